Context: an optimization exercise on an open-source flow, tuned for small area, a short achievable clock period and few clock cycles per item. The choices shown serve that exercise and are no tape-out recipe. Only simulation tests tie the RTL to the original design; equivalence was not proved. The runs stand in the order in which they began. Some may have run side by side, so a run need not build on the results above it, and the first need not be the original design. The series may have gaps, and a smaller design here may also do less where the tests do not look. No driver is modelled on the clock port, so clocking that relies on it looks cheaper here than on a real chip. Power and IR drop assume default switching activity.

==> flow/design.v <==
`timescale 1ns / 1ps
module deinterleaver(
    input  wire clk,
    input  wire reset ,
    input  wire [3:0] in_bits,
    input  wire data_ready,
    input  wire hold,           
    output wire in_ready,
    output reg  out_ready ,
    output reg  data_out
);
    reg [7:0] matrix [0:15];
    reg read;
    reg [6:0] cycle_count;   
    reg [3:0] row;
    reg [2:0] bit_pos_r;
    wire [1:0] col_w     = cycle_count[4:3];
    wire [2:0] bit_pos_w = cycle_count[2:0];
    assign in_ready = !read && !hold;
always @(posedge clk) begin
   if (reset) begin
      out_ready <= 0 ;
      read <= 0;
      cycle_count <= 7'd31;
      row <= 0;
      bit_pos_r <= 0;
      end else begin
        out_ready <= 0;
        if (in_ready && data_ready) begin
            matrix[12-4*col_w][bit_pos_w] <= in_bits[0];
            matrix[13- 4*col_w][bit_pos_w] <= in_bits[1];
            matrix[14-4*col_w][bit_pos_w] <= in_bits[2];
            matrix[15- 4*col_w][bit_pos_w] <= in_bits[3];
            if (cycle_count == 7'd0) begin
                read <= 1;
                cycle_count <= 7'd31;
            end else begin
                cycle_count <= cycle_count -1;
            end
        end
        else if (read) begin
    data_out <= matrix[row][bit_pos_r];
   out_ready <=1 ;
    if (bit_pos_r == 7) begin
        bit_pos_r <= 0;
        if (row == 15) begin
            row <= 0;
            read <= 0;
            cycle_count <= 7'd31;
        end else begin
            row <= row + 1;
        end
      end else begin
        bit_pos_r <= bit_pos_r + 1;
      end
     end
    end
end
endmodule
module serial_to_pair (
    input clk,
    input reset,
    input deint_out,
    input deint_out_valid,
    output reg [1:0] vitebri_data_in,
    output reg vitebri_valid_in
);
    reg [0:0] bit0;
    reg collected;
    always @(posedge clk) begin
        if (reset) begin
            vitebri_valid_in <= 0;
            vitebri_data_in <= 2'b00;
            bit0 <= 0;
            collected <= 0;
        end else begin
            vitebri_valid_in <= 0;
            if (deint_out_valid) begin
                if (!collected) begin
                    bit0 <= deint_out;
                    collected <= 1;
                end else begin
                    vitebri_data_in <= {bit0, deint_out};
                    vitebri_valid_in <= 1;
                    collected <= 0;
                end
            end
        end
    end
endmodule
module vitebri (
    input reset,
    input [1:0] data_in,
    output reg [61:0] data_out,
    output reg valid_output,
    input valid_input,
    input clk,
    output wire busy
);
     reg PathM0 [0:63];
     reg PathM1 [0:63];
     reg PathM2 [0:63];
     reg PathM3 [0:63];
     reg [1:0] hummingd [0:7];
     reg [15:0] PM0 [0:64];
     reg [15:0] PM1 [0:64];
     reg [15:0] PM2 [0:64];
     reg [15:0] PM3 [0:64];
     reg [15:0] PM_min0, PM_min1;
     reg PathSel;
      reg [2:0] state;
      reg [8:0] counter;
    reg [1:0] final_min;
    reg [1:0] min0 , min1 ;
    assign busy = (state != 0) || (counter != 0);
    always @(*) begin
        min0 = (PM0[64] < PM1[64]) ? 2'd0 : 2'd1 ;
        min1 = (PM2[64] < PM3[64]) ? 2'd2 : 2'd3 ;
        PM_min0 = min0[0] ? PM1[64] : PM0[64];
        PM_min1 = min1[0] ? PM3[64] : PM2[64];
        case (final_min)
            2'd0: PathSel = PathM0[counter[5:0]];
            2'd1: PathSel = PathM1[counter[5:0]];
            2'd2: PathSel = PathM2[counter[5:0]];
            default: PathSel = PathM3[counter[5:0]];
        endcase
    end
    always @(posedge clk) begin
        if (reset) begin
            counter <= 0;
            state <= 0;
            valid_output <= 0;
            PM0[0] <= 16'd0 ;
            PM1[0] <= 16'h7FFF;
            PM2[0] <= 16'h7FFF;
            PM3[0] <= 16'h7FFF;
        end else begin
            valid_output <= 0;
            if (state==0 ) begin
                    if ( valid_input ) begin
                      hummingd[0] <=(data_in[0]  ^ 1'b0) +  (data_in[1]  ^ 1'b0 );
                      hummingd[1] <=(data_in[0]  ^ 1'b1 )+  (data_in[1]  ^ 1'b1) ;
                      hummingd[2] <=(data_in[0]  ^ 1'b1 )+  (data_in[1]  ^ 1'b1) ;
                      hummingd[3] <=(data_in[0]  ^ 1'b0 )+  (data_in[1]  ^ 1'b0 );
                      hummingd[4] <=(data_in[0]  ^ 1'b0) + ( data_in[1]  ^ 1'b1) ;
                      hummingd[5] <=(data_in[0]  ^ 1'b1 )+  (data_in[1]  ^ 1'b0 );
                      hummingd[6] <=(data_in[0]  ^ 1'b1)+ ( data_in[1]  ^ 1'b0 );
                      hummingd[7] <=(data_in[0]  ^ 1'b0)+  (data_in[1]  ^ 1'b1 );
                     state <= 1 ;
                  end
            end
            if  (state == 1 ) begin
               if (PM0[counter] +hummingd[0]< PM2[counter] + hummingd[1]) begin
                        PM0[counter+1] <= PM0[counter] + hummingd[0];
                        PathM0[counter] <=  1'b0 ;
                    end else begin
                     PM0[counter+1] <= PM2[counter] + hummingd[1];
                        PathM0[counter] <=  1'b1 ;
                        end
                      if (  PM0[counter] +  hummingd[2]<  PM2[counter] +  hummingd[3]) begin
                        PM1[counter+1] <= PM0[counter] + hummingd[2];
                        PathM1[counter] <=  1'b0 ;
                    end else begin
                     PM1[counter+1] <= PM2[counter] + hummingd[3];
                        PathM1[counter] <=  1'b1 ;
                        end
                       if (PM1[counter]+hummingd[4]< PM3[counter]+hummingd[5]) begin
                        PM2[counter+1] <= PM1[counter] + hummingd[4];
                        PathM2[counter] <=  1'b0 ;
                    end else begin
                     PM2[counter+1] <= PM3[counter] + hummingd[5];
                        PathM2[counter] <=  1'b1 ;
                        end
                       if ( PM1[counter] + hummingd[6]<  PM3[counter] +hummingd[7]) begin
                        PM3[counter+1] <= PM1[counter] + hummingd[6];
                        PathM3[counter] <=  1'b0 ;
                    end else begin
                     PM3[counter+1] <= PM3[counter] + hummingd[7];
                        PathM3[counter] <=  1'b1 ;
                        end
                       if (counter != 63) begin
                        counter <= counter +1 ;
                       state <= 0 ;
                   end   else begin
                        state <= 2 ;
                    end
            end
            if  (state == 2 ) begin
                final_min <= (PM_min0 < PM_min1) ? min0 : min1 ;
                state <= 3 ;
            end
            if (state == 3) begin
                if (counter<62) begin
                    data_out[counter] <= final_min[0];
                end
                final_min <= {PathSel, final_min[1]};
                if (counter==0) begin
                    state <= 0;
                    valid_output <= 1;
                end else begin
                    counter <= counter - 1;
                end
            end
        end
    end
endmodule
module TopMod2 (
    input clk,
    input reset,
    input [3:0] file_in_bits,
    input data_ready,
    output wire in_ready,
    output wire [61:0] decoded_data,
    output wire decoded_valid
);
    wire deint_data_out;
    wire deint_out_ready;
    wire vitebri_busy;
    deinterleaver deinterleaver_inst (
        .clk(clk),
        .reset(reset),
        .in_bits(file_in_bits),
        .data_ready(data_ready),
        .hold(vitebri_busy),
        .in_ready(in_ready),
        .data_out(deint_data_out),
        .out_ready(deint_out_ready)
    );
    wire [1:0] vitebri_data_in;
    wire vitebri_valid_in;
    serial_to_pair u_serial_to_pair (
        .clk(clk),
        .reset(reset),
        .deint_out(deint_data_out),
        .deint_out_valid(deint_out_ready),
        .vitebri_data_in(vitebri_data_in),
        .vitebri_valid_in(vitebri_valid_in)
    );
    vitebri vitebri_inst (
        .clk(clk),
        .reset(reset),
        .data_in(vitebri_data_in),
        .valid_input(vitebri_valid_in),
        .data_out(decoded_data),
        .valid_output(decoded_valid),
        .busy(vitebri_busy)
    );
endmodule
==> flow/run.sh <==
#!/bin/bash
# synth_recipe.tcl (not shown) runs the flow's synth.tcl, then flattens the netlist and writes it again
# the make line also repeats each setting of config.mk as NAME=value (left out here)
make -C /OpenROAD-flow-scripts/flow DESIGN_CONFIG=/design/flow/config.mk WORK_HOME=/design/flow/orfs CLKGATE_MAP_FILE= SYNTH_SCRIPT=/design/flow/synth_recipe.tcl finish
==> flow/config.mk <==
export PLATFORM = sky130hd
export DESIGN_NAME = TopMod2
export DESIGN_NICKNAME = TopMod2
export VERILOG_FILES = /design/flow/design.v
export SDC_FILE = /design/flow/constraint.sdc
export NUM_CORES = 4
export LEC_CHECK = 0
export CAP_MARGIN = 20
export CORE_MARGIN = 2
export CORE_UTILIZATION = 40
export SLEW_MARGIN = 20
export SYNTH_MEMORY_MAX_BITS = 65536
==> flow/constraint.sdc <==
create_clock -name core_clock -period 10.0 [get_ports {clk}]
set_input_delay 2.0000 -clock core_clock [delete_from_list [all_inputs] [get_ports {clk}]]
set_output_delay 2.0000 -clock core_clock [all_outputs]
set_load 0.01 [all_outputs]
==> out/metrics.cfg, run 1 <==
[global_routing]
grt_pass1_vias=109158
track_usage_pct=29.6
grt_remaining_overflow=0
grt_pass1_wl_um=958000
grt_antenna_before_repair=44
grt_max_degree=114

[critical_path]
critical-path-max-stage-delay_ns=0.93
crit_path_frequent_cell=buf_4
r2r_slack_ns=0.96
setup.worst_path.start_class=register
reg2reg_to=vitebri_inst.PM1[17][6]
criticalPathCategory=reg -> reg
crit_chain=and2b_4 -> buf_4 -> a22oi_1 -> o22ai_1 -> a21oi_1 -> and3_1 -> a32oi_2 -> nand3_4 -> or4_1 -> xnor2_1 -> inv_1 -> ha_1 -> and4_1 -> o2111ai_1 -> o21a_1 -> o21ai_0 -> buf_4 -> nor2_1 -> buf_4 -> a22oi_2 -> buf_4
crit_required_ns=10.71
worstPathArrival_ns=9.75
cp-end-kind=register
critPathLaunch=vitebri_inst.counter[1]
r2r_start=vitebri_inst.counter[1]
ff2ff_path_depth=21
cpMaxStageDelayCell=and2b_4
cp_max_fo=65

[timing]
hold_viol=0
fin_crit_ns=9.04
fmax_ghz=0.111
finClkSkew_ns=0.0869
period_share_pct=90.4
final.setup.tns_ns=0
slew_headroom_pct=12.1
final-setup-viol-count=0
rsz0062_at_grt=false
slew_violations=0
tightest_slew_ns=1.32

[clocking]
clkSlewWorstSetupHoldPaths_ns=0.07
clock_latency_ns=1.08
post-cts-setup-buffers=0
cts_root_buf=clkbuf_16
cts_sinks=4653
clockBufferDepth=4
cts_resized=0
tritoncts=done
htree_levels=5
cts_buffers=450
hold_buffers=0

[route]
wl_um=722000
routedWlPerCell_um=41.4
vias_per_cell=6.70
firstDrtPassIters=14
antenna_left=0
vias=116846
drc_errors=0
drt_iter0_markers=21647

[synth]
ys_ff_latch=4653
synthCells=10529
yosys_warnings=4
synth_edf_count=4615
synth_ff_type=edfxtp_1
synthTopCellsByArea=edfxtp_1, mux4_2, mux2i_1
synth_nets=10677
synth.avg_cell_area_um2=17.7
synth_cell_types=127
yosysSeqAreaShare_pct=74.6
synth_common_cells=edfxtp_1, nor2_1, a22oi_1
synth_most_common_cell=edfxtp_1
yosys.area.top_type=edfxtp_1
async_flop_share_pct=0
post-synth-top-area-fraction_pct=74.2
syn_area_um2=187000

[worst_hold_path]
min_to=deinterleaver_inst.cycle_count[6]
hold_depth=2
worstHoldStart=deinterleaver_inst.cycle_count[6]
worstHoldPathType=reg -> reg

[power]
intPower_mw=32.1
netSwitchingFraction_pct=24.6
seqPwrFrac_pct=49.6
combPwrFrac_pct=10.0
clockPowerShare_pct=40.4
switchingPower_mw=10.5
p_leak_nw=71.7
vdd_drop_max_mv=0.171
finalPower_mw=42.6
power.density_nw_per_um2=201

[placed_design]
placedCellCount=16567
dpl.hpwl_um=411000
gp_congestion=0.968
port_buffers=70

[layout]
final_cells=17444
fill_cells=39399
post_route_cells_drive_above_1_share_pct=19.3
multi_input_area_um2=44000
final_nets=10994
area_growth_pct=13.3
regArea_um2=139000

[job]
maxCapViolCount=0

[floorplanning]
die_x_um=687
die_area_um2=472000
fp-row-count=250
initial_utilization_pct=40.2
io_pins=71
core_region_area_um2=464000
fp.dieH_um=687

[outcome]
status=timing/DRC/antenna clean

==> cell families after synthesis <==
kind of cell / synth area share (%)
AOI/OAI and AO/OA: 9.32
DFF: 74.6
buffers and inverters: 2.75
and+or+nand+nor: 3.59
xor gates and xnor gates: 0.600
muxes: 8.12
adders and majority gates: 0.977
==> cell usage in the layout (no fill, tap or decap), types with 310 or more instances in the layout <==
master / count
mux4_2: 310
mux2i_1: 426
a21oi_1: 320
a221oi_1: 390
clkbuf_16: 454
buf_4: 439
mux2_2: 330
edfxtp_1: 4615
a22oi_1: 512
nor2_1: 428
==> worst max-delay path, delay by kind of cell (launching register included) <==
| family | cells | cell delay, ns |
|---|---|---|
| xor+xnor | 1 | 0.68 |
| flops | 1 | 0.86 |
| simple gates | 6 | 2.47 |
| buf+inv | 5 | 1.84 |
| compound gates | 8 | 2.22 |
| fa+ha+maj | 1 | 0.33 |
==> per-stage QoR <==
| stage | worst slack [ns] | hold WS, ns | util [%] | instance area, um^2 |
|---|---|---|---|---|
| 6_report | 0.958 | 0.444 | 45.6 | 212000 |
| 5_1_grt | 0.901 | 0.495 | 45.6 | 211000 |
| 4_1_cts | 1.44 | 0.449 | 45.5 | 211000 |
| 3_5_place_dp | 1.53 | 0.441 | 42.4 | 197000 |
| 3_3_place_gp | 1.44 | 0.433 | 42.3 | 196000 |
| 2_1_floorplan | 0.434 | 0.421 | - | 187000 |
==> power by group through the flow <==
stage	clock network [mW]	logic, mW	registers (mW)
after floorplan	0	2.66	21.6
after global placement	0	4.07	21.6
after detailed placement	0	4.05	21.6
after CTS	17.2	4.07	21.2
after global routing	18.0	4.40	21.2
final	17.2	4.25	21.2
==> final cells by class <==
type,count,area share (%)
clock inverter,308,1.45
tap,6174,3.65
multi-input combinational,5063,20.8
antenna,35,0.0414
inverter,110,0.206
timing repair buffer,568,2.44
clock buffer,533,5.51
sequential,4653,65.9
==> flip-flops by register name, indices dropped and copies added (netlist names), 2 cells and up, named ones only <==
| signal | cells |
|---|---|
| deinterleaver_inst.cycle_count | 7 |
| vitebri_inst.data_out | 62 |
| deinterleaver_inst.matrix | 128 |
| vitebri_inst.PathM0 | 64 |
| vitebri_inst.PM3 | 1040 |
| deinterleaver_inst.bit_pos_r | 3 |
| vitebri_inst.PathM1 | 64 |
| vitebri_inst.PM0 | 1040 |
| vitebri_inst.PathM2 | 64 |
| vitebri_inst.hummingd | 6 |
| vitebri_inst.PathM3 | 64 |
| u_serial_to_pair.vitebri_data_in | 2 |
| deinterleaver_inst.row | 4 |
| vitebri_inst.PM2 | 1040 |
| vitebri_inst.final_min | 2 |
| vitebri_inst.counter | 9 |
| vitebri_inst.PM1 | 1040 |
| vitebri_inst.state | 3 |
==> routing by layer <==
layer | track usage [%] | up-vias | share of wire, %
met5 | 0 | - | 0.027
met4 | 17.7 | 30 | 7.1
met2 | 42.7 | 10292 | 43
li1 | - | 43903 | -
met3 | 9.17 | 2101 | 14
met1 | 39.4 | 60520 | 36
==> how the worst max path moves through the flow <==
| stage | cells after the start | slack (ns) | to |
|---|---|---|---|
| final | 21 | 0.96 | vitebri_inst.PM1[17][6] |
| after global placement | 20 | 1.44 | vitebri_inst.PM0[40][13] |
| after detailed placement | 26 | 1.53 | vitebri_inst.PM1[24][6] |
| after CTS | 26 | 1.44 | vitebri_inst.PM1[26][6] |
| after floorplan | 2 | 0.43 | vitebri_inst.data_out[0] |
| after global routing | 27 | 0.90 | vitebri_inst.PM1[16][6] |
Testbench counts, summed over its fixed seeds: cycles 36,488, frames 160.
==> run 2, diff against run 1 <==
==> flow/design.v (replaced) <==
module deinterleaver (
    input            clk,
    input            reset,
    input      [3:0] in_bits,
    input            data_ready,
    output reg       in_ready,
    output reg       rd_act,      
    output reg [2:0] rd_cyc,      
    output reg [1:0] rd_grp,      
    output     [3:0] rd_sym       
);
    reg [3:0] din_q;
    reg       xfer_q;
    reg [4:0] acc;                
    reg [4:0] wptr;               
    reg [1:0] full;
    reg [3:0] buf0 [0:7];
    reg [3:0] buf1 [0:7];
    wire rb = rd_grp[0];
    wire wlast = xfer_q && (wptr[2:0] == 3'd7);
    wire [1:0] full_nx = full | {wlast && wptr[3], wlast && !wptr[3]};
    wire rd_done = rd_act && (rd_cyc == 3'd7);
    function ok_idx;
        input [4:0] x;
        begin
            ok_idx = (x[2:0] != 3'd0) || !full[x[3]] ||
                     (rd_act && (rb == x[3]) && (rd_cyc >= 3'd5));
        end
    endfunction
    wire [3:0] n7 = rb ? buf1[7] : buf0[7];
    wire [3:0] n6 = rb ? buf1[6] : buf0[6];
    wire [3:0] n5 = rb ? buf1[5] : buf0[5];
    wire [3:0] n4 = rb ? buf1[4] : buf0[4];
    wire [3:0] n3 = rb ? buf1[3] : buf0[3];
    wire [3:0] n2 = rb ? buf1[2] : buf0[2];
    wire [3:0] n1 = rb ? buf1[1] : buf0[1];
    wire [3:0] n0 = rb ? buf1[0] : buf0[0];
    wire [1:0] k = rd_cyc[2:1];
    assign rd_sym = rd_cyc[0] ? {n3[k], n2[k], n1[k], n0[k]}
                              : {n7[k], n6[k], n5[k], n4[k]};
    always @(posedge clk) begin
        din_q <= in_bits;
        if (xfer_q) begin
            if (wptr[3]) buf1[wptr[2:0]] <= din_q;
            else         buf0[wptr[2:0]] <= din_q;
        end
        if (reset) begin
            xfer_q   <= 1'b0;
            in_ready <= 1'b1;
            acc      <= 5'd0;
            wptr     <= 5'd0;
            full     <= 2'b00;
            rd_act   <= 1'b0;
            rd_cyc   <= 3'd0;
            rd_grp   <= 2'd0;
        end else begin
            xfer_q   <= data_ready && in_ready;
            acc      <= acc + (data_ready && in_ready);
            in_ready <= ok_idx(acc) && (!in_ready || ok_idx(acc + 5'd1));
            if (xfer_q) wptr <= wptr + 5'd1;
            full <= full_nx & ~{rd_done && rb, rd_done && !rb};
            if (rd_act) begin
                rd_cyc <= rd_cyc + 3'd1;
                if (rd_done) begin
                    rd_grp <= rd_grp + 2'd1;
                    rd_act <= full_nx[!rb];
                end
            end else begin
                rd_act <= full_nx[rb];
            end
        end
    end
endmodule
module serial_to_pair (
    input  [7:0] m_in,       
    input        first,      
    input  [3:0] r,          
    output [7:0] m_out,      
    output [7:0] pp,         
    output [1:0] pp_end      
);
    function [1:0] bm;
        input [1:0] s; input u; input r1; input r2;
        begin
            bm = (r1 ^ (u ^ s[0] ^ s[1])) + (r2 ^ (u ^ s[1]));
        end
    endfunction
    reg [3:0] M [0:3];
    reg [3:0] N1 [0:3];
    reg [3:0] N2 [0:3];
    reg [3:0] A, B, mn;
    reg D1 [0:3];
    reg D2 [0:3];
    reg [1:0] P [0:3];
    reg [1:0] mi, e0, e1, en;
    integer ns;
    always @(*) begin
        M[0] = first ? 4'd0 : {2'b00, m_in[1:0]};
        M[1] = first ? 4'd7 : {2'b00, m_in[3:2]};
        M[2] = first ? 4'd7 : {2'b00, m_in[5:4]};
        M[3] = first ? 4'd7 : {2'b00, m_in[7:6]};
        for (ns = 0; ns < 4; ns = ns + 1) begin
            A = M[ns >> 1]     + bm(ns >> 1, ns & 1, r[3], r[2]);
            B = M[2 + (ns >> 1)] + bm(2 + (ns >> 1), ns & 1, r[3], r[2]);
            if (A < B) begin N1[ns] = A; D1[ns] = 1'b0; end
            else       begin N1[ns] = B; D1[ns] = 1'b1; end
        end
        for (ns = 0; ns < 4; ns = ns + 1) begin
            A = N1[ns >> 1]     + bm(ns >> 1, ns & 1, r[1], r[0]);
            B = N1[2 + (ns >> 1)] + bm(2 + (ns >> 1), ns & 1, r[1], r[0]);
            if (A < B) begin N2[ns] = A; D2[ns] = 1'b0; end
            else       begin N2[ns] = B; D2[ns] = 1'b1; end
        end
        for (ns = 0; ns < 4; ns = ns + 1) begin
            mi = {D2[ns], ns[1]};
            P[ns] = {D1[mi], D2[ns]};
        end
        mn = N2[0];
        if (N2[1] < mn) mn = N2[1];
        if (N2[2] < mn) mn = N2[2];
        if (N2[3] < mn) mn = N2[3];
        e0 = (N2[0] < N2[1]) ? 2'd0 : 2'd1;
        e1 = (N2[2] < N2[3]) ? 2'd2 : 2'd3;
        en = (N2[e0] < N2[e1]) ? e0 : e1;
    end
    wire [3:0] n0 = N2[0] - mn, n1 = N2[1] - mn, n2 = N2[2] - mn, n3 = N2[3] - mn;
    assign m_out = {n3[1:0], n2[1:0], n1[1:0], n0[1:0]};
    assign pp = {P[3], P[2], P[1], P[0]};
    assign pp_end = P[en];
endmodule
module vitebri (
    input             clk,
    input             reset,
    input             rd_act,
    input      [2:0]  rd_cyc,
    input      [1:0]  rd_grp,
    input      [3:0]  rd_sym,
    output     [61:0] data_out,
    output reg        valid_output
);
    reg [3:0] sym;
    reg       act_a, first_a, last_a;
    reg [7:0] M;
    reg [1:0] sel0, sel1, sel2, sel3;
    reg       act_p, last_p;
    reg [61:0] P0, P1, P2, P3;
    wire [7:0] m_nx, pp;
    wire [1:0] pp_end;
    serial_to_pair acs (
        .m_in(M), .first(first_a), .r(sym),
        .m_out(m_nx), .pp(pp), .pp_end(pp_end)
    );
    function [61:0] pick;
        input [1:0] s;
        input [61:0] a0, a1, a2, a3;
        begin
            case (s)
                2'd0: pick = {a0[59:0], s};
                2'd1: pick = {a1[59:0], s};
                2'd2: pick = {a2[59:0], s};
                default: pick = {a3[59:0], s};
            endcase
        end
    endfunction
    always @(posedge clk) begin
        sym <= rd_sym;
        first_a <= (rd_cyc == 3'd0) && (rd_grp == 2'd0);
        last_a  <= (rd_cyc == 3'd7) && (rd_grp == 2'd3);
        if (act_a) begin
            M <= m_nx;
            sel0 <= last_a ? pp_end : pp[1:0];
            sel1 <= pp[3:2];
            sel2 <= pp[5:4];
            sel3 <= pp[7:6];
        end
        last_p <= last_a;
        if (act_p) begin
            P0 <= pick(sel0, P0, P1, P2, P3);
            P1 <= pick(sel1, P0, P1, P2, P3);
            P2 <= pick(sel2, P0, P1, P2, P3);
            P3 <= pick(sel3, P0, P1, P2, P3);
        end
        if (reset) begin
            act_a <= 1'b0;
            act_p <= 1'b0;
            valid_output <= 1'b0;
        end else begin
            act_a <= rd_act;
            act_p <= act_a;
            valid_output <= act_p && last_p;
        end
    end
    genvar t;
    generate
        for (t = 0; t < 62; t = t + 1) begin : g_out
            assign data_out[t] = P0[61 - t];
        end
    endgenerate
endmodule
module TopMod2 (
    input clk,
    input reset,
    input [3:0] file_in_bits,
    input data_ready,
    output wire in_ready,
    output wire [61:0] decoded_data,
    output wire decoded_valid
);
    wire       rd_act;
    wire [2:0] rd_cyc;
    wire [1:0] rd_grp;
    wire [3:0] rd_sym;
    deinterleaver deinterleaver_inst (
        .clk(clk),
        .reset(reset),
        .in_bits(file_in_bits),
        .data_ready(data_ready),
        .in_ready(in_ready),
        .rd_act(rd_act),
        .rd_cyc(rd_cyc),
        .rd_grp(rd_grp),
        .rd_sym(rd_sym)
    );
    vitebri vitebri_inst (
        .clk(clk),
        .reset(reset),
        .rd_act(rd_act),
        .rd_cyc(rd_cyc),
        .rd_grp(rd_grp),
        .rd_sym(rd_sym),
        .data_out(decoded_data),
        .valid_output(decoded_valid)
    );
endmodule
==> out/metrics.cfg, run 2 <==
[outcome]
status=timing/DRC/antenna clean

[critical_path]
crit_required_ns=10.31
crit_path_frequent_cell=ha_1
criticalPathCategory=reg -> reg
cp-end-kind=register
worstPathArrival_ns=9.59
critical-path-max-stage-delay_ns=0.71
cpMaxStageDelayCell=dfxtp_1
setup.worst_path.start_class=register
cp_max_fo=18

[timing]
fmax_ghz=0.108
slew_headroom_pct=29.3
slew_violations=0
period_share_pct=92.8
hold_viol=0
fin_crit_ns=9.28
tightest_slew_ns=1.06
finClkSkew_ns=0.0195
final.setup.tns_ns=0
final-setup-viol-count=0

[synth]
syn_area_um2=20100
async_flop_share_pct=0
yosysSeqAreaShare_pct=51.3
yosys_warnings=9
synth_edf_count=322
synth_ff_type=edfxtp_1
ys_ff_latch=354
synth_cell_types=65
synth.avg_cell_area_um2=17.2
post-synth-top-area-fraction_pct=48.1
synth_most_common_cell=edfxtp_1
yosys.area.top_type=edfxtp_1
synthTopCellsByArea=edfxtp_1, mux4_2, ha_1
synthCells=1170
synth_common_cells=edfxtp_1, mux4_2, ha_1
synth_nets=1281

[clocking]
hold_buffers=0
cts_root_buf=clkbuf_16
clockBufferDepth=3
clock_latency_ns=0.57
htree_levels=2
clkSlewWorstSetupHoldPaths_ns=0.05
cts_buffers=43
cts_sinks=354
tritoncts=done

[route]
drt_iter0_markers=771
drc_errors=0
firstDrtPassIters=5
routedWlPerCell_um=21.6
vias_per_cell=5.73
wl_um=41800
antenna_left=0
vias=11090

[global_routing]
track_usage_pct=16.4
grt_antenna_before_repair=0
grt_remaining_overflow=0
grt_pass1_wl_um=67400
grt_max_degree=80
grt_pass1_vias=11655

[floorplanning]
core_region_area_um2=49900
initial_utilization_pct=40.3
die_x_um=228
die_area_um2=52000
io_pins=71
fp-row-count=82
fp.dieH_um=228

[layout]
insertedDiodeCount=0
layout_commonest_cell=edfxtp_1
postLayoutCoreUtil_pct=45.8
fill_cells=4311
final_nets=1345
area_growth_pct=13.8
multi_input_area_um2=9270
largest_register_ffs=62
top_register=vitebri_inst.P0
regArea_um2=10300
post_route_cells_drive_above_1_share_pct=29.3
final_cell_mix=edfxtp_1, mux4_2, ha_1, inv_1, clkdlybuf4s50_1

[job]
maxCapViolCount=0

[placed_design]
port_buffers=70
gp_congestion=0.821
dpl.hpwl_um=26000

[worst_hold_path]
worstHoldPathType=reg -> reg

[run 2: cell types whose count changed in the layout (fill, tap and decap cells not counted), sizes merged, moves of 154 or more]
cell / previous run / this run
a21oi: 323 / 39
a221oi: 395 / 0
a22oi: 531 / 1
buf: 499 / 15
clkbuf: 533 / 54
clkinv: 227 / 17
edfxtp: 4615 / 322
mux2: 348 / 15
mux2i: 426 / 23
nand2: 317 / 21
nor2: 572 / 59
o21ai: 229 / 27
o22ai: 160 / 6
[run 2: worst paths after layout]
path | from | to | slack (ns) | depth (start not counted)
hold reg to reg | vitebri_inst.last_a | vitebri_inst.last_p | 0.41 | 0
hold / removal | vitebri_inst.last_a | vitebri_inst.last_p | 0.41 | 0
setup reg to reg | vitebri_inst.first_a | vitebri_inst.M[3] | 0.72 | 41
setup / recovery | vitebri_inst.first_a | vitebri_inst.M[3] | 0.72 | 41
[run 2: kinds of logic after synthesis]
kind of cell,share of synthesized area (%)
xor gates and xnor gates,1.40
buffers and inverters,2.60
DFF,51.3
muxes,30.5
AOI/OAI and AO/OA,3.86
adders and majority gates,6.85
and+or+nand+nor,3.44
[run 2: cell type report]
cell class	count	area share, %
timing repair buffer	85	3.57
inverter	72	1.18
clock buffer	54	4.89
multi-input combinational	678	40.6
clock inverter	22	0.969
tap	672	3.68
sequential	354	45.1
[run 2: timing repair]
action                     in CTS  in global routing
gates resized for setup         0                  4
setup endpoints to repair       0                  8
setup buffers                   0                  1
[run 2: metrics by stage]
step | setup slack (ns) | hold slack (ns) | cell area (um^2) | instances
final | 0.717 | 0.407 | 22900 | 1937
after CTS | 0.497 | 0.419 | 22800 | 1936
after global routing | -0.00107 | 0.432 | 22900 | 1937
after detailed placement | 0.527 | 0.406 | 21500 | 1860
after global placement | 0.941 | 0.420 | 21500 | 1860
after floorplan | 1.49 | 0.362 | 20100 | 1170
[run 2: worst max-delay path, delay by kind of cell (launching register included)]
kind / cells / cell delay [ns]
and+or+nand+nor: 11 / 1.58
DFF: 1 / 0.71
buffers and inverters: 6 / 0.88
AOI/OAI and AO/OA: 10 / 1.99
muxes: 3 / 1.01
adders and majority gates: 9 / 2.60
xor gates and xnor gates: 2 / 0.24
[run 2: per-layer routing]
| metal | part of all wire (%) | GRT usage [%] |
|---|---|---|
| met1 | 44 | 22.3 |
| met2 | 50 | 27.3 |
| met3 | 4.3 | 2.96 |
| met4 | 1.8 | 4.15 |
| met5 | 0 | 0 |
Testbench counts for the RTL of run 2, summed over its fixed seeds: cycles 5,216, frames 160.
Power of run 2 is not shown: the default activity estimate is doubtful for this run.
==> run 3, diff against run 2 <==
==> flow/design.v (replaced) <==
module deinterleaver (
    input            clk,
    input            reset,
    input      [3:0] in_bits,
    input            data_ready,
    output           in_ready,
    output reg       rd_act,      
    output reg [2:0] rd_cyc,      
    output reg [1:0] rd_grp,      
    output     [3:0] rd_sym       
);
    reg [3:0] skid;               
    reg [4:0] wptr;               
    reg       wo, ro;             
    reg [1:0] cm [0:15];          
    assign in_ready = 1'b1;
    wire xfer  = data_ready && !reset;
    wire wpair = xfer && wptr[0];     
    wire wlast = wpair && (wptr[2:1] == 2'd3);
    wire rd_done = rd_act && (rd_cyc == 3'd7);
    reg [3:0] rd_sym_r;
    assign rd_sym = rd_sym_r;
    always @(*) begin
        case ({ro, rd_cyc})
            4'b0000: rd_sym_r = {cm[12], cm[8]};
            4'b0001: rd_sym_r = {cm[4], cm[0]};
            4'b0010: rd_sym_r = {cm[13], cm[9]};
            4'b0011: rd_sym_r = {cm[5], cm[1]};
            4'b0100: rd_sym_r = {cm[14], cm[10]};
            4'b0101: rd_sym_r = {cm[6], cm[2]};
            4'b0110: rd_sym_r = {cm[15], cm[11]};
            4'b0111: rd_sym_r = {cm[7], cm[3]};
            4'b1000: rd_sym_r = {cm[3], cm[2]};
            4'b1001: rd_sym_r = {cm[1], cm[0]};
            4'b1010: rd_sym_r = {cm[7], cm[6]};
            4'b1011: rd_sym_r = {cm[5], cm[4]};
            4'b1100: rd_sym_r = {cm[11], cm[10]};
            4'b1101: rd_sym_r = {cm[9], cm[8]};
            4'b1110: rd_sym_r = {cm[15], cm[14]};
            4'b1111: rd_sym_r = {cm[13], cm[12]};
        endcase
    end
    integer r, q;
    always @(posedge clk) begin
        if (xfer && !wptr[0]) skid <= in_bits;
        for (r = 0; r < 4; r = r + 1)
            for (q = 0; q < 4; q = q + 1)
                if (wpair && (wptr[2:1] == (wo ? q : r)))
                    cm[4*r + q] <= wo ? {in_bits[r], skid[r]} : {in_bits[q], skid[q]};
        if (reset) begin
            wptr   <= 5'd0;
            wo     <= 1'b0;
            ro     <= 1'b0;
            rd_act <= 1'b0;
            rd_cyc <= 3'd0;
            rd_grp <= 2'd0;
        end else begin
            if (xfer) wptr <= wptr + 5'd1;
            if (wlast) wo <= !wo;
            if (rd_done) ro <= !ro;
            if (rd_act) rd_cyc <= rd_cyc + 3'd1;
            if (rd_done) rd_grp <= rd_grp + 2'd1;
            if (wlast) rd_act <= 1'b1;
            else if (rd_done) rd_act <= 1'b0;
        end
    end
endmodule
module serial_to_pair (
    input  [11:0] t_in,
    input  [3:0]  sa,        
    input  [3:0]  sb,        
    input  [3:0]  w0,        
    output [11:0] t_out,
    output [15:0] oh,        
    output [3:0]  en         
);
    function [3:0] addbm;
        input [3:0] c; input [1:0] s; input u; input [3:0] y;
        reg [1:0] e;
        begin
            e = {u ^ s[0] ^ s[1], u ^ s[1]};
            addbm = ({4{y[e]}} & c) |                                   
                    ({4{y[~e]}} & {c[1:0], 2'b00}) |                    
                    ({4{y[e ^ 2'b01] | y[e ^ 2'b10]}} & {c[2:0], 1'b0});  
        end
    endfunction
    function lt;
        input [3:0] a, b;
        begin
            lt = |(a & ~b);
        end
    endfunction
    reg [3:0] T0 [0:3];
    reg [3:0] T1 [0:3];
    reg [3:0] T2 [0:3];
    reg [3:0] ca, cb;
    reg D1 [0:3];
    reg D2 [0:3];
    reg z0, l01, l23, l02, l03, l12, l13;
    reg [11:0] to;
    reg [15:0] o;
    reg [3:0] e;
    integer ns, k;
    always @(*) begin
        for (ns = 0; ns < 4; ns = ns + 1)
            T0[ns] = {1'b1, t_in[3*ns +: 3]};
        for (ns = 0; ns < 4; ns = ns + 1) begin
            ca = addbm(T0[ns >> 1], ns >> 1, ns & 1, sa);
            cb = addbm(T0[2 + (ns >> 1)], 2 + (ns >> 1), ns & 1, sa);
            T1[ns] = {1'b1, ca[2:0] | cb[2:0]};
            D1[ns] = !lt(ca, cb);
        end
        for (ns = 0; ns < 4; ns = ns + 1) begin
            ca = addbm(T1[ns >> 1], ns >> 1, ns & 1, sb);
            cb = addbm(T1[2 + (ns >> 1)], 2 + (ns >> 1), ns & 1, sb);
            T2[ns] = ca | cb;
            D2[ns] = !lt(ca, cb);
        end
        for (ns = 0; ns < 4; ns = ns + 1) begin
            o[4*ns + 0] = !D2[ns] & !D1[{1'b0, ns[1]}];
            o[4*ns + 1] =  D2[ns] & !D1[{1'b1, ns[1]}];
            o[4*ns + 2] = !D2[ns] &  D1[{1'b0, ns[1]}];
            o[4*ns + 3] =  D2[ns] &  D1[{1'b1, ns[1]}];
        end
        z0 = 1'b0;
        for (ns = 0; ns < 4; ns = ns + 1)
            z0 = z0 | (t_in[3*ns] & w0[ns]);
        for (ns = 0; ns < 4; ns = ns + 1)
            for (k = 0; k < 3; k = k + 1)
                to[3*ns + k] = z0 ? T2[ns][k] : T2[ns][k+1];
        l01 = lt(T2[0], T2[1]); l23 = lt(T2[2], T2[3]);
        l02 = lt(T2[0], T2[2]); l03 = lt(T2[0], T2[3]);
        l12 = lt(T2[1], T2[2]); l13 = lt(T2[1], T2[3]);
        e[0] = l01 & (l23 ? l02 : l03);
        e[1] = !l01 & (l23 ? l12 : l13);
        e[2] = l23 & !(l01 ? l02 : l12);
        e[3] = !l23 & !(l01 ? l03 : l13);
    end
    assign t_out = to;
    assign oh = o;
    assign en = e;
endmodule
module vitebri (
    input             clk,
    input             reset,
    input             rd_act,
    input      [2:0]  rd_cyc,
    input      [1:0]  rd_grp,
    input      [3:0]  rd_sym,
    output     [61:0] data_out,
    output reg        valid_output
);
    reg [3:0] sa, sb, w0;
    reg       first_a;
    reg       act_a, last_a;
    reg [11:0] M;
    reg [15:0] oh;           
    reg [3:0]  en;
    reg        act_p, last_p;
    reg [61:0] P0, P1, P2, P3;
    wire [11:0] m_nx;
    wire [15:0] oh_nx;
    wire [3:0]  en_nx;
    serial_to_pair acs (
        .t_in(M), .sa(sa), .sb(sb), .w0(w0),
        .t_out(m_nx), .oh(oh_nx), .en(en_nx)
    );
    function [1:0] eo;
        input [1:0] s; input u;
        begin
            eo = {u ^ s[0] ^ s[1], u ^ s[1]};
        end
    endfunction
    reg [3:0] w0_nx;
    integer s, u1, u2;
    always @(*) begin
        for (s = 0; s < 4; s = s + 1) begin
            w0_nx[s] = 1'b0;
            for (u1 = 0; u1 < 2; u1 = u1 + 1)
                for (u2 = 0; u2 < 2; u2 = u2 + 1)
                    w0_nx[s] = w0_nx[s] | ((rd_sym[3:2] == eo(s, u1)) &&
                                           (rd_sym[1:0] == eo({s[0], u1[0]}, u2)));
        end
    end
    function [11:0] start;
        input [3:0] r;
        begin
            case (r)
            4'd0: start = 12'b000000100111;   
            4'd1: start = 12'b110000111111;   
            4'd2: start = 12'b000110111111;   
            4'd3: start = 12'b000000111100;   
            4'd4: start = 12'b110110100111;   
            4'd5: start = 12'b111100110110;   
            4'd6: start = 12'b100111110110;   
            4'd7: start = 12'b110110111100;   
            4'd8: start = 12'b110110100111;   
            4'd9: start = 12'b111100110110;   
            4'd10: start = 12'b100111110110;   
            4'd11: start = 12'b110110111100;   
            4'd12: start = 12'b111111000110;   
            4'd13: start = 12'b111100000000;   
            4'd14: start = 12'b100111000000;   
            4'd15: start = 12'b111111110000;   
            endcase
        end
    endfunction
    wire first = (rd_cyc == 3'd0) && (rd_grp == 2'd0);
    function [61:0] nxt;
        input [3:0] o;
        input [61:0] q, a0, a1, a2, a3;
        input h;
        begin
            nxt = ({62{h}} & q) |
                  ({62{o[0]}} & {a0[59:0], 2'd0}) | ({62{o[1]}} & {a1[59:0], 2'd1}) |
                  ({62{o[2]}} & {a2[59:0], 2'd2}) | ({62{o[3]}} & {a3[59:0], 2'd3});
        end
    endfunction
    wire hold = !act_p;
    wire [3:0] oh0 = last_p ? (({4{en[0]}} & oh[3:0]) | ({4{en[1]}} & oh[7:4]) |
                               ({4{en[2]}} & oh[11:8]) | ({4{en[3]}} & oh[15:12]))
                            : oh[3:0];
    always @(posedge clk) begin
        sa <= 4'b0001 << rd_sym[3:2];
        sb <= 4'b0001 << rd_sym[1:0];
        w0 <= w0_nx;
        first_a <= first;
        last_a <= (rd_cyc == 3'd7) && (rd_grp == 2'd3);
        if (act_a) M <= first_a ? start({sa[3] | sa[2], sa[3] | sa[1], sb[3] | sb[2], sb[3] | sb[1]})
                                : m_nx;
        oh <= act_a ? oh_nx : 16'd0;
        en <= en_nx;
        last_p <= last_a;
        P0 <= nxt(oh0,       P0, P0, P1, P2, P3, hold);
        P1 <= nxt(oh[7:4],   P1, P0, P1, P2, P3, hold);
        P2 <= nxt(oh[11:8],  P2, P0, P1, P2, P3, hold);
        P3 <= nxt(oh[15:12], P3, P0, P1, P2, P3, hold);
        if (reset) begin
            act_a <= 1'b0;
            act_p <= 1'b0;
            valid_output <= 1'b0;
        end else begin
            act_a <= rd_act;
            act_p <= act_a;
            valid_output <= act_p && last_p;
        end
    end
    genvar t;
    generate
        for (t = 0; t < 62; t = t + 1) begin : g_out
            assign data_out[t] = P0[61 - t];
        end
    endgenerate
endmodule
module TopMod2 (
    input clk,
    input reset,
    input [3:0] file_in_bits,
    input data_ready,
    output wire in_ready,
    output wire [61:0] decoded_data,
    output wire decoded_valid
);
    wire       rd_act;
    wire [2:0] rd_cyc;
    wire [1:0] rd_grp;
    wire [3:0] rd_sym;
    deinterleaver deinterleaver_inst (
        .clk(clk),
        .reset(reset),
        .in_bits(file_in_bits),
        .data_ready(data_ready),
        .in_ready(in_ready),
        .rd_act(rd_act),
        .rd_cyc(rd_cyc),
        .rd_grp(rd_grp),
        .rd_sym(rd_sym)
    );
    vitebri vitebri_inst (
        .clk(clk),
        .reset(reset),
        .rd_act(rd_act),
        .rd_cyc(rd_cyc),
        .rd_grp(rd_grp),
        .rd_sym(rd_sym),
        .data_out(decoded_data),
        .valid_output(decoded_valid)
    );
endmodule
==> flow/flow/run.sh (new file) <==
#!/bin/bash
# Layout: the standard flow (standard.sh), with the port buffers made of
# plain buffer cells instead of the delay cells the resizer picks by itself.
set -euo pipefail
bash standard.sh BUFFER_PORTS_ARGS="-buffer_cell sky130_fd_sc_hd__buf_1" finish > standard_flow.log 2>&1
==> flow/standard.sh (new file) <==
#!/bin/bash
# synth_recipe.tcl (not shown) runs the flow's synth.tcl, then flattens the netlist and writes it again
# the make line also repeats each setting of config.mk as NAME=value (left out here)
make -C /OpenROAD-flow-scripts/flow DESIGN_CONFIG=/design/flow/config.mk WORK_HOME=/design/flow/orfs CLKGATE_MAP_FILE= SYNTH_SCRIPT=/design/flow/synth_recipe.tcl "${@:-finish}"
--- a/flow/config.mk
+++ b/flow/config.mk
@@ -6,7 +6,12 @@
 export NUM_CORES = 4
 export LEC_CHECK = 0
 export CAP_MARGIN = 20
+export CELL_PAD_IN_SITES_DETAIL_PLACEMENT = 1
+export CELL_PAD_IN_SITES_GLOBAL_PLACEMENT = 1
 export CORE_MARGIN = 2
 export CORE_UTILIZATION = 40
+export CTS_BUF_LIST = sky130_fd_sc_hd__clkbuf_16
+export CTS_CLUSTER_DIAMETER = 100
+export CTS_CLUSTER_SIZE = 20
 export SLEW_MARGIN = 20
 export SYNTH_MEMORY_MAX_BITS = 65536
removed: flow/run.sh
==> out/metrics.cfg, run 3 <==
[synth]
synth_common_cells=nand2_1, dfxtp_1, a22oi_1
yosys_warnings=9
synth_ff_type=dfxtp_1
yosys.area.top_type=dfxtp_1
synthCells=1755
yosysSeqAreaShare_pct=44.6
ys_ff_latch=339
synth_most_common_cell=nand2_1
synthTopCellsByArea=dfxtp_1, a222oi_1, a22oi_1
synth_cell_types=76
post-synth-top-area-fraction_pct=35.8
async_flop_share_pct=0
synth_edf_count=48
syn_area_um2=16300
synth.avg_cell_area_um2=9.27
synth_nets=1770

[clocking]
tritoncts=done
hold_buffers=0
clkSlewWorstSetupHoldPaths_ns=0.09
htree_levels=1
clock_latency_ns=0.56
cts_root_buf=clkbuf_16
cts_resized=0
post-cts-setup-buffers=0
cts_sinks=339
clockBufferDepth=3
cts_buffers=21

[layout]
layout_commonest_cell=nand2_1
largest_register_ffs=62
multi_input_area_um2=8230
fill_cells=4496
top_register=vitebri_inst.P0
postLayoutCoreUtil_pct=43.3
regArea_um2=7280
area_growth_pct=6.07
final_cell_mix=nand2_1, dfxtp_1, a22oi_1, a222oi_1, buf_1
post_route_cells_drive_above_1_share_pct=5.21
final_nets=1702
insertedDiodeCount=0

[outcome]
status=timing/DRC/antenna clean

[route]
wl_met1_um=25000
routedWlPerCell_um=26.4
vias=15481
vias_per_cell=6.99
wl_um=58500
drt_iter0_markers=2414
drc_errors=0
wl_met2_um=28400
firstDrtPassIters=13
topRoutingLayerUsed=met4
antenna_left=0
met3_length_um=3720

[critical_path]
worstPathArrival_ns=1.27
critPathLaunch=vitebri_inst.P0[8]
critPathTopFamily=flip-flops
setup.worst_path.start_class=register
cpMaxStageDelayCell=dfxtp_1
r2r_slack_ns=6.83
cp-end-kind=output port
path_buf_inv=1
cp_max_fo=6
r2r_start=vitebri_inst.sa[2]
crit_required_ns=8.00
critical-path-max-stage-delay_ns=0.46
criticalPathCategory=reg -> out
crit_chain=buf_1

[global_routing]
grt_pass1_wl_um=91900
grt_pass1_vias=15715
grt_antenna_before_repair=0
grt_remaining_overflow=0
grt_max_degree=139
track_usage_pct=27.1

[floorplanning]
die_x_um=206
core_region_area_um2=39900
io_pins=71
fp.dieH_um=206
initial_utilization_pct=40.8
fp-row-count=73
die_area_um2=42300

[timing]
slew_violations=0
fmax_ghz=0.306
fin_ws_ns=6.73
finClkSkew_ns=0.0171
final.setup.tns_ns=0
rsz0062_at_grt=false
fin_crit_ns=3.27
slew_headroom_pct=23.7
period_share_pct=32.7
holdWs_ns=0.350
hold_viol=0
tightest_slew_ns=1.14
final-setup-viol-count=0

[placed_design]
dpl.hpwl_um=32000
gp_congestion=0.901
port_buffers=69
pre_cts_ws_ns=6.51

[worst_hold_path]
worstHoldStart=vitebri_inst.last_a
worstHoldPathType=reg -> reg

[job]
maxCapViolCount=0

==> run 3: cell types whose count changed in the layout (fill, tap and decap cells not counted), sizes merged, moves of 22 or more <==
cell	change
nand2	+314
edfxtp	-274
dfxtp	+259
mux4	-254
a22oi	+253
a222oi	+246
ha	-86
buf	+78
clkdlybuf4s50	-70
inv	-50
clkbuf	-33
o21ai	+22
==> run 3: stage by stage <==
stage                     area, um^2  cells
after CTS                      17200   2214
after detailed placement       16700   2188
after floorplan                16300   1755
after global placement         16700   2188
final                          17300   2215
after global routing           17300   2215
==> run 3: worst paths after layout <==
path | end | cells after the start
max | decoded_data[53] | 1
min | vitebri_inst.last_p | 0
max reg2reg | vitebri_inst.en[2] | 6
min reg2reg | vitebri_inst.last_p | 0
==> run 3: kinds of logic after synthesis <==
family,count (synthesis),synth area share [%]
AO/OA/AOI/OAI,689,35.2
AND/OR/NAND/NOR,479,12.3
flip-flops,339,44.6
buffers and inverters,205,5.09
multiplexers,24,1.55
XOR/XNOR,10,0.538
adder cells (fa/ha/maj),8,0.615
other,1,0.0230
==> run 3: layout make-up <==
cell class,count,area share [%]
repair buffers,93,2.62
well taps,525,3.80
multi-input cells,1211,47.6
clock inverters,5,0.225
flip-flops and latches,339,42.2
clock buffers,21,3.04
inverters,21,0.486
==> run 3: metal layers <==
metal | global-route usage, % | vias to the layer above
li1 | - | 6946
met1 | 35.2 | 7879
met2 | 47.2 | 558
met3 | 2.91 | 98
met4 | 8.71 | 0
met5 | 0 | -
Testbench counts for the RTL of run 3, summed over its fixed seeds: cycles 5,208, frames 160.
Power of run 3 is not shown: the default activity estimate is doubtful for this run.
==> run 4, diff against run 3 <==
==> flow/run.sh (new file) <==
#!/bin/bash
# synth_recipe.tcl (not shown) runs the flow's synth.tcl, then flattens the netlist and writes it again
# the make line also repeats each setting of config.mk as NAME=value (left out here)
make -C /OpenROAD-flow-scripts/flow DESIGN_CONFIG=/design/flow/config.mk WORK_HOME=/design/flow/orfs CLKGATE_MAP_FILE= SYNTH_SCRIPT=/design/flow/synth_recipe.tcl finish
removed: flow/flow/run.sh
removed: flow/standard.sh
==> out/metrics.cfg, run 4 <==
[outcome]
status=timing/DRC/antenna clean

[layout]
largest_register_ffs=62
fill_cells=4479
post_route_cells_drive_above_1_share_pct=5.09
final_nets=1701
final_cell_mix=nand2_1, dfxtp_1, a22oi_1, a222oi_1, clkdlybuf4s50_1
layout_commonest_cell=nand2_1
top_register=vitebri_inst.P0
area_growth_pct=8.53
insertedDiodeCount=0
postLayoutCoreUtil_pct=44.3

[route]
wl_um=58400
routedWlPerCell_um=26.4
drc_errors=0
vias=15534
antenna_left=0
vias_per_cell=7.02
firstDrtPassIters=11
drt_iter0_markers=2499

[clocking]
cts_resized=0
clock_latency_ns=0.55
hold_buffers=0
htree_levels=1
cts_root_buf=clkbuf_16
clkSlewWorstSetupHoldPaths_ns=0.09
cts_buffers=20
post-cts-setup-buffers=0
clockBufferDepth=3
tritoncts=done
cts_sinks=339

[critical_path]
critical-path-max-stage-delay_ns=0.66
cp-end-kind=output port
crit_chain=clkdlybuf4s50_1
setup.worst_path.start_class=register
path_buf_inv=1
criticalPathCategory=reg -> out
crit_required_ns=8.00
worstPathArrival_ns=1.66
cp_max_fo=6
critPathTopFamily=buffers and inverters
cpMaxStageDelayCell=clkdlybuf4s50_1

[global_routing]
grt_antenna_before_repair=0
grt_max_degree=138
grt_remaining_overflow=0
grt_pass1_vias=15444
grt_pass1_wl_um=90300
track_usage_pct=26.7

[timing]
finClkSkew_ns=0.0192
rsz0062_at_grt=false
final-setup-viol-count=0
slew_violations=0
fmax_ghz=0.273
final.setup.tns_ns=0
tightest_slew_ns=1.10
hold_viol=0
slew_headroom_pct=26.5
period_share_pct=36.6
fin_crit_ns=3.66

[placed_design]
port_buffers=69
gp_congestion=0.820
dpl.hpwl_um=32000

[floorplanning]
initial_utilization_pct=40.8
fp.dieH_um=206
fp-row-count=73
die_x_um=206
die_area_um2=42300
io_pins=71
core_region_area_um2=39900

[synth]
yosys.area.top_type=dfxtp_1
synth_top_family_by_area=compound AO/OA/AOI/OAI gates
synth-compound-area-share_pct=35.2
synth_cell_types=76
syn_area_um2=16300
synth_edf_count=48
post-synth-top-area-fraction_pct=35.8
synth_most_common_cell=nand2_1
yosys_warnings=9
synth.avg_cell_area_um2=9.27
yosysSeqAreaShare_pct=44.6
synthCells=1755
synth_ff_type=dfxtp_1
synthAdderAreaFrac_pct=0.615
synth_mux_area_share_pct=1.55
ys_ff_latch=339
synthSimpleGateAreaFrac_pct=12.3
synth_nets=1770
synthTopCellsByArea=dfxtp_1, a222oi_1, a22oi_1
synth_common_cells=nand2_1, dfxtp_1, a22oi_1
synthXorXnorAreaFrac_pct=0.538
async_flop_share_pct=0

[job]
maxCapViolCount=0

[worst_hold_path]
worstHoldPathType=reg -> reg

==> run 4: cell counts after synthesis <==
No cell type changed its count.
==> run 4: metrics by stage <==
stage / instances / instance area, um^2 / hold slack (ns) / worst slack (ns)
after CTS: 2214 / 17700 / 0.354 / 6.30
after floorplan: 1755 / 16300 / 0.310 / 7.17
after global placement: 2189 / 17100 / 0.334 / 6.18
final: 2214 / 17700 / 0.357 / 6.34
after detailed placement: 2189 / 17100 / 0.335 / 6.13
after global routing: 2214 / 17700 / 0.366 / 6.26
==> run 4: area by class of cell <==
class	count	area (um^2)	share of cell area (%)
Multi-Input combinational cell	1211	8230	46.6
Inverter	21	83.8	0.475
Clock buffer	21	526	2.98
Sequential cell	339	7280	41.2
Tap cell	525	657	3.72
Clock inverter	4	15.0	0.0850
Timing Repair Buffer	93	875	4.95
==> run 4: path summary, 6_finish.rpt <==
kind / from / to / slack [ns] / depth (start not counted)
min: vitebri_inst.last_a / vitebri_inst.last_p / 0.36 / 0
max: vitebri_inst.P0[12] / decoded_data[49] / 6.34 / 1
max reg2reg: vitebri_inst.M[3] / vitebri_inst.en[2] / 6.83 / 6
min reg2reg: vitebri_inst.last_a / vitebri_inst.last_p / 0.36 / 0
==> run 4: logic make-up after synthesis <==
logic type      count (synthesis)
xor+xnor                       10
simple gates                  479
fa+ha+maj                       8
mux                            24
buf+inv                       205
other cells                     1
flops                         339
compound gates                689
==> run 4: metal layers <==
layer | vias up | global-route usage [%] | part of all wire [%]
met5 | - | 0 | 0
met4 | 0 | 8.20 | 2.2
met3 | 102 | 2.90 | 6.3
met2 | 600 | 45.9 | 49
met1 | 7890 | 35.1 | 43
li1 | 6942 | - | -
Power of run 4 is not shown: the default activity estimate is doubtful for this run.
==> run 5, diff against run 4 <==
--- a/flow/design.v
+++ b/flow/design.v
@@ -12,7 +12,7 @@
     reg [3:0] skid;               
     reg [4:0] wptr;               
     reg       wo, ro;             
-    reg [1:0] cm [0:15];          
+    reg [31:0] cm;                
     assign in_ready = 1'b1;
     wire xfer  = data_ready && !reset;
     wire wpair = xfer && wptr[0];     
@@ -22,22 +22,22 @@
     assign rd_sym = rd_sym_r;
     always @(*) begin
         case ({ro, rd_cyc})
-            4'b0000: rd_sym_r = {cm[12], cm[8]};
-            4'b0001: rd_sym_r = {cm[4], cm[0]};
-            4'b0010: rd_sym_r = {cm[13], cm[9]};
-            4'b0011: rd_sym_r = {cm[5], cm[1]};
-            4'b0100: rd_sym_r = {cm[14], cm[10]};
-            4'b0101: rd_sym_r = {cm[6], cm[2]};
-            4'b0110: rd_sym_r = {cm[15], cm[11]};
-            4'b0111: rd_sym_r = {cm[7], cm[3]};
-            4'b1000: rd_sym_r = {cm[3], cm[2]};
-            4'b1001: rd_sym_r = {cm[1], cm[0]};
-            4'b1010: rd_sym_r = {cm[7], cm[6]};
-            4'b1011: rd_sym_r = {cm[5], cm[4]};
-            4'b1100: rd_sym_r = {cm[11], cm[10]};
-            4'b1101: rd_sym_r = {cm[9], cm[8]};
-            4'b1110: rd_sym_r = {cm[15], cm[14]};
-            4'b1111: rd_sym_r = {cm[13], cm[12]};
+            4'b0000: rd_sym_r = {cm[25:24], cm[17:16]};
+            4'b0001: rd_sym_r = {cm[9:8], cm[1:0]};
+            4'b0010: rd_sym_r = {cm[27:26], cm[19:18]};
+            4'b0011: rd_sym_r = {cm[11:10], cm[3:2]};
+            4'b0100: rd_sym_r = {cm[29:28], cm[21:20]};
+            4'b0101: rd_sym_r = {cm[13:12], cm[5:4]};
+            4'b0110: rd_sym_r = {cm[31:30], cm[23:22]};
+            4'b0111: rd_sym_r = {cm[15:14], cm[7:6]};
+            4'b1000: rd_sym_r = {cm[7:6], cm[5:4]};
+            4'b1001: rd_sym_r = {cm[3:2], cm[1:0]};
+            4'b1010: rd_sym_r = {cm[15:14], cm[13:12]};
+            4'b1011: rd_sym_r = {cm[11:10], cm[9:8]};
+            4'b1100: rd_sym_r = {cm[23:22], cm[21:20]};
+            4'b1101: rd_sym_r = {cm[19:18], cm[17:16]};
+            4'b1110: rd_sym_r = {cm[31:30], cm[29:28]};
+            4'b1111: rd_sym_r = {cm[27:26], cm[25:24]};
         endcase
     end
     integer r, q;
@@ -46,7 +46,7 @@
         for (r = 0; r < 4; r = r + 1)
             for (q = 0; q < 4; q = q + 1)
                 if (wpair && (wptr[2:1] == (wo ? q : r)))
-                    cm[4*r + q] <= wo ? {in_bits[r], skid[r]} : {in_bits[q], skid[q]};
+                    cm[8*r + 2*q +: 2] <= wo ? {in_bits[r], skid[r]} : {in_bits[q], skid[q]};
         if (reset) begin
             wptr   <= 5'd0;
             wo     <= 1'b0;
@@ -69,7 +69,6 @@
     input  [11:0] t_in,
     input  [3:0]  sa,        
     input  [3:0]  sb,        
-    input  [3:0]  w0,        
     output [11:0] t_out,
     output [15:0] oh,        
     output [3:0]  en         
@@ -101,6 +100,22 @@
     reg [15:0] o;
     reg [3:0] e;
     integer ns, k;
+    function [1:0] eo;
+        input [1:0] s; input u;
+        begin
+            eo = {u ^ s[0] ^ s[1], u ^ s[1]};
+        end
+    endfunction
+    reg [3:0] w0;
+    integer s0, u1, u2;
+    always @(*) begin
+        for (s0 = 0; s0 < 4; s0 = s0 + 1) begin
+            w0[s0] = 1'b0;
+            for (u1 = 0; u1 < 2; u1 = u1 + 1)
+                for (u2 = 0; u2 < 2; u2 = u2 + 1)
+                    w0[s0] = w0[s0] | (sa[eo(s0, u1)] & sb[eo({s0[0], u1[0]}, u2)]);
+        end
+    end
     always @(*) begin
         for (ns = 0; ns < 4; ns = ns + 1)
             T0[ns] = {1'b1, t_in[3*ns +: 3]};
@@ -150,7 +165,7 @@
     output     [61:0] data_out,
     output reg        valid_output
 );
-    reg [3:0] sa, sb, w0;
+    reg [3:0] sa, sb;        
     reg       first_a;
     reg       act_a, last_a;
     reg [11:0] M;
@@ -162,47 +177,28 @@
     wire [15:0] oh_nx;
     wire [3:0]  en_nx;
     serial_to_pair acs (
-        .t_in(M), .sa(sa), .sb(sb), .w0(w0),
+        .t_in(M), .sa(sa), .sb(sb),
         .t_out(m_nx), .oh(oh_nx), .en(en_nx)
     );
-    function [1:0] eo;
-        input [1:0] s; input u;
-        begin
-            eo = {u ^ s[0] ^ s[1], u ^ s[1]};
-        end
-    endfunction
-    reg [3:0] w0_nx;
-    integer s, u1, u2;
-    always @(*) begin
-        for (s = 0; s < 4; s = s + 1) begin
-            w0_nx[s] = 1'b0;
-            for (u1 = 0; u1 < 2; u1 = u1 + 1)
-                for (u2 = 0; u2 < 2; u2 = u2 + 1)
-                    w0_nx[s] = w0_nx[s] | ((rd_sym[3:2] == eo(s, u1)) &&
-                                           (rd_sym[1:0] == eo({s[0], u1[0]}, u2)));
-        end
-    end
+    localparam [15:0] ST0 = 16'b0000000100010111;
+    localparam [15:0] ST1 = 16'b0001011101110111;
+    localparam [15:0] ST2 = 16'b0001111111111111;
+    localparam [15:0] ST3 = 16'b0000100010001110;
+    localparam [15:0] ST4 = 16'b1000111011101110;
+    localparam [15:0] ST5 = 16'b1000111111111111;
+    localparam [15:0] ST6 = 16'b1101010001000000;
+    localparam [15:0] ST7 = 16'b1101110111010100;
+    localparam [15:0] ST8 = 16'b1111111111110100;
+    localparam [15:0] ST9 = 16'b1011001000100000;
+    localparam [15:0] ST10 = 16'b1011101110110010;
+    localparam [15:0] ST11 = 16'b1111111111110010;
+    localparam [191:0] ST = {ST11, ST10, ST9, ST8, ST7, ST6, ST5, ST4, ST3, ST2, ST1, ST0};
     function [11:0] start;
         input [3:0] r;
-        begin
-            case (r)
-            4'd0: start = 12'b000000100111;   
-            4'd1: start = 12'b110000111111;   
-            4'd2: start = 12'b000110111111;   
-            4'd3: start = 12'b000000111100;   
-            4'd4: start = 12'b110110100111;   
-            4'd5: start = 12'b111100110110;   
-            4'd6: start = 12'b100111110110;   
-            4'd7: start = 12'b110110111100;   
-            4'd8: start = 12'b110110100111;   
-            4'd9: start = 12'b111100110110;   
-            4'd10: start = 12'b100111110110;   
-            4'd11: start = 12'b110110111100;   
-            4'd12: start = 12'b111111000110;   
-            4'd13: start = 12'b111100000000;   
-            4'd14: start = 12'b100111000000;   
-            4'd15: start = 12'b111111110000;   
-            endcase
+        integer b;
+        begin
+            for (b = 0; b < 12; b = b + 1)
+                start[b] = ST[16*b + r];
         end
     endfunction
     wire first = (rd_cyc == 3'd0) && (rd_grp == 2'd0);
@@ -223,7 +219,6 @@
     always @(posedge clk) begin
         sa <= 4'b0001 << rd_sym[3:2];
         sb <= 4'b0001 << rd_sym[1:0];
-        w0 <= w0_nx;
         first_a <= first;
         last_a <= (rd_cyc == 3'd7) && (rd_grp == 2'd3);
         if (act_a) M <= first_a ? start({sa[3] | sa[2], sa[3] | sa[1], sb[3] | sb[2], sb[3] | sb[1]})
==> flow/flow/run.sh (new file) <==
#!/bin/bash
# Layout: the standard flow (standard.sh) with two changes on the output
# side. The port buffers are plain buf_1 cells instead of the delay cells the
# resizer picks by itself, and after clock tree synthesis eco_outputs.tcl
# gives each output port's buffer and the flip-flop that drives it a larger
# drive strength. ORFS writes each step's full log under orfs/logs/.
set -euo pipefail
here=$(pwd)
bash standard.sh \
  BUFFER_PORTS_ARGS="-buffer_cell sky130_fd_sc_hd__buf_1" \
  POST_CTS_TCL="$here/flow/eco_outputs.tcl" \
  finish > standard_flow.log 2>&1
==> flow/flow/eco_outputs.tcl (new file) <==
# After clock tree synthesis: give the output paths stronger cells. Each
# output port's buffer becomes a buf_2 and the flip-flop behind it a
# dfxtp_2 (same cells, larger drive), then the placement is legalised.
set block [ord::get_db_block]
set nbuf 0
set nff 0
foreach bterm [$block getBTerms] {
  if {[$bterm getIoType] ne "OUTPUT"} { continue }
  set net [$bterm getNet]
  if {$net eq "NULL"} { continue }
  foreach it [$net getITerms] {
    if {![$it isOutputSignal]} { continue }
    set buf [$it getInst]
    if {[[$buf getMaster] getName] ne "sky130_fd_sc_hd__buf_1"} { continue }
    replace_cell [$buf getName] sky130_fd_sc_hd__buf_2
    incr nbuf
    foreach bi [$buf getITerms] {
      if {![$bi isInputSignal]} { continue }
      set inet [$bi getNet]
      if {$inet eq "NULL"} { continue }
      foreach di [$inet getITerms] {
        if {![$di isOutputSignal]} { continue }
        set ff [$di getInst]
        if {[[$ff getMaster] getName] eq "sky130_fd_sc_hd__dfxtp_1"} {
          replace_cell [$ff getName] sky130_fd_sc_hd__dfxtp_2
          incr nff
        }
      }
    }
  }
}
puts "eco_outputs: $nbuf port buffers and $nff flip-flops resized"
detailed_placement
check_placement -verbose
==> flow/standard.sh (new file) <==
#!/bin/bash
# synth_recipe.tcl (not shown) runs the flow's synth.tcl, then flattens the netlist and writes it again
# the make line also repeats each setting of config.mk as NAME=value (left out here)
make -C /OpenROAD-flow-scripts/flow DESIGN_CONFIG=/design/flow/config.mk WORK_HOME=/design/flow/orfs CLKGATE_MAP_FILE= SYNTH_SCRIPT=/design/flow/synth_recipe.tcl "${@:-finish}"
removed: flow/run.sh
==> out/metrics.cfg, run 5 <==
[outcome]
status=timing/DRC/antenna clean

[critical_path]
r2r_start=vitebri_inst.act_p
crit_required_ns=8.00
critical-path-max-stage-delay_ns=0.42
r2r_slack_ns=7.11
reg2reg_to=vitebri_inst.P0[23]
ff2ff_path_depth=5
critPathTopFamily=flip-flops
cp_max_fo=6
cpMaxStageDelayCell=dfxtp_2
criticalPathCategory=reg -> out
cp-end-kind=output port
setup.worst_path.start_class=register
worstPathArrival_ns=1.13
crit_chain=buf_2
path_buf_inv=1

[route]
drt_iter0_markers=2532
antenna_left=0
wl_um=57400
routedWlPerCell_um=26.3
drc_errors=0
firstDrtPassIters=12
vias=15195
vias_per_cell=6.97

[layout]
layout_commonest_cell=nand2_1
area_growth_pct=7.10
fill_cells=4452
final_cell_mix=nand2_1, a22oi_1, a222oi_1, dfxtp_1, dfxtp_2
finalInstanceArea_um2=17100
post_route_cells_drive_above_1_share_pct=12.4
insertedDiodeCount=0
top_register=vitebri_inst.P0
largest_register_ffs=62
final_nets=1667

[synth]
yosysSeqAreaShare_pct=45.1
yosys.area.top_type=dfxtp_1
syn_area_um2=15900
yosys_warnings=8
ys_ff_latch=335
async_flop_share_pct=0
synth_ff_type=dfxtp_1
synth_edf_count=48
synthTopCellsByArea=dfxtp_1, a222oi_1, a22oi_1
synth.avg_cell_area_um2=9.26
synth_common_cells=nand2_1, dfxtp_1, a22oi_1
post-synth-top-area-fraction_pct=36.0
synthCells=1722
synth_cell_types=66
synth_nets=1737
synth_most_common_cell=nand2_1

[timing]
finClkSkew_ns=0.0305
slew_headroom_pct=29.6
period_share_pct=31.3
rsz0062_at_grt=false
fmax_ghz=0.320
slew_violations=0
fin_crit_ns=3.13
fin_ws_ns=6.87
hold_viol=0
tightest_slew_ns=1.06
final-setup-viol-count=0
final.setup.tns_ns=0

[clocking]
cts_sinks=335
clock_latency_ns=0.54
clkSlewWorstSetupHoldPaths_ns=0.08
tritoncts=done

[placed_design]
gp_congestion=0.829
port_buffers=69
pre_cts_ws_ns=6.61
post_dp_cell_area_um2=16400
dpl.hpwl_um=31500

[global_routing]
grt_max_degree=93
grt_antenna_before_repair=0
grt_pass1_vias=15524
grt_remaining_overflow=0
grt_pass1_wl_um=90400
track_usage_pct=26.9

[floorplanning]
die_area_um2=41500
die_x_um=204
io_pins=71
fp-row-count=73
core_region_area_um2=39500
fp.dieH_um=204
initial_utilization_pct=40.3

[job]
maxCapViolCount=0

[worst_hold_path]
worstHoldPathType=reg -> reg
min_to=vitebri_inst.last_p
worstHoldStart=vitebri_inst.last_a
hold_depth=0

[run 5: changes by cell type in the layout (fill, tap and decap cells not counted), sizes merged, moves of 5 or more]
cell / delta
a31oi: -6
clkdlybuf4s50: -69
o21a: +6
mux2i: -7
buf: +67
and2: +8
a221oi: +10
nor2b: -5
nand2: -12
o22ai: -6
mux2: -7
a22o: -5
[run 5: worst max path at each step]
stage	slack, ns	startpoint	cells past startpoint	end
after floorplan	7.17	reset	3	deinterleaver_inst.cm[4]
after global placement	6.64	reset	4	deinterleaver_inst.cm[6]
after detailed placement	6.61	reset	4	deinterleaver_inst.cm[17]
after global routing	6.80	vitebri_inst.sa[0]	6	vitebri_inst.en[0]
final	6.87	vitebri_inst.P0[19]	1	decoded_data[42]
[run 5: cells by family (layout without fill, tap and decap cells)]
| group | count (synthesis) | in the layout | synth area share [%] |
|---|---|---|---|
| AO/OA/AOI/OAI | 673 | 673 | 35.0 |
| XOR/XNOR | 9 | 9 | 0.495 |
| adder cells (fa/ha/maj) | 8 | 8 | 0.628 |
| buffers and inverters | 200 | 132 | 4.98 |
| flip-flops | 335 | 335 | 45.1 |
| multiplexers | 10 | 10 | 0.644 |
| other | 1 | 1 | 0.0235 |
| AND/OR/NAND/NOR | 486 | 486 | 13.1 |
[run 5: per-layer routing]
layer  global-route usage [%]  routed length, um  vias up
li1                         -                  -     6802
met1                     35.1              24800     7774
met2                     47.0              28500      542
met3                     3.08               3040       77
met4                     7.53               1060        0
met5                        0                  0        -
[run 5: cell type report]
class                      instances  area, um^2  area share (%)
timing repair buffer              91         503            2.95
clock inverter                     4        36.3           0.213
inverter                          16        65.1           0.381
multi-input combinational       1187        8010            46.9
tap                              525         657            3.85
clock buffer                      21         526            3.08
sequential                       335        7280            42.6
[run 5: stage by stage]
step | hold WS [ns] | utilization [%] | instances
after floorplan | 0.310 | - | 1722
after global placement | 0.311 | 41.3 | 2154
after detailed placement | 0.314 | 41.3 | 2154
after global routing | 0.356 | 43.2 | 2179
final | 0.332 | 43.2 | 2179
Testbench counts for the RTL of run 5, summed over its fixed seeds: cycles 5,208, frames 160.
Power of run 5 is not shown: the default activity estimate is doubtful for this run.
==> run 6, diff against run 5 <==
--- a/flow/design.v
+++ b/flow/design.v
@@ -128,7 +128,7 @@
         for (ns = 0; ns < 4; ns = ns + 1) begin
             ca = addbm(T1[ns >> 1], ns >> 1, ns & 1, sb);
             cb = addbm(T1[2 + (ns >> 1)], 2 + (ns >> 1), ns & 1, sb);
-            T2[ns] = ca | cb;
+            T2[ns] = {1'b1, ca[2:0] | cb[2:0]};    
             D2[ns] = !lt(ca, cb);
         end
         for (ns = 0; ns < 4; ns = ns + 1) begin
==> out/metrics.cfg, run 6 <==
[outcome]
status=timing/DRC/antenna clean

[global_routing]
grt_antenna_before_repair=0
grt_remaining_overflow=0
grt_pass1_vias=15081
grt_pass1_wl_um=87300
grt_max_degree=142
track_usage_pct=26.2

[synth]
synth_cell_types=70
synth_most_common_cell=nand2_1
yosys_warnings=8
synth_edf_count=48
synthCells=1695
synthTopCellsByArea=dfxtp_1, a222oi_1, a22oi_1
synth_nets=1710
synth_common_cells=nand2_1, dfxtp_1, a222oi_1
synth.avg_cell_area_um2=9.32
async_flop_share_pct=0
ys_ff_latch=335
yosys.area.top_type=dfxtp_1
synth_ff_type=dfxtp_1
syn_area_um2=15800
yosysSeqAreaShare_pct=45.5
post-synth-top-area-fraction_pct=36.4

[clocking]
tritoncts=done
clkSlewWorstSetupHoldPaths_ns=0.08
cts_sinks=335
clock_latency_ns=0.53

[placed_design]
gp_congestion=0.828
port_buffers=69
placedCellCount=2121
dpl.hpwl_um=30200
pre_cts_ws_ns=6.58

[critical_path]
critPathTopFamily=flip-flops
cp-end-kind=output port
critPathLaunch=vitebri_inst.P0[6]
crit_path_end=decoded_data[55]
worstPathArrival_ns=1.11
criticalPathCategory=reg -> out
crit_chain=buf_2
reg2reg_to=vitebri_inst.en[0]
critical-path-max-stage-delay_ns=0.41
path_depth=1
path_buf_inv=1
crit_required_ns=8.00
ff2ff_path_depth=7
cp_max_fo=6
r2r_slack_ns=7.04
r2r_start=vitebri_inst.sa[2]
cpMaxStageDelayCell=dfxtp_2
setup.worst_path.start_class=register

[layout]
post_route_cells_drive_above_1_share_pct=12.4
largest_register_ffs=62
final_cell_mix=nand2_1, a222oi_1, a22oi_1, dfxtp_1, dfxtp_2
final_cells=2148
area_growth_pct=7.11
top_register=vitebri_inst.P0
insertedDiodeCount=0
layout_commonest_cell=nand2_1
final_nets=1641

[route]
vias_per_cell=6.94
drc_errors=0
routedWlPerCell_um=26.0
firstDrtPassIters=11
drt_iter0_markers=2534
antenna_left=0
wl_um=55900
vias=14901

[timing]
fmax_ghz=0.321
rsz0062_at_grt=false
slew_violations=0
period_share_pct=31.1
tightest_slew_ns=1.00
holdWs_ns=0.334
final.setup.tns_ns=0
finClkSkew_ns=0.0167
fin_ws_ns=6.89
hold_viol=0
slew_headroom_pct=33.0
final-setup-viol-count=0
fin_crit_ns=3.11

[floorplanning]
die_area_um2=41100
fp.dieH_um=203
fp-row-count=72
die_x_um=203
core_region_area_um2=38800
io_pins=71
initial_utilization_pct=40.7

[worst_hold_path]
worstHoldPathType=reg -> reg

[job]
maxCapViolCount=0

## run 6: cell count changes after synthesis, sizes merged, moves of 6 or more
| cell | delta |
|---|---|
| a21oi | +8 |
| a222oi | +11 |
| a211oi | -7 |
| o211ai | -9 |
| o21ai | -16 |
| nor2b | +9 |
| a221oi | -11 |
| buf | +6 |
| clkbuf | -12 |
## run 6: kinds of logic (layout without fill, tap and decap cells)
kind of cell | count (synthesis) | in the layout | synth area share, %
AO/OA/AOI/OAI | 644 | 644 | 34.1
XOR/XNOR | 9 | 9 | 0.499
adder cells (fa/ha/maj) | 9 | 9 | 0.697
buffers and inverters | 197 | 132 | 5.02
flip-flops | 335 | 335 | 45.5
multiplexers | 15 | 15 | 0.974
other | 1 | 1 | 0.0237
AND/OR/NAND/NOR | 485 | 485 | 13.1
## run 6: worst min-delay path by stage
stage                     cells after the start  slack [ns]                 from             endpoint
after floorplan                               0        0.31  vitebri_inst.last_a  vitebri_inst.last_p
after global placement                        0        0.31  vitebri_inst.last_a  vitebri_inst.last_p
after detailed placement                      0        0.32  vitebri_inst.last_a  vitebri_inst.last_p
after global routing                          0        0.35  vitebri_inst.last_a  vitebri_inst.last_p
final                                         0        0.33  vitebri_inst.last_a  vitebri_inst.last_p
## run 6: through the flow
step                utilization, %  area [um^2]
floorplan                        -        15800
global placement              41.7        16200
detailed placement            41.7        16200
global route                  43.6        16900
finish                        43.6        16900
## run 6: final cells by class
type / instances / area [um^2]
clock buffers: 22 / 551
clock inverters: 4 / 15.0
fillers: 4441 / 21900
inverters: 19 / 78.8
multi-input cells: 1163 / 7860
flip-flops and latches: 335 / 7280
well taps: 518 / 648
repair buffers: 87 / 485
## run 6: routing by layer
layer,share of wire [%],up-vias,track usage [%]
li1,-,6701,-
met1,43,7538,35.0
met2,49,585,44.7
met3,5.9,77,2.87
met4,2.1,0,7.53
met5,0,-,0
Testbench counts for the RTL of run 6, summed over its fixed seeds: cycles 5,208, frames 160.
Power of run 6 is not shown: the default activity estimate is doubtful for this run.

[re-timing with driven ports]
The flow's constraints put no driver on any port. The routed layouts listed below were extracted and timed again, unchanged, in two steps. Step 1 (the two cells are an assumption about what drives the block):
set clk [get_ports {clk}]
set_driving_cell -lib_cell sky130_fd_sc_hd__clkbuf_16 $clk
set_driving_cell -lib_cell sky130_fd_sc_hd__buf_2 [delete_from_list [all_inputs] $clk]
Step 2 moves the port delays by t, midway between the first and last clock arrival at a register: inputs arrive t later, outputs are due t later. That takes back most of the time a late clock gives input paths. Slacks: ideal ports / drivers / drivers and shift; pairs: ideal ports / drivers.
run | t, ns | slack for setup (ns) | worst register clock-pin slew, ns
run 1 | 1.155 | 0.958 / 0.958 / 0.958 | 0.07 / 0.07
run 2 | 0.620 | 0.717 / 0.717 / 0.717 | 0.06 / 0.06
run 3 | 0.603 | 6.732 / 6.676 / 6.548 | 0.09 / 0.09
run 4 | 0.596 | 6.343 / 6.287 / 6.158 | 0.09 / 0.09
run 5 | 0.584 | 6.874 / 6.819 / 6.624 | 0.09 / 0.09
run 6 | 0.573 | 6.885 / 6.830 / 6.582 | 0.09 / 0.09
After both steps setup and hold are still met in every run listed. The setup slack of run 6, which loses most, moves by -0.055 ns with the drivers and by -0.303 ns with both steps.
